Background: an optimization exercise with open tools, aiming at small area. Do not read the settings as production practice.
Function was checked by simulation only, so behaviour that the tests miss may differ from the original.
Order is by start time. A run may have started before the one above it ended, and the first run may already hold edits.
Some runs may be left out. An edit can pass the tests and still lose a function that they never use.
No activity file was given, so power comes from the tool's default toggle rates.

==> design.v <==
module ram_1r1w_sync
  #(parameter [31:0] width_p = 8
  ,parameter [31:0] depth_p = 512
  /*verilator lint_off UNUSEDPARAM*/
  ,parameter filename_p = "memory_init_file.bin")
  /*verilator lint_on UNUSEDPARAM*/
  (input [0:0] clk_i
  ,input [0:0] reset_i
  ,input [0:0] wr_valid_i
  ,input [width_p-1:0] wr_data_i
  ,input [$clog2(depth_p) - 1 : 0] wr_addr_i
  ,input [0:0] rd_valid_i
  ,input [$clog2(depth_p) - 1 : 0] rd_addr_i
  ,output [width_p-1:0] rd_data_o);
  logic [width_p-1:0] ram [depth_p-1:0];
  logic [width_p-1:0] rd_data_l;
  always_ff @(posedge clk_i) begin
    if (~reset_i && rd_valid_i)
      rd_data_l <= ram[rd_addr_i];
    if (~reset_i && wr_valid_i) 
      ram[wr_addr_i] <= wr_data_i;
  end
  assign rd_data_o = rd_data_l;
endmodule
module fifo_1r1w
  #(parameter [31:0] width_p = 32
   ,parameter [31:0] depth_log2_p = 4
   )
  (input [0:0] clk_i
  ,input [0:0] reset_i
  ,input [width_p-1:0] data_i
  ,input [0:0] ready_i
  ,input [0:0] valid_i
  ,output [0:0] ready_o 
  ,output [0:0] valid_o 
  ,output [width_p-1:0] data_o 
  );
  logic [depth_log2_p:0] wr_ptr, rd_ptr;
  logic wr_en;
  assign wr_en = valid_i & ready_o;
  logic rd_en;
  assign rd_en = valid_o & ready_i;
  logic [0:0] full;
  assign full = (wr_ptr[depth_log2_p] ^ rd_ptr[depth_log2_p]) 
                && (wr_ptr[depth_log2_p-1:0] == rd_ptr[depth_log2_p-1:0]);
  logic [0:0] empty;
  assign empty = ~(wr_ptr[depth_log2_p] ^ rd_ptr[depth_log2_p]) 
                 && (wr_ptr[depth_log2_p-1:0] == rd_ptr[depth_log2_p-1:0]);
  assign ready_o = ~full;
  assign valid_o = ~empty;
  logic [width_p-1:0] rd_data_l;
  logic [depth_log2_p:0] mux;
  assign mux = (rd_en) ? (rd_ptr + 1) : rd_ptr;
  ram_1r1w_sync #(
    .width_p(width_p),
    .depth_p(1<<depth_log2_p),
    .filename_p("")
  ) ram_inst (
    .clk_i(clk_i),
    .reset_i(reset_i),
    .wr_valid_i(wr_en),
    .wr_data_i(data_i),
    .wr_addr_i(wr_ptr[depth_log2_p-1:0]),
    .rd_valid_i(1'b1),
    .rd_addr_i(mux[depth_log2_p-1:0]),
    .rd_data_o(rd_data_l)
  );
  logic [0:0] trail;
  logic [width_p-1:0] data_l;
  logic [0:0] firstwrite;
  always_ff @(posedge clk_i) begin
    if (reset_i) begin
      wr_ptr <= '0;
      rd_ptr <= '0;
      data_l <= '0;
      trail <= '0;
      firstwrite <= '0;
    end
    else begin
      if (wr_en) begin
        wr_ptr <= wr_ptr + 1;
        data_l <= data_i;
      end
      if (rd_en) begin
        rd_ptr <= rd_ptr + 1;
      end
    firstwrite <= (wr_en & empty) | (firstwrite & rd_en);
    trail <= (mux == wr_ptr) & rd_en;
    end
  end
  assign data_o = (firstwrite | trail) ? data_l : rd_data_l;
endmodule
==> run.sh <==
#!/bin/bash
# synth_recipe.tcl (not shown) runs the flow's synth.tcl, then flattens the netlist and writes it again
# the make line also repeats each setting of config.mk as NAME=value (left out here)
make -C /OpenROAD-flow-scripts/flow DESIGN_CONFIG=/design/flow/config.mk WORK_HOME=/design/flow/orfs CLKGATE_MAP_FILE= SYNTH_SCRIPT=/design/flow/synth_recipe.tcl finish
==> config.mk <==
export PLATFORM = sky130hd
export DESIGN_NAME = fifo_1r1w
export DESIGN_NICKNAME = fifo_1r1w
export VERILOG_FILES = /design/flow/design.v
export SDC_FILE = /design/flow/constraint.sdc
export NUM_CORES = 4
export LEC_CHECK = 0
export CAP_MARGIN = 20
export CORE_MARGIN = 2
export CORE_UTILIZATION = 40
export SLEW_MARGIN = 20
==> constraint.sdc <==
create_clock -name core_clock -period 5.0 [get_ports {clk_i}]
set_input_delay 1.0000 -clock core_clock [delete_from_list [all_inputs] [get_ports {clk_i}]]
set_output_delay 1.0000 -clock core_clock [all_outputs]
set_load 0.01 [all_outputs]
==> out/results.txt, run 1 <==
outcome - finished clean
DP Worst Slack - 0.862 ns
IO buf count - 69
residual DRC count - 0
Clk pwr share - 0.335
worst skew pair latency - 0.63 ns
number of flops mapped to enable cells by yosys - 544
Via-to-Cell Ratio - 6.14
CTS tree - done
Overflow after GRT - 0
Placed Instances - 2,590
Clk pin slew, worst setup/hold paths - 0.06 ns
FMAX - 236 MHz
Slew HR - 0.371
Net Sw Frac - 0.277
clock sink count - 588
Mapped Nets - 1,759
Crit. End Element - output port
Avg Inst Size Synth - 16.1 µm²
Main synth FF type - edfxtp_1
Worst setup SP type - flop
largest net degree at the start of global routing - 125
post-synth cell types - 45
Final Non-Filler Cells - 2,704
period utilisation layout - 0.849
final period demand of the worst path - 4.24 ns
Req. time, crit path - 4.00 ns
async set-reset flop share out of synthesis - 0
Syn Std Cell Area - 27,600 µm²
Data arrival, critical path - 3.24 ns
peak supply drop - 0.277 mV
routed vias - 16.6k
Max-Cap Viols - 0
Final Hold Viols - 0
Setup violations, final - 0
die area - 71,100 µm²
die span in x - 267 µm
Synth Instances - 1,718
placed wire-length estimate - 43,600 µm
Power Total - 13.2 mW
hold path depth - 2
cts bufs inserted - 60
all-layer global routing usage - 0.215
initial drt markers - 1,664
row count - 96
Leakage Power - 10.1 nW
Sw Pwr - 3.65 mW
P_int - 9.54 mW
post-CTS resize count - 0
Logic pwr share - 0.239
register area share after synthesis - 0.624
Starting Density - 0.403
final setup margin - 0.757 ns
initial antenna violation count - 1
worst slew pin tran - 0.941 ns
GPL Wtd Cong - 0.828
number of nets in the layout - 1,811
chip height - 267 µm
RSZ-0062 raised after global routing - no
CP Max Fanout - 17
io pins - 70
router iterations before antenna repair - 6
final WL - 76,100 µm
Detail Route Antenna Nets - 0
Ys Warns - 2
Layout Skew - 0.0174 ns
#FFs+latches synth - 588
wire per inst - 28.1 µm
clock root cell - clkbuf_16
Slew Limit Fails - 0
placeable core area - 68,500 µm²
layout cells sized above 1 - 0.263
setup bufs post-CTS - 0
Worst Hold Class - flop to flop
PwrDens - 419 nW/µm²
Area growth syn-to-layout - 14.1%
kind of critical path - flop to output port
vias in the first global route - 17.2k
H-tree depth - 2
cts hold-fix bufs - 0
global-route wire length before repair - 113,000 µm
Setup Total Neg Slack - 0 ns
Worst Reg-to-Reg Cells - 7
Seq pwr share - 0.425
Max Buffers Root-to-Sink - 3
[worst paths after layout]
path	endpoint	start	slack (ns)
worst min-delay path	data_l[25]$_SDFFE_PP0N_	data_l[25]$_SDFFE_PP0N_	0.45
worst min register to register	data_l[25]$_SDFFE_PP0N_	data_l[25]$_SDFFE_PP0N_	0.45
worst max register to register	ram_inst.rd_data_l[13]$_DFFE_PN_	rd_ptr[3]$_SDFFE_PP0N_	1.13
worst max-delay path	ready_o[0]	rd_ptr[3]$_SDFFE_PP0N_	0.76
[state kept, by name, indices dropped and copies added, names as in the netlist]
| name | count |
|---|---|
| data_l | 32 |
| firstwrite | 1 |
| ram_inst.ram | 512 |
| ram_inst.rd_data_l | 32 |
| rd_ptr | 5 |
| trail | 1 |
| wr_ptr | 5 |
[kinds of logic after synthesis]
kind of cell | synth area share
compound gates | 0.0541
mux | 0.234
buf+inv | 0.0236
xor+xnor | 0.00508
fa+ha+maj | 0.00227
simple gates | 0.0575
flops | 0.624
[layer usage]
metal,share of wire,GRT usage
met1,0.41,0.290
met5,0,0
met4,0.037,0.0809
met2,0.49,0.353
met3,0.062,0.0351
[power by group through the flow]
stage               Sequential (mW)  Combinational, mW  Clock, mW
finish                         5.61               3.16       4.42
CTS                            5.61               3.18       4.50
global route                   5.62               3.39       4.69
global placement               5.72               3.14          0
floorplan                      5.65               2.30          0
detailed placement             5.72               3.17          0
[area by class of cell]
| cell class | instances | area (µm²) |
|---|---|---|
| tap | 882 | 1100 |
| clock inverter | 34 | 253 |
| inverter | 6 | 22.5 |
| multi-input combinational | 989 | 9940 |
| sequential | 588 | 17200 |
| antenna | 1 | 2.50 |
| fill | 5874 | 37000 |
| clock buffer | 79 | 1680 |
| timing repair buffer | 125 | 1270 |
[cells in the final DEF, fill, tap and decap left out, types with 7 or more instances in the layout]
master,synthesis,layout
clkdlybuf4s50_1,0,68
clkbuf_8,0,9
mux2_2,56,56
nor3_1,13,13
mux4_2,232,232
clkinv_2,0,19
buf_4,10,43
nor2_1,96,78
a21oi_1,110,109
dfxtp_1,44,42
a211o_1,22,22
xnor2_1,9,8
mux2i_1,60,60
nor2_4,0,17
o21ai_0,51,51
buf_12,0,13
a22oi_1,21,21
xor2_1,7,7
nand2_1,200,199
o221ai_1,22,22
clkinv_1,0,7
or4_1,11,11
nand3_1,35,35
clkbuf_1,57,9
edfxtp_1,544,544
clkbuf_16,0,61
[stage by stage]
| stage | utilization | instance area [µm²] | hold WS (ns) |
|---|---|---|---|
| after global routing | 0.460 | 31500 | 0.470 |
| after CTS | 0.460 | 31500 | 0.454 |
| after floorplan | - | 27600 | 0.434 |
| after detailed placement | 0.432 | 29600 | 0.446 |
| after global placement | 0.432 | 29500 | 0.439 |
| final | 0.460 | 31500 | 0.452 |
[synthesized netlist by cell type, types with 3 or more instances]
master | n | share of area
or4_1 | 11 | 0.0030
nand3_1 | 35 | 0.0063
xnor2_1 | 9 | 0.0029
clkbuf_1 | 57 | 0.0078
dfxtp_1 | 44 | 0.032
a21oi_1 | 110 | 0.020
ha_1 | 5 | 0.0023
nand2b_1 | 5 | 0.0011
edfxtp_1 | 544 | 0.59
a22oi_1 | 21 | 0.0057
o221ai_1 | 22 | 0.0070
mux2_2 | 56 | 0.023
mux4_2 | 232 | 0.19
nor2_1 | 96 | 0.013
o21ai_0 | 51 | 0.0092
nand4_1 | 3 | 0.00068
nor3_1 | 13 | 0.0024
nand2_1 | 200 | 0.027
a2bb2oi_1 | 3 | 0.00095
mux2i_1 | 60 | 0.022
a211o_1 | 22 | 0.0070
inv_1 | 6 | 0.00082
or2_2 | 5 | 0.0011
buf_4 | 10 | 0.0027
buf_1 | 11 | 0.0015
xor2_1 | 7 | 0.0022
buf_2 | 55 | 0.010
[worst max-delay path: stages (launching register included)]
cell	delay (ns)
dfxtp_1	0.63
xnor2_1	0.26
and4_1	0.80
nand2_1	0.35
clkdlybuf4s50_1	0.56
==> run 2: changes to the inputs <==
==> design.v (replaced) <==
module ram_1r1w_sync
  #(parameter [31:0] width_p = 8
   ,parameter [31:0] depth_p = 16
   )
  (input [0:0] clk_i
  ,input [0:0] shift_i
  ,input [width_p-1:0] data_i
  ,input [$clog2(depth_p)-1:0] rd_addr_i
  ,output [width_p-1:0] rd_data_o
  );
  logic [width_p-1:0] mem [depth_p-1:0];
  always_ff @(posedge clk_i) begin
    if (shift_i) begin
      mem[0] <= data_i;
      for (int i = 1; i < depth_p; i++)
        mem[i] <= mem[i-1];
    end
  end
  assign rd_data_o = mem[rd_addr_i];
endmodule
module fifo_1r1w
  #(parameter [31:0] width_p = 32
   ,parameter [31:0] depth_log2_p = 4
   )
  (input [0:0] clk_i
  ,input [0:0] reset_i
  ,input [width_p-1:0] data_i
  ,input [0:0] ready_i
  ,input [0:0] valid_i
  ,output [0:0] ready_o
  ,output [0:0] valid_o
  ,output [width_p-1:0] data_o
  );
  localparam int depth_lp = 1 << depth_log2_p;
  logic [depth_log2_p-1:0] ptr;
  logic v, f;
  assign valid_o = v;
  assign ready_o = ~f;
  wire wr_en = valid_i & ~f;
  wire rd_en = v & ready_i;
  always_ff @(posedge clk_i) begin
    if (reset_i) begin
      ptr <= '1;
      v <= 1'b0;
      f <= 1'b0;
    end else if (wr_en & ~rd_en) begin
      ptr <= ptr + 1'b1;
      v <= 1'b1;
      f <= (ptr == depth_log2_p'(depth_lp - 2));
    end else if (rd_en & ~wr_en) begin
      ptr <= ptr - 1'b1;
      v <= (ptr != '0);
      f <= 1'b0;
    end
  end
  ram_1r1w_sync #(.width_p(width_p), .depth_p(depth_lp)) mem
    (.clk_i(clk_i)
    ,.shift_i(wr_en)
    ,.data_i(data_i)
    ,.rd_addr_i(ptr)
    ,.rd_data_o(data_o)
    );
endmodule
==> run 2 against run 1 <==
Still clean. Final area shrank 28%. Via count shrank 34%. Worst hold slack lost 0.0059 ns. Fmax shrank 12%. Non-clock buffer count shrank 19. Critical path depth grew 4. Die area shrank 29%.
==> out/results.txt, run 2 <==
async set-reset flop share out of synthesis - 0 (unchanged)
RSZ-0062 raised after global routing - no (unchanged)
largest family of logic cells by synthesized area - compound AO/OA/AOI/OAI gates (was multiplexers)
cts bufs inserted - 52 (was 60)
Starting Density - 0.407 (was 0.403)
Final Cell Area - 22,600 µm² (was 31,500 µm²)
global-route wire length before repair - 67,300 µm (was 113,000 µm)
peak supply drop - 0.215 mV (was 0.277 mV)
cts hold-fix bufs - 0 (unchanged)
Final Non-Filler Cells - 1,849 (was 2,704)
mux share of post-synthesis cell area - 0.0118 (was 0.234)
H-tree depth - 2 (unchanged)
Area growth syn-to-layout - 15.7% (was 14.1%)
Biggest register - mem.mem (was ram_inst.ram)
Max-Cap Viols - 0 (unchanged)
final WL - 44,700 µm (was 76,100 µm)
Placed Instance Area - 21,000 µm² (was 29,600 µm²)
max incr delay on CP - 0.67 ns (was 0.80 ns)
most common cell after layout, fill and taps aside - edfxtp_1 (unchanged)
Leakage Power - 7.51 nW (was 10.1 nW)
chip height - 225 µm (was 267 µm)
Worst Hold Class - flop to flop (unchanged)
post-synth cell types - 46 (was 45)
Clk pin slew, worst setup/hold paths - 0.06 ns (about the same)
period utilisation layout - 0.970 (was 0.849)
die span in x - 225 µm (was 267 µm)
initial drt markers - 1,248 (was 1,664)
Clk pwr share - 0.335 (about the same)
simple-gate share of the synthesized area - 0.0308 (was 0.0575)
Commonest cells post-synth - edfxtp_1 (512), a22oi_1 (91), nor2_1 (55), clkbuf_1 (54), a221oi_1 (46) (was edfxtp_1 (544), mux4_2 (232), nand2_1 (200), a21oi_1 (110), nor2_1 (96))
routed vias - 10.9k (was 16.6k)
Seq pwr share - 0.494 (was 0.425)
residual DRC count - 0 (unchanged)
Max Buffers Root-to-Sink - 3 (unchanged)
kind of critical path - flop to output port (unchanged)
Via-to-Cell Ratio - 5.90 (was 6.14)
P_int - 7.95 mW (was 9.54 mW)
FMAX - 206 MHz (was 236 MHz)
row count - 80 (was 96)
Overflow after GRT - 0 (unchanged)
Synth Instances - 1,119 (was 1,718)
xor/xnor cell area share of the yosys netlist - 0.00135 (was 0.00508)
Data arrival, critical path - 3.85 ns (was 3.24 ns)
largest net degree at the start of global routing - 189 (was 125)
CP Max Fanout - 24 (was 17)
Regs by FF count - mem.mem (512), ptr (4) (was ram_inst.ram (512), data_l (32), ram_inst.rd_data_l (32))
Detail Route Antenna Nets - 0 (unchanged)
Crit. End Element - output port (unchanged)
Req. time, crit path - 4.00 ns (about the same)
Logic pwr share - 0.171 (was 0.239)
#FFs+latches synth - 518 (was 588)
setup bufs post-CTS - 0 (unchanged)
final period demand of the worst path - 4.85 ns (was 4.24 ns)
GPL Wtd Cong - 0.778 (was 0.828)
adder-cell share of the synthesized area - 0.00385 (was 0.00227)
placeable core area - 47,900 µm² (was 68,500 µm²)
Syn Std Cell Area - 19,500 µm² (was 27,600 µm²)
Net Sw Frac - 0.267 (was 0.277)
Slowest cell on crit path - ha_2 (was and4_1)
Slew HR - 0.246 (was 0.371)
CP cell instances - inv_1 > ha_2 > nor2b_2 > buf_4 > a22oi_1 > a211o_1 > a31oi_1 > clkdlybuf4s50_1 (was xnor2_1 > and4_1 > nand2_1 > clkdlybuf4s50_1)
wire per inst - 24.2 µm (was 28.1 µm)
most frequent cells in the layout - edfxtp_1 (512), a22oi_1 (91), clkdlybuf4s50_1 (69) (was edfxtp_1 (544), mux4_2 (232), nand2_1 (199))
vias in the first global route - 10.9k (was 17.2k)
clock root cell - clkbuf_16 (unchanged)
Slew Limit Fails - 0 (unchanged)
post-CTS resize count - 0 (unchanged)
final setup margin - 0.152 ns (was 0.757 ns)
io pins - 70 (unchanged)
Sw Pwr - 2.89 mW (was 3.65 mW)
all-layer global routing usage - 0.175 (was 0.215)
post-synthesis compound-gate area fraction - 0.138 (was 0.0541)
Placed Instances - 1,756 (was 2,590)
Setup violations, final - 0 (unchanged)
count leader, synth - edfxtp_1 (unchanged)
outcome - finished clean (unchanged)
PwrDens - 481 nW/µm² (was 419 nW/µm²)
DP Worst Slack - 0.799 ns (was 0.862 ns)
Inserted Diodes - 0 (was 1)
die area - 50,600 µm² (was 71,100 µm²)
Avg Inst Size Synth - 17.4 µm² (was 16.1 µm²)
worst slew pin tran - 1.13 ns (was 0.941 ns)
Main synth FF type - edfxtp_1 (unchanged)
Worst setup SP type - flop (unchanged)
Ys Warns - 3 (was 2)
worst skew pair latency - 0.59 ns (was 0.63 ns)
CTS tree - done (unchanged)
post-synth top area cell - edfxtp_1 (unchanged)
layout cells sized above 1 - 0.0956 (was 0.263)
Yosys top cell area share - 0.788 (was 0.592)
Mapped Nets - 1,161 (was 1,759)
Layout Skew - 0.0218 ns (was 0.0174 ns)
initial antenna violation count - 0 (was 1)
number of flops mapped to enable cells by yosys - 512 (was 544)
clock sink count - 518 (was 588)
number of nets in the layout - 1,237 (was 1,811)
worst hold slack - 0.446 ns (was 0.452 ns)
IO buf count - 69 (unchanged)
number of flip-flops in the largest register - 512 (unchanged)
Final Hold Viols - 0 (unchanged)
router iterations before antenna repair - 5 (was 6)
register area share after synthesis - 0.794 (was 0.624)
placed wire-length estimate - 24,200 µm (was 43,600 µm)
top cells by area, synth - edfxtp_1 (79%), a22oi_1 (3.5%), a221oi_1 (2.1%) (was edfxtp_1 (59%), mux4_2 (19%), dfxtp_1 (3.2%))
[run 2: cell types whose count changed after synthesis, moves of 37 or more]
cell,previous run,this run
dfxtp_1,44,6
mux2i_1,60,23
mux2_2,56,0
a221oi_1,0,46
nand2_1,200,22
a21oi_1,110,42
nor2_1,96,55
mux4_2,232,0
buf_2,55,15
o21ai_0,51,3
a22oi_1,21,91
[run 2: path summary, 6_finish.rpt]
path                            startpoint                        to  slack (ns)  cells past startpoint
setup / recovery       ptr[0]$_SDFFE_PP1P_                data_o[31]        0.15                      8
hold / removal    mem.mem[7][23]$_DFFE_PP_  mem.mem[8][23]$_DFFE_PP_        0.45                      0
setup reg to reg       ptr[3]$_SDFFE_PP1P_            f$_SDFFE_PP0P_        2.55                      7
hold reg to reg   mem.mem[7][23]$_DFFE_PP_  mem.mem[8][23]$_DFFE_PP_        0.45                      0
[run 2: layout make-up]
class,instances,area (µm²)
fillers,3975,25400
clock inverters,32,195
inverters,3,11.3
well taps,615,769
clock buffers,61,1360
multi-input cells,514,3690
repair buffers,106,1040
flip-flops and latches,518,15500
[run 2: kinds of logic (layout without fill, tap and decap cells)]
| kind of cell | count (synthesis) | in the layout |
|---|---|---|
| multiplexers | 23 | 23 |
| adder cells (fa/ha/maj) | 6 | 6 |
| AO/OA/AOI/OAI | 356 | 356 |
| AND/OR/NAND/NOR | 126 | 126 |
| XOR/XNOR | 3 | 3 |
| buffers and inverters | 87 | 202 |
| flip-flops | 518 | 518 |
[run 2: routing by layer]
metal  global-route usage  share of wire  wire length (µm)
met2                0.269           0.46             20800
met1                0.252           0.44             19600
met5                    0              0                 0
met3               0.0358          0.070              3150
met4               0.0549          0.026              1150
[run 2: power groups by stage]
stage / clock (mW) / combinational, mW / sequential [mW]
finish: 3.63 / 1.85 / 5.36
global route: 3.89 / 1.97 / 5.40
CTS: 3.72 / 1.86 / 5.36
detailed placement: 0 / 1.85 / 5.44
global placement: 0 / 1.84 / 5.44
floorplan: 0 / 1.03 / 5.42
[run 2: through the flow]
| stage | util | power [mW] | setup TNS, ns |
|---|---|---|---|
| finish | 0.471 | 10.8 | 0 |
| global route | 0.471 | 11.3 | 0 |
| CTS | 0.471 | 10.9 | 0 |
| detailed placement | 0.438 | 7.30 | 0 |
| global placement | 0.438 | 7.28 | 0 |
| floorplan | - | 6.44 | -2125.05 |
[run 2: worst max-delay path: cells and delay by family (launching register included)]
family	cells	cell delay [ns]
adders and majority gates	1	0.67
DFF	1	0.41
and+or+nand+nor	1	0.32
AOI/OAI and AO/OA	3	0.76
buffers and inverters	3	1.09
==> run 3: changes to the inputs <==
--- a/design.v
+++ b/design.v
@@ -1,22 +1,10 @@
 module ram_1r1w_sync
-  #(parameter [31:0] width_p = 8
-   ,parameter [31:0] depth_p = 16
-   )
-  (input [0:0] clk_i
-  ,input [0:0] shift_i
-  ,input [width_p-1:0] data_i
-  ,input [$clog2(depth_p)-1:0] rd_addr_i
-  ,output [width_p-1:0] rd_data_o
+  #(parameter [31:0] depth_p = 16)
+  (input [depth_p-1:0] d_i
+  ,input [depth_p-1:0] sel_n_i
+  ,output d_o
   );
-  logic [width_p-1:0] mem [depth_p-1:0];
-  always_ff @(posedge clk_i) begin
-    if (shift_i) begin
-      mem[0] <= data_i;
-      for (int i = 1; i < depth_p; i++)
-        mem[i] <= mem[i-1];
-    end
-  end
-  assign rd_data_o = mem[rd_addr_i];
+  assign d_o = &(d_i | sel_n_i);
 endmodule
 module fifo_1r1w
   #(parameter [31:0] width_p = 32
@@ -53,11 +41,24 @@
       f <= 1'b0;
     end
   end
-  ram_1r1w_sync #(.width_p(width_p), .depth_p(depth_lp)) mem
-    (.clk_i(clk_i)
-    ,.shift_i(wr_en)
-    ,.data_i(data_i)
-    ,.rd_addr_i(ptr)
-    ,.rd_data_o(data_o)
-    );
+  logic [width_p-1:0] mem [depth_lp-1:0];
+  always_ff @(posedge clk_i) begin
+    if (wr_en) begin
+      mem[0] <= data_i;
+      for (int i = 1; i < depth_lp; i++)
+        mem[i] <= mem[i-1];
+    end
+  end
+  logic [depth_lp-1:0] sel_n;
+  always_comb
+    for (int i = 0; i < depth_lp; i++)
+      sel_n[i] = (ptr != depth_log2_p'(i));
+  for (genvar b = 0; b < width_p; b++) begin : rd
+    logic [depth_lp-1:0] col;
+    for (genvar i = 0; i < depth_lp; i++) begin : c
+      assign col[i] = mem[i][b];
+    end
+    ram_1r1w_sync #(.depth_p(depth_lp)) mux
+      (.d_i(col), .sel_n_i(sel_n), .d_o(data_o[b]));
+  end
 endmodule
--- a/config.mk
+++ b/config.mk
@@ -9,3 +9,4 @@
 export CORE_MARGIN = 2
 export CORE_UTILIZATION = 40
 export SLEW_MARGIN = 20
+export SYNTH_HIERARCHICAL = 1
==> run 3 against run 2 <==
Still clean. First-iteration DRC count up 6.3%. Register-to-register slack gained 0.39 ns. Non-clock buffer count is 7 lower. Clock-buffer cell count grew 11. Sequential cell count stayed put. Clock power about the same. Sequential power hardly changed. Global-route usage hardly changed. Final area fell by 4.6%. Synthesized cell count is 12% lower. Setup slack improved by 0.58 ns. Critical endpoint is now data_o[7].
==> out/results.txt, run 3 <==
clock root cell - clkbuf_16 (unchanged)
kind of critical path - flop to output port (unchanged)
Syn Std Cell Area - 18,200 µm² (was 19,500 µm²)
layout cells sized above 1 - 0.0840 (was 0.0956)
most common cell after layout, fill and taps aside - edfxtp_1 (unchanged)
Sw Pwr - 2.37 mW (was 2.89 mW)
outcome - finished clean (unchanged)
worst slew pin tran - 1.04 ns (was 1.13 ns)
#FFs+latches synth - 518 (unchanged)
H-tree depth - 2 (unchanged)
Worst Hold Class - flop to flop (unchanged)
FMAX - 234 MHz (was 206 MHz)
peak supply drop - 0.231 mV (was 0.215 mV)
routed vias - 10.2k (was 10.9k)
Buf/Inv on CP - 3 (unchanged)
GR Util met2 - 0.254 (was 0.269)
PwrDens - 467 nW/µm² (was 481 nW/µm²)
row count - 78 (was 80)
GRT met3 Usage - 0.0331 (was 0.0358)
most frequent cells in the layout - edfxtp_1 (512), o22ai_1 (256), nor2_1 (131) (was edfxtp_1 (512), a22oi_1 (91), clkdlybuf4s50_1 (69))
Slowest cell on crit path - clkdlybuf4s50_1 (was ha_2)
clock sink count - 518 (unchanged)
Final Hold Viols - 0 (unchanged)
io pins - 70 (unchanged)
Slew Limit Fails - 0 (unchanged)
number of flip-flops in the largest register - 512 (unchanged)
die area - 47,200 µm² (was 50,600 µm²)
vias in the first global route - 10.2k (was 10.9k)
worst hold slack - 0.439 ns (was 0.446 ns)
number of flops mapped to enable cells by yosys - 512 (unchanged)
IO buf count - 69 (unchanged)
Slew HR - 0.306 (was 0.246)
async set-reset flop share out of synthesis - 0 (unchanged)
register area share after synthesis - 0.852 (was 0.794)
count leader, synth - edfxtp_1 (unchanged)
router iterations before antenna repair - 5 (unchanged)
initial antenna violation count - 0 (unchanged)
Final Non-Filler Cells - 1,778 (was 1,849)
Regs by FF count - mem (512), ptr (4) (was mem.mem (512), ptr (4))
Leakage Power - 7.03 nW (was 7.51 nW)
die span in x - 217 µm (was 225 µm)
post-synth cell types - 23 (was 46)
Commonest cells post-synth - edfxtp_1 (512), o22ai_1 (256), nor2_1 (131), and4_1 (32), nand2_1 (16) (was edfxtp_1 (512), a22oi_1 (91), nor2_1 (55), clkbuf_1 (54), a221oi_1 (46))
CP cell instances - inv_1 > ha_1 > nand2_1 > buf_4 > o22ai_1 > nor2_1 > and4_1 > clkdlybuf4s50_1 (was inv_1 > ha_2 > nor2b_2 > buf_4 > a22oi_1 > a211o_1 > a31oi_1 > clkdlybuf4s50_1)
Area growth syn-to-layout - 18.4% (was 15.7%)
top cells by area, synth - edfxtp_1 (85%), o22ai_1 (8.8%), nor2_1 (2.7%) (was edfxtp_1 (79%), a22oi_1 (3.5%), a221oi_1 (2.1%))
final WL - 41,500 µm (was 44,700 µm)
placeable core area - 45,100 µm² (was 47,900 µm²)
Worst setup SP type - flop (unchanged)
Net Sw Frac - 0.235 (was 0.267)
post-CTS resize count - 0 (unchanged)
Max Buffers Root-to-Sink - 3 (unchanged)
initial drt markers - 1,327 (was 1,248)
max incr delay on CP - 0.57 ns (was 0.67 ns)
Seq pwr share - 0.532 (was 0.494)
global-route wire length before repair - 62,200 µm (was 67,300 µm)
Main synth FF type - edfxtp_1 (unchanged)
all-layer global routing usage - 0.175 (about the same)
grt met1 use - 0.266 (was 0.252)
Clk pwr share - 0.360 (was 0.335)
Detail Route Antenna Nets - 0 (unchanged)
cts bufs inserted - 52 (unchanged)
Clk pin slew, worst setup/hold paths - 0.06 ns (about the same)
chip height - 217 µm (was 225 µm)
largest net degree at the start of global routing - 170 (was 189)
CP delay by family, top - buffers and inverters (unchanged)
residual DRC count - 0 (unchanged)
Layout Skew - 0.0139 ns (was 0.0218 ns)
Req. time, crit path - 4.00 ns (about the same)
Starting Density - 0.403 (was 0.407)
placed wire-length estimate - 22,800 µm (was 24,200 µm)
worst skew pair latency - 0.58 ns (was 0.59 ns)
Setup violations, final - 0 (unchanged)
Power Total - 10.1 mW (was 10.8 mW)
cts hold-fix bufs - 0 (unchanged)
post-synth top area cell - edfxtp_1 (unchanged)
Inserted Diodes - 0 (unchanged)
Max-Cap Viols - 0 (unchanged)
Biggest register - mem (was mem.mem)
Via-to-Cell Ratio - 5.72 (was 5.90)
Synth Instances - 989 (was 1,119)
CP Max Fanout - 16 (was 24)
wire per inst - 23.3 µm (was 24.2 µm)
Logic pwr share - 0.108 (was 0.171)
period utilisation layout - 0.853 (was 0.970)
GPL Wtd Cong - 0.773 (was 0.778)
final period demand of the worst path - 4.27 ns (was 4.85 ns)
Avg Inst Size Synth - 18.4 µm² (was 17.4 µm²)
Fill cells - 3,774 (was 3,975)
Crit. End Element - output port (unchanged)
Ys Warns - 8 (was 3)
Data arrival, critical path - 3.27 ns (was 3.85 ns)
busiest grt layer - met1 (was met2)
P_int - 7.70 mW (was 7.95 mW)
Yosys top cell area share - 0.845 (was 0.788)
Mapped Nets - 1,031 (was 1,161)
CTS tree - done (unchanged)
setup bufs post-CTS - 0 (unchanged)
RSZ-0062 raised after global routing - no (unchanged)
Placed Instances - 1,685 (was 1,756)
Overflow after GRT - 0 (unchanged)
number of nets in the layout - 1,181 (was 1,237)
[run 3: changes by cell type after synthesis, moves of 29 or more]
| cell | previous run | this run |
|---|---|---|
| a211oi_1 | 29 | 0 |
| a21oi_1 | 42 | 0 |
| a221oi_1 | 46 | 0 |
| a22oi_1 | 91 | 0 |
| a31oi_1 | 32 | 0 |
| and4_1 | 0 | 32 |
| clkbuf_1 | 54 | 2 |
| nor2_1 | 55 | 131 |
| o22ai_1 | 23 | 256 |
[run 3: cell families after synthesis]
logic type,after synthesis,share of synthesized area
multiplexers,2,0.00110
AO/OA/AOI/OAI,261,0.0903
buffers and inverters,8,0.00172
AND/OR/NAND/NOR,192,0.0499
adder cells (fa/ha/maj),6,0.00413
flip-flops,518,0.852
XOR/XNOR,2,0.000963
[run 3: worst paths after layout]
check / startpoint / to / slack (ns) / cells after the start
hold / removal: mem[1][11]$_DFFE_PP_ / mem[2][11]$_DFFE_PP_ / 0.44 / 0
hold reg to reg: mem[1][11]$_DFFE_PP_ / mem[2][11]$_DFFE_PP_ / 0.44 / 0
setup reg to reg: f$_SDFFE_PP0P_ / mem[15][9]$_DFFE_PP_ / 2.94 / 3
setup / recovery: ptr[0]$_SDFFE_PP1P_ / data_o[7] / 0.73 / 8
[run 3: per-stage QoR]
step                 util  worst slack (ns)  TNS [ns]  area, µm²
finish              0.478             0.735         0      21500
global route        0.478             0.589         0      21500
CTS                 0.478             0.715         0      21500
detailed placement  0.443              1.35         0      20000
global placement    0.443              1.41         0      20000
floorplan               -             -5.12  -2124.36      18200
[run 3: routing by layer]
layer  share of wire  wire (µm)  vias to the layer above
met5               0          0                        -
met4           0.027       1110                        0
met3           0.074       3090                       93
met2            0.44      18300                      416
met1            0.46      19000                     5211
li1                -          -                     4456
[run 3: power groups by stage]
stage                     clock, mW  sequential, mW  combinational [mW]
after floorplan                   0            5.42               0.536
after global placement            0            5.42                1.09
after detailed placement          0            5.43                1.09
after CTS                      3.72            5.35                1.09
after global routing           3.87            5.39                1.16
final                          3.63            5.35                1.09
[run 3: final cells by class]
| type | instances | area, µm² | area share |
|---|---|---|---|
| multi-input cells | 463 | 2680 | 0.124 |
| inverters | 5 | 18.8 | 0.000872 |
| flip-flops and latches | 518 | 15500 | 0.720 |
| well taps | 600 | 751 | 0.0349 |
| clock buffers | 72 | 1400 | 0.0649 |
| repair buffers | 99 | 1040 | 0.0483 |
| clock inverters | 21 | 150 | 0.00697 |
[run 3: worst register-to-register path, delay by kind of cell (launching register included)]
family | cells | cell delay (ns)
buffers and inverters | 2 | 0.85
DFF | 1 | 0.34
and+or+nand+nor | 1 | 0.17
==> run 4: changes to the inputs <==
==> design.v (replaced) <==
module ram_1r1w_sync
  #(parameter [31:0] depth_p = 16)
  (input [depth_p-1:0] d_i
  ,input [depth_p-1:0] sel_n_i
  ,input odd_i
  ,output d_o
  );
  localparam int pairs_lp = depth_p / 2;
  logic [pairs_lp-1:0] y;
  for (genvar p = 0; p < pairs_lp; p++) begin : pr
    localparam int k = 4 * (p / 2) + (p % 2);
    rd_pair u (.a_i(d_i[k]), .sa_n_i(sel_n_i[k]), .b_i(d_i[k+2]), .sb_n_i(sel_n_i[k+2]), .y_o(y[p]));
  end
  logic [pairs_lp/2-1:0] ye, yo;
  for (genvar p = 0; p < pairs_lp / 2; p++) begin : sp
    assign ye[p] = y[2*p];
    assign yo[p] = y[2*p+1];
  end
  rd_fin uf (.ye_i(ye), .yo_i(yo), .odd_i(odd_i), .d_o(d_o));
endmodule
module ring_bit
  (input din_i
  ,input we_i
  ,input we_n_i
  ,input prev_i
  ,output d_o
  );
  assign d_o = ~((din_i | we_n_i) & (prev_i | we_i));
endmodule
module rd_pair
  (input a_i
  ,input sa_n_i
  ,input b_i
  ,input sb_n_i
  ,output y_o
  );
  assign y_o = ~((a_i | sa_n_i) & (b_i | sb_n_i));
endmodule
module rd_fin
  (input [3:0] ye_i
  ,input [3:0] yo_i
  ,input odd_i
  ,output d_o
  );
  assign d_o = ~|ye_i & ~(~|yo_i & odd_i);
endmodule
module fifo_1r1w
  #(parameter [31:0] width_p = 32
   ,parameter [31:0] depth_log2_p = 4
   )
  (input [0:0] clk_i
  ,input [0:0] reset_i
  ,input [width_p-1:0] data_i
  ,input [0:0] ready_i
  ,input [0:0] valid_i
  ,output [0:0] ready_o
  ,output [0:0] valid_o
  ,output [width_p-1:0] data_o
  );
  localparam int depth_lp = 1 << depth_log2_p;
  logic [depth_log2_p-1:0] wp, rp;
  logic v, f;
  assign valid_o = v;
  assign ready_o = ~f;
  wire wr_en = valid_i & ~f;
  wire rd_en = v & ready_i;
  always_ff @(posedge clk_i) begin
    if (reset_i) begin
      wp <= depth_log2_p'(1);
      rp <= '0;
      v <= 1'b0;
      f <= 1'b0;
    end else begin
      wp <= wp + {{(depth_log2_p-1){1'b0}}, 1'b1} + {{(depth_log2_p-1){1'b0}}, wr_en};
      rp <= rp + {{(depth_log2_p-1){1'b0}}, 1'b1} + {{(depth_log2_p-1){1'b0}}, rd_en};
      if (wr_en & ~rd_en) begin
        v <= 1'b1;
        f <= (wp == rp);
      end else if (rd_en & ~wr_en) begin
        v <= (wp != rp + depth_log2_p'(2));
        f <= 1'b0;
      end
    end
  end
  logic [depth_lp-1:0] we, we_n;
  always_comb
    for (int j = 0; j < depth_lp; j++) begin
      we[j] = wr_en & (wp == depth_log2_p'(j));
      we_n[j] = ~we[j];
    end
  logic [depth_lp-1:0] rs_n;
  always_comb
    for (int j = 0; j < depth_lp; j++)
      rs_n[j] = (rp != depth_log2_p'(j));
  wire [width_p-1:0] data_n = ~data_i;
  logic [width_p-1:0] mem [depth_lp-1:0];
  logic [width_p-1:0] mem_d [depth_lp-1:0];
  for (genvar j = 0; j < depth_lp; j++) begin : slot
    wire [width_p-1:0] din = (j % 2 == 0) ? data_n : data_i;
    for (genvar b = 0; b < width_p; b++) begin : b_
      ring_bit rb
        (.din_i(din[b]), .we_i(we[j]), .we_n_i(we_n[j])
        ,.prev_i(mem[(j + depth_lp - 1) % depth_lp][b])
        ,.d_o(mem_d[j][b]));
    end
  end
  always_ff @(posedge clk_i)
    for (int j = 0; j < depth_lp; j++)
      mem[j] <= mem_d[j];
  for (genvar b = 0; b < width_p; b++) begin : rd
    logic [depth_lp-1:0] col;
    for (genvar j = 0; j < depth_lp; j++) begin : c
      assign col[j] = mem[j][b];
    end
    ram_1r1w_sync #(.depth_p(depth_lp)) mux
      (.d_i(col), .sel_n_i(rs_n), .odd_i(rp[0]), .d_o(data_o[b]));
  end
endmodule
==> run 4 against run 3 <==
Setup slack got worse by 0.57 ns. Sequential cell count rose by 4. Global-route usage increased by 14 points. Sequential share of layout area is 21 points lower. Combinational power rose to 2.6 times the previous value. Cell count grew 28%. Core utilization is 2.2 points higher. Critical endpoint is now data_o[8]. Largest power group unchanged.
==> out/results.txt, run 4 <==
setup bufs post-CTS - 0 (unchanged)
Worst setup SP type - flop (unchanged)
Area growth syn-to-layout - 23.0% (was 18.4%)
Slew Limit Fails - 0 (unchanged)
Yosys top cell area share - 0.627 (was 0.845)
outcome - finished clean (unchanged)
Crit. End Element - output port (unchanged)
peak supply drop - 0.306 mV (was 0.231 mV)
layout cells sized above 1 - 0.111 (was 0.0840)
Buf/Inv on CP - 3 (unchanged)
Slowest cell on crit path - nand2_2 (was clkdlybuf4s50_1)
Req. time, crit path - 4.00 ns (about the same)
row count - 74 (was 78)
post-synth cell types - 31 (was 23)
Inserted Diodes - 0 (unchanged)
Overflow after GRT - 0 (unchanged)
Fill cells - 3,715 (was 3,774)
flop-to-flop setup slack - 2.17 ns (was 2.94 ns)
Max-Cap Viols - 0 (unchanged)
FF-to-FF End - mem[4][24]$_DFF_P_ (was mem[15][9]$_DFFE_PP_)
Avg Inst Size Synth - 10.8 µm² (was 18.4 µm²)
residual DRC count - 0 (unchanged)
end of the critical path - data_o[8] (was data_o[7])
cts bufs inserted - 52 (unchanged)
clock root cell - clkbuf_16 (unchanged)
most common cell after layout, fill and taps aside - o22ai_1 (was edfxtp_1)
count leader, synth - o22ai_1 (was edfxtp_1)
number of nets in the layout - 1,750 (was 1,181)
largest net degree at the start of global routing - 33 (was 170)
initial antenna violation count - 1 (was 0)
Crit path depth - 8 (unchanged)
clock sink count - 522 (was 518)
Mapped Nets - 1,580 (was 1,031)
RSZ-0062 raised after global routing - no (unchanged)
CTS tree - done (unchanged)
final period demand of the worst path - 4.83 ns (was 4.27 ns)
crit path from - rp[0]$_SDFF_PP0_ (was ptr[0]$_SDFFE_PP1P_)
worst skew pair latency - 0.61 ns (was 0.58 ns)
H-tree depth - 2 (unchanged)
die span in x - 208 µm (was 217 µm)
chip height - 208 µm (was 217 µm)
Starting Density - 0.407 (was 0.403)
Ys Warns - 10 (was 8)
Biggest register - mem (unchanged)
top cells by area, synth - dfxtp_1 (63%), o22ai_1 (29%), or4_1 (1.4%) (was edfxtp_1 (85%), o22ai_1 (8.8%), nor2_1 (2.7%))
global-route wire length before repair - 103,000 µm (was 62,200 µm)
GPL Wtd Cong - 0.880 (was 0.773)
Commonest cells post-synth - o22ai_1 (768), dfxtp_1 (522), inv_1 (38) (was edfxtp_1 (512), o22ai_1 (256), nor2_1 (131), and4_1 (32), nand2_1 (16))
area taken by multi-input logic gates - 6260 µm² (was 2680 µm²)
IO buf count - 69 (unchanged)
Layout Skew - 0.0214 ns (was 0.0139 ns)
Regs by FF count - mem (512), rp (4), wp (4) (was mem (512), ptr (4))
Synth Instances - 1,538 (was 989)
most frequent cells in the layout - o22ai_1 (768), dfxtp_1 (521), clkdlybuf4s50_1 (69) (was edfxtp_1 (512), o22ai_1 (256), nor2_1 (131))
router iterations before antenna repair - 6 (was 5)
final WL - 71,500 µm (was 41,500 µm)
CP delay by family, top - buffers and inverters (unchanged)
worst hold slack - 0.424 ns (was 0.439 ns)
vias in the first global route - 16.3k (was 10.2k)
Max Buffers Root-to-Sink - 3 (unchanged)
register area share after synthesis - 0.627 (was 0.852)
kind of critical path - flop to output port (unchanged)
Via-to-Cell Ratio - 7.18 (was 5.72)
initial drt markers - 2,196 (was 1,327)
number of flip-flops in the largest register - 512 (unchanged)
die area - 43,300 µm² (was 47,200 µm²)
PwrDens - 716 nW/µm² (was 467 nW/µm²)
#FFs+latches synth - 522 (was 518)
number of flops mapped to enable cells by yosys - 0 (was 512)
worst slew pin tran - 1.16 ns (was 1.04 ns)
Main synth FF type - dfxtp_1 (was edfxtp_1)
placed wire-length estimate - 38,700 µm (was 22,800 µm)
all-layer global routing usage - 0.317 (was 0.175)
Slew HR - 0.225 (was 0.306)
FMAX - 207 MHz (was 234 MHz)
io pins - 70 (unchanged)
wire per inst - 31.3 µm (was 23.3 µm)
Power Total - 14.7 mW (was 10.1 mW)
FF/Latch Area - 10,500 µm² (was 15,500 µm²)
Clk pin slew, worst setup/hold paths - 0.07 ns (was 0.06 ns)
CP Max Fanout - 21 (was 16)
Setup violations, final - 0 (unchanged)
placeable core area - 41,000 µm² (was 45,100 µm²)
Detail Route Antenna Nets - 0 (unchanged)
r2r startpoint - wp[2]$_SDFF_PP0_ (was f$_SDFFE_PP0P_)
Setup Total Neg Slack - 0 ns (unchanged)
Final Hold Viols - 0 (unchanged)
Worst Hold Class - flop to flop (unchanged)
async set-reset flop share out of synthesis - 0 (unchanged)
max incr delay on CP - 0.60 ns (was 0.57 ns)
period utilisation layout - 0.966 (was 0.853)
Data arrival, critical path - 3.83 ns (was 3.27 ns)
CP cell instances - inv_1 > nor2_1 > nand2_2 > buf_4 > o22ai_1 > nor4_1 > a21oi_1 > clkdlybuf4s50_1 (was inv_1 > ha_1 > nand2_1 > buf_4 > o22ai_1 > nor2_1 > and4_1 > clkdlybuf4s50_1)
Syn Std Cell Area - 16,700 µm² (was 18,200 µm²)
post-synth top area cell - dfxtp_1 (was edfxtp_1)
routed vias - 16.4k (was 10.2k)
Leakage Power - 7.71 nW (was 7.03 nW)
Worst Reg-to-Reg Cells - 4 (was 3)
run 4: cell type report:
| type | count | share of cell area |
|---|---|---|
| multi-input cells | 968 | 0.305 |
| well taps | 532 | 0.0325 |
| inverters | 38 | 0.00696 |
| flip-flops and latches | 522 | 0.510 |
| clock buffers | 68 | 0.0703 |
| repair buffers | 126 | 0.0564 |
| clock inverters | 27 | 0.0187 |
run 4: layer usage:
layer | share of wire | wire length [µm] | track usage | up-vias
met4 | 0.064 | 4560 | 0.196 | 0
li1 | - | - | - | 6777
met3 | 0.13 | 8950 | 0.0762 | 358
met5 | 0 | 0 | 0.00445 | -
met1 | 0.38 | 27400 | 0.408 | 7921
met2 | 0.43 | 30600 | 0.481 | 1320
run 4: per-module statistics from Yosys (local to each module, per instance), excerpt:
module     copies in the design  cell area (µm²)
rd_fin                       32             18.8
ring_bit                    512             6.26
fifo_1r1w                     1            11300
rd_pair                     256             6.26
run 4: stage by stage:
stage / setup slack [ns] / instance area [µm²] / util / std cells
2_1_floorplan: 1.40 / 16700 / - / 1538
3_3_place_gp: 0.861 / 18600 / 0.454 / 2185
3_5_place_dp: 0.839 / 18600 / 0.454 / 2185
4_1_cts: 0.119 / 20500 / 0.499 / 2280
5_1_grt: 0.0785 / 20500 / 0.500 / 2281
6_report: 0.169 / 20500 / 0.500 / 2281
run 4: repair_timing:
item,4_1_cts,5_1_grt
hold buffers,0,0
endpoints found under the setup margin,0,1
gates resized for setup,0,1
run 4: worst reg2reg max path: cells and delay by family (launching register included):
kind                   cells  cell delay, ns
AO/OA/AOI/OAI              1            0.14
flip-flops                 1            0.87
buffers and inverters      1            0.41
AND/OR/NAND/NOR            2            1.25
run 4: how the worst min path moves through the flow:
stage,cells after the start,endpoint,slack [ns],startpoint
CTS,1,mem[5][14]$_DFF_P_,0.42,mem[4][14]$_DFF_P_
global route,1,mem[9][2]$_DFF_P_,0.44,mem[8][2]$_DFF_P_
finish,1,mem[5][14]$_DFF_P_,0.42,mem[4][14]$_DFF_P_
detailed placement,1,mem[2][22]$_DFF_P_,0.42,mem[1][22]$_DFF_P_
floorplan,1,mem[10][0]$_DFF_P_,0.41,mem[9][0]$_DFF_P_
global placement,1,mem[9][2]$_DFF_P_,0.41,mem[8][2]$_DFF_P_
run 4: cells by family after synthesis:
group,share of synthesized area
AOI/OAI and AO/OA,0.299
DFF,0.627
and+or+nand+nor,0.0517
buffers and inverters,0.0120
xor gates and xnor gates,0.00638
adders and majority gates,0.00450
run 4: power by group:
part / switching (mW) / internal [mW] / leakage, nW / total [mW]
clock network: 1.69 / 2.50 / 0.902 / 4.19
logic: 1.44 / 1.38 / 2.40 / 2.82
registers: 1.28 / 6.39 / 4.41 / 7.67
total: 4.41 / 10.3 / 7.71 / 14.7
==> run 5: changes to the inputs <==
--- a/config.mk
+++ b/config.mk
@@ -8,5 +8,7 @@
 export CAP_MARGIN = 20
 export CORE_MARGIN = 2
 export CORE_UTILIZATION = 40
+export CTS_CLUSTER_DIAMETER = 100
+export CTS_CLUSTER_SIZE = 30
 export SLEW_MARGIN = 20
 export SYNTH_HIERARCHICAL = 1
==> run 5 against run 4 <==
Power fell by 15%. Critical path type unchanged. Sequential share of layout area rose by 3.4 points. Sequential cell count did not move. Clock power fell by 51%. Critical path depth did not move. Routed wire length fell by 1.7%. Largest cell class unchanged. Worst hold slack improved by 0.0074 ns. Cell count fell by 3.2%. Clock-buffer cell count fell by 47. Area after synthesis did not move.
==> out/results.txt, run 5 <==
outcome - finished clean (unchanged)
DP Worst Slack - 0.839 ns (unchanged)
async set-reset flop share out of synthesis - 0 (unchanged)
Avg Inst Size Synth - 10.8 µm² (unchanged)
Clk pwr share - 0.165 (was 0.285)
#FFs+latches synth - 522 (unchanged)
largest net degree at the start of global routing - 33 (unchanged)
final setup margin - 0.159 ns (was 0.169 ns)
cts bufs inserted - 21 (was 52)
die span in x - 208 µm (unchanged)
Starting Density - 0.407 (unchanged)
Worst Hold Class - flop to flop (unchanged)
post-synth cell types - 31 (unchanged)
CP Max Fanout - 16 (was 21)
H-tree depth - 1 (was 2)
hold path depth - 1 (unchanged)
FMAX - 207 MHz (about the same)
post-synth top area cell - dfxtp_1 (unchanged)
setup bufs post-CTS - 0 (unchanged)
final WL - 70,300 µm (was 71,500 µm)
top cells by area, synth - dfxtp_1 (63%), o22ai_1 (29%), or4_1 (1.4%) (unchanged)
number of flops mapped to enable cells by yosys - 0 (unchanged)
Placed Instances - 2,185 (unchanged)
Placed Instance Area - 18,600 µm² (unchanged)
Leakage Power - 7.08 nW (was 7.71 nW)
post-CTS resize count - 0 (unchanged)
Syn Std Cell Area - 16,700 µm² (unchanged)
row count - 74 (unchanged)
placed wire-length estimate - 38,700 µm (unchanged)
Req. time, crit path - 4.00 ns (about the same)
Mapped Nets - 1,580 (unchanged)
initial drt markers - 2,235 (was 2,196)
io pins - 70 (unchanged)
clock sink count - 522 (unchanged)
Power Total - 12.5 mW (was 14.7 mW)
Worst Reg-to-Reg Cells - 4 (unchanged)
Commonest cells post-synth - o22ai_1 (768), dfxtp_1 (522), inv_1 (38) (unchanged)
Logic pwr share - 0.225 (was 0.192)
most common cell after layout, fill and taps aside - o22ai_1 (unchanged)
all-layer global routing usage - 0.310 (was 0.317)
Sw Pwr - 4.00 mW (was 4.41 mW)
layout cells sized above 1 - 0.0776 (was 0.111)
Via-to-Cell Ratio - 7.35 (was 7.18)
Setup Total Neg Slack - 0 ns (unchanged)
Area growth syn-to-layout - 15.3% (was 23.0%)
kind of critical path - flop to output port (unchanged)
Slew HR - 0.220 (was 0.225)
Final Hold Viols - 0 (unchanged)
Overflow after GRT - 0 (unchanged)
most frequent cells in the layout - o22ai_1 (768), dfxtp_1 (521), clkdlybuf4s50_1 (69) (unchanged)
Yosys top cell area share - 0.627 (unchanged)
global-route wire length before repair - 102,000 µm (was 103,000 µm)
Regs by FF count - mem (512), rp (4), wp (4) (unchanged)
Slew Limit Fails - 0 (unchanged)
Final Non-Filler Cells - 2,209 (was 2,281)
Worst setup SP type - flop (unchanged)
final period demand of the worst path - 4.84 ns (was 4.83 ns)
Crit. End Element - output port (unchanged)
Max Buffers Root-to-Sink - 3 (unchanged)
PwrDens - 652 nW/µm² (was 716 nW/µm²)
Setup violations, final - 0 (unchanged)
number of flip-flops in the largest register - 512 (unchanged)
period utilisation layout - 0.968 (was 0.966)
Net Sw Frac - 0.320 (was 0.300)
worst hold slack - 0.432 ns (was 0.424 ns)
die area - 43,300 µm² (unchanged)
IO buf count - 69 (unchanged)
residual DRC count - 0 (unchanged)
Data arrival, critical path - 3.84 ns (was 3.83 ns)
Fill cells - 3,820 (was 3,715)
placeable core area - 41,000 µm² (unchanged)
count leader, synth - o22ai_1 (unchanged)
number of nets in the layout - 1,719 (was 1,750)
final core occ - 0.469 (was 0.500)
cts hold-fix bufs - 0 (unchanged)
clock root cell - clkbuf_16 (unchanged)
worst skew pair latency - 0.58 ns (was 0.61 ns)
Layout Skew - 0.0243 ns (was 0.0214 ns)
Seq pwr share - 0.610 (was 0.523)
Biggest register - mem (unchanged)
router iterations before antenna repair - 7 (was 6)
worst slew pin tran - 1.17 ns (was 1.16 ns)
Main synth FF type - dfxtp_1 (unchanged)
Detail Route Antenna Nets - 0 (unchanged)
GPL Wtd Cong - 0.880 (unchanged)
register area share after synthesis - 0.627 (unchanged)
Max-Cap Viols - 0 (unchanged)
Clk pin slew, worst setup/hold paths - 0.12 ns (was 0.07 ns)
P_int - 8.53 mW (was 10.3 mW)
wire per inst - 31.8 µm (was 31.3 µm)
initial antenna violation count - 1 (unchanged)
flop-to-flop setup slack - 2.17 ns (about the same)
peak supply drop - 0.346 mV (was 0.306 mV)
CTS tree - done (unchanged)
Final Cell Area - 19,200 µm² (was 20,500 µm²)
Ys Warns - 10 (unchanged)
vias in the first global route - 15.8k (was 16.3k)
routed vias - 16.2k (was 16.4k)
RSZ-0062 raised after global routing - no (unchanged)
Synth Instances - 1,538 (unchanged)
chip height - 208 µm (unchanged)
==> run 5: cell types whose count changed in the layout (fill, tap and decap cells not counted), sizes merged <==
cell,before,now
clkinv,15,0
bufinv,9,0
clkinvlp,2,0
diode,0,1
clkbuf,68,21
==> run 5: final cells by class <==
type / count / area (µm²) / share of cell area
diodes: 1 / 2.50 / 0.000130
clock buffers: 21 / 526 / 0.0273
clock inverters: 1 / 20.0 / 0.00104
inverters: 38 / 143 / 0.00742
multi-input cells: 968 / 6260 / 0.326
flip-flops and latches: 522 / 10500 / 0.544
well taps: 532 / 666 / 0.0346
repair buffers: 126 / 1160 / 0.0601
==> run 5: logic make-up (layout without fill, tap and decap cells) <==
family | after synthesis | in the layout | synth area share
other | 0 | 1 | 0
AO/OA/AOI/OAI | 802 | 802 | 0.299
XOR/XNOR | 10 | 10 | 0.00638
flip-flops | 522 | 522 | 0.627
buffers and inverters | 48 | 186 | 0.0120
AND/OR/NAND/NOR | 150 | 150 | 0.0517
adder cells (fa/ha/maj) | 6 | 6 | 0.00450
==> run 5: Yosys stat by module, one instance, submodules excluded, excerpt <==
module / cell area [µm²] / flip-flops and latches / cells
fifo_1r1w: 11300 / 522 / 674
rd_fin: 18.8 / 0 / 3
rd_pair: 6.26 / 0 / 1
ring_bit: 6.26 / 0 / 1
==> run 5: per-layer routing <==
metal / vias to the layer above / GRT usage / share of wire
li1: 6679 / - / -
met1: 7894 / 0.405 / 0.38
met2: 1344 / 0.481 / 0.44
met3: 323 / 0.0670 / 0.12
met4: 2 / 0.168 / 0.059
met5: - / 0 / 0.00014
==> run 5: power groups by stage <==
stage	logic, mW	clock network [mW]	registers, mW
3_3_place_gp	2.65	0	7.67
6_report	2.82	2.07	7.65
3_5_place_dp	2.74	0	7.67
2_1_floorplan	1.75	0	7.29
4_1_cts	2.75	2.08	7.60
5_1_grt	3.03	2.22	7.86
==> run 5: critical path, stage by stage, from the launching register on <==
cell             delay [ns]
dfxtp_2                0.60
inv_1                  0.13
nor2_1                 0.44
nand2_2                0.51
buf_4                  0.37
o22ai_1                0.20
nor4_1                 0.08
a21oi_1                0.32
clkdlybuf4s50_1        0.61
==> run 5: path summary, 6_finish.rpt <==
kind	startpoint	to
worst min register to register	mem[9][23]$_DFF_P_	mem[10][23]$_DFF_P_
worst max-delay path	rp[0]$_SDFF_PP0_	data_o[14]
worst min-delay path	mem[9][23]$_DFF_P_	mem[10][23]$_DFF_P_
worst max register to register	wp[2]$_SDFF_PP0_	mem[5][31]$_DFF_P_
==> run 6: changes to the inputs <==
--- a/design.v
+++ b/design.v
@@ -85,7 +85,7 @@
   logic [depth_lp-1:0] we, we_n;
   always_comb
     for (int j = 0; j < depth_lp; j++) begin
-      we[j] = wr_en & (wp == depth_log2_p'(j));
+      we[j] = ~f & (wp == depth_log2_p'(j));
       we_n[j] = ~we[j];
     end
   logic [depth_lp-1:0] rs_n;
--- a/config.mk
+++ b/config.mk
@@ -7,8 +7,9 @@
 export LEC_CHECK = 0
 export CAP_MARGIN = 20
 export CORE_MARGIN = 2
-export CORE_UTILIZATION = 40
+export CORE_UTILIZATION = 70
 export CTS_CLUSTER_DIAMETER = 100
 export CTS_CLUSTER_SIZE = 30
+export PLACE_DENSITY = 0.8
 export SLEW_MARGIN = 20
 export SYNTH_HIERARCHICAL = 1
==> run 6 against run 5 <==
Register-to-register slack got worse by 0.44 ns. Critical path depth unchanged. Core utilization increased by 34 points. Area after synthesis decreased by 0.31%. Critical endpoint is now data_o[6]. Largest cell class unchanged.
==> out/results.txt, run 6 <==
PwrDens - 673 nW/µm² (was 652 nW/µm²)
most frequent cells in the layout - o22ai_1 (768), dfxtp_1 (521), clkdlybuf4s50_1 (69) (unchanged)
initial drt markers - 3,096 (was 2,235)
Final Hold Viols - 0 (unchanged)
io pins - 70 (unchanged)
setup bufs post-CTS - 0 (unchanged)
post-synth cell types - 27 (was 31)
RSZ-0062 raised after global routing - no (unchanged)
chip height - 158 µm (was 208 µm)
Ys Warns - 10 (unchanged)
Worst Hold Class - flop to flop (unchanged)
Slew Limit Fails - 0 (unchanged)
Avg Inst Size Synth - 10.8 µm² (about the same)
Yosys top cell area share - 0.629 (was 0.627)
Detail Route Antenna Nets - 0 (unchanged)
CTS tree - done (unchanged)
Setup violations, final - 0 (unchanged)
Data arrival, critical path - 3.93 ns (was 3.84 ns)
Regs by FF count - mem (512), rp (4), wp (4) (unchanged)
CP Max Fanout - 23 (was 16)
Req. time, crit path - 4.00 ns (about the same)
Main synth FF type - dfxtp_1 (unchanged)
router iterations before antenna repair - 9 (was 7)
Worst setup SP type - flop (unchanged)
Max Buffers Root-to-Sink - 3 (unchanged)
Overflow after GRT - 0 (unchanged)
final WL - 65,300 µm (was 70,300 µm)
final period demand of the worst path - 4.93 ns (was 4.84 ns)
layout cells sized above 1 - 0.0662 (was 0.0776)
Synth Instances - 1,533 (was 1,538)
cts hold-fix bufs - 0 (unchanged)
FMAX - 203 MHz (was 207 MHz)
placed wire-length estimate - 34,800 µm (was 38,700 µm)
post-CTS resize count - 0 (unchanged)
period utilisation layout - 0.985 (was 0.968)
peak supply drop - 0.450 mV (was 0.346 mV)
count leader, synth - o22ai_1 (unchanged)
Leakage Power - 7.11 nW (was 7.08 nW)
Crit. End Element - output port (unchanged)
H-tree depth - 1 (unchanged)
Inserted Diodes - 0 (was 1)
residual DRC count - 0 (unchanged)
Layout Skew - 0.0217 ns (was 0.0243 ns)
kind of critical path - flop to output port (unchanged)
number of flip-flops in the largest register - 512 (unchanged)
Syn Std Cell Area - 16,600 µm² (was 16,700 µm²)
#FFs+latches synth - 522 (unchanged)
Slew HR - 0.145 (was 0.220)
die area - 25,000 µm² (was 43,300 µm²)
placeable core area - 23,400 µm² (was 41,000 µm²)
Setup Total Neg Slack - 0 ns (unchanged)
Mapped Nets - 1,575 (was 1,580)
global-route wire length before repair - 95,500 µm (was 102,000 µm)
Area growth syn-to-layout - 13.2% (was 15.3%)
Placed Instance Area - 18,300 µm² (was 18,600 µm²)
initial antenna violation count - 0 (was 1)
number of flops mapped to enable cells by yosys - 0 (unchanged)
routed vias - 16.8k (was 16.2k)
register area share after synthesis - 0.629 (was 0.627)
clock root cell - clkbuf_16 (unchanged)
number of nets in the layout - 1,720 (was 1,719)
GPL Wtd Cong - 0.949 (was 0.880)
final setup margin - 0.0744 ns (was 0.159 ns)
Starting Density - 0.710 (was 0.407)
Final Non-Filler Cells - 1,996 (was 2,209)
largest net degree at the start of global routing - 34 (was 33)
Clk pin slew, worst setup/hold paths - 0.11 ns (was 0.12 ns)
die span in x - 158 µm (was 208 µm)
DP Worst Slack - 0.929 ns (was 0.839 ns)
top cells by area, synth - dfxtp_1 (63%), o22ai_1 (29%), or4_1 (1.4%) (unchanged)
row count - 56 (was 74)
post-synth top area cell - dfxtp_1 (unchanged)
outcome - finished clean (unchanged)
Power Total - 12.7 mW (was 12.5 mW)
cts bufs inserted - 21 (unchanged)
async set-reset flop share out of synthesis - 0 (unchanged)
IO buf count - 69 (unchanged)
worst skew pair latency - 0.56 ns (was 0.58 ns)
wire per inst - 32.7 µm (was 31.8 µm)
Placed Instances - 1,973 (was 2,185)
Biggest register - mem (unchanged)
all-layer global routing usage - 0.513 (was 0.310)
Via-to-Cell Ratio - 8.43 (was 7.35)
Max-Cap Viols - 0 (unchanged)
vias in the first global route - 16.5k (was 15.8k)
Final Cell Area - 18,800 µm² (was 19,200 µm²)
Commonest cells post-synth - o22ai_1 (768), dfxtp_1 (522), inv_1 (52) (was o22ai_1 (768), dfxtp_1 (522), inv_1 (38))
worst slew pin tran - 1.28 ns (was 1.17 ns)
most common cell after layout, fill and taps aside - o22ai_1 (unchanged)
clock sink count - 522 (unchanged)
run 6: final cells by class:
type	count	area, µm²
fillers	1582	4580
multi-input cells	951	6040
flip-flops and latches	522	10500
well taps	319	399
repair buffers	130	1200
inverters	52	195
clock inverters	1	20.0
clock buffers	21	526
run 6: logic make-up (layout without fill, tap and decap cells):
family	count (synthesis)	after routing	share of synthesized area
simple gates	133	133	0.0473
flops	522	522	0.629
buf+inv	60	204	0.0142
fa+ha+maj	6	6	0.00452
compound gates	802	802	0.300
xor+xnor	10	10	0.00572
run 6: worst max-delay path: stages (launching register included):
cell	delay [ns]
dfxtp_2	0.40
buf_4	0.36
nor2_1	0.18
nand2_1	0.47
buf_12	0.29
o22ai_1	0.11
or4_1	0.55
a21oi_1	0.37
clkdlybuf4s50_1	0.62
run 6: final timing paths:
path	start	end	slack (ns)	depth (start not counted)
setup reg to reg	wp[3]$_SDFF_PP0_	mem[9][18]$_DFF_P_	1.73	6
setup / recovery	rp[0]$_SDFF_PP0_	data_o[6]	0.07	8
hold reg to reg	mem[11][4]$_DFF_P_	mem[12][4]$_DFF_P_	0.42	1
hold / removal	mem[11][4]$_DFF_P_	mem[12][4]$_DFF_P_	0.42	1
run 6: stage by stage:
step,util,hold WS [ns]
finish,0.804,0.423
global route,0.804,0.423
CTS,0.804,0.426
detailed placement,0.780,0.423
global placement,0.780,0.415
floorplan,-,0.412
run 6: per-module statistics from Yosys (local to each module, per instance), excerpt:
| module | flops+latches | copies in the design | area [µm²] | cells |
|---|---|---|---|---|
| fifo_1r1w | 522 | 1 | 11200 | 669 |
| rd_fin | 0 | 32 | 18.8 | 3 |
| rd_pair | 0 | 256 | 6.26 | 1 |
| ring_bit | 0 | 512 | 6.26 | 1 |
run 6: per-layer routing:
layer | vias to the layer above | global-route usage | part of all wire
met5 | - | 0 | 0
met1 | 7728 | 0.662 | 0.33
met2 | 1865 | 0.723 | 0.40
li1 | 6649 | - | -
met4 | 0 | 0.336 | 0.087
met3 | 590 | 0.188 | 0.18
run 6: power by group:
part | switching, mW | total, mW | leakage [nW] | internal, mW
sequential | 1.29 | 7.66 | 4.40 | 6.37
combinational | 1.58 | 2.99 | 2.44 | 1.42
clock | 1.25 | 2.02 | 0.269 | 0.773
total | 4.11 | 12.7 | 7.11 | 8.56
==> run 7: changes to the inputs <==
--- a/design.v
+++ b/design.v
@@ -20,12 +20,11 @@
 endmodule
 module ring_bit
   (input din_i
-  ,input we_i
   ,input we_n_i
   ,input prev_i
   ,output d_o
   );
-  assign d_o = ~((din_i | we_n_i) & (prev_i | we_i));
+  assign d_o = ~((din_i | we_n_i) & prev_i);
 endmodule
 module rd_pair
   (input a_i
@@ -82,24 +81,30 @@
       end
     end
   end
-  logic [depth_lp-1:0] we, we_n;
+  wire at_wp = ~f | rd_en;
+  wire at_wp1 = ~f & ((wp != rp) | rd_en);
+  logic [depth_lp-1:0] we_n;
   always_comb
-    for (int j = 0; j < depth_lp; j++) begin
-      we[j] = ~f & (wp == depth_log2_p'(j));
-      we_n[j] = ~we[j];
-    end
+    for (int j = 0; j < depth_lp; j++)
+      we_n[j] = ~((at_wp & (wp == depth_log2_p'(j)))
+                | (at_wp1 & (wp == depth_log2_p'(j + depth_lp - 1)))
+                | (reset_i & (j == 0)));
+  wire hs = wr_en & ~reset_i;
+  wire hs_e = hs & ~wp[0];
+  wire hs_o = hs & wp[0];
+  wire [width_p-1:0] din_e = ~data_i & {width_p{hs_e}};
+  wire [width_p-1:0] din_o = data_i & {width_p{hs_o}};
   logic [depth_lp-1:0] rs_n;
   always_comb
     for (int j = 0; j < depth_lp; j++)
       rs_n[j] = (rp != depth_log2_p'(j));
-  wire [width_p-1:0] data_n = ~data_i;
   logic [width_p-1:0] mem [depth_lp-1:0];
   logic [width_p-1:0] mem_d [depth_lp-1:0];
   for (genvar j = 0; j < depth_lp; j++) begin : slot
-    wire [width_p-1:0] din = (j % 2 == 0) ? data_n : data_i;
+    wire [width_p-1:0] din = (j % 2 == 0) ? din_e : din_o;
     for (genvar b = 0; b < width_p; b++) begin : b_
       ring_bit rb
-        (.din_i(din[b]), .we_i(we[j]), .we_n_i(we_n[j])
+        (.din_i(din[b]), .we_n_i(we_n[j])
         ,.prev_i(mem[(j + depth_lp - 1) % depth_lp][b])
         ,.d_o(mem_d[j][b]));
     end
==> run 7 against run 6 <==
Still clean. Cell count down 0.20%. Fmax up 0.73%. Setup slack better by 0.036 ns. Highest routed layer unchanged.
==> out/results.txt, run 7 <==
outcome - finished clean (unchanged)
Worst setup SP type - flop (unchanged)
final WL - 54,100 µm (was 65,300 µm)
Leakage Power - 6.99 nW (was 7.11 nW)
register area share after synthesis - 0.641 (was 0.629)
worst skew pair latency - 0.55 ns (was 0.56 ns)
H-tree depth - 1 (unchanged)
Worst Hold Class - flop to flop (unchanged)
Commonest cells post-synth - dfxtp_1 (522), o21ai_1 (512), o22ai_1 (256), nor2_1 (42), a21oi_1 (34) (was o22ai_1 (768), dfxtp_1 (522), inv_1 (52))
top cells by area, synth - dfxtp_1 (64%), o21ai_1 (16%), o22ai_1 (9.8%) (was dfxtp_1 (63%), o22ai_1 (29%), or4_1 (1.4%))
RSZ-0062 raised after global routing - no (unchanged)
r2r startpoint - wp[1]$_SDFF_PP0_ (was wp[3]$_SDFF_PP0_)
hold path depth - 1 (unchanged)
placed wire-length estimate - 30,400 µm (was 34,800 µm)
post-synth top area cell - dfxtp_1 (unchanged)
Main synth FF type - dfxtp_1 (unchanged)
placeable core area - 22,800 µm² (was 23,400 µm²)
router iterations before antenna repair - 10 (was 9)
final core occ - 0.803 (was 0.804)
CP cell instances - nor2_1 > nand2_2 > buf_4 > o22ai_1 > or4_1 > a21oi_1 > clkdlybuf4s50_1 (was buf_4 > nor2_1 > nand2_1 > buf_12 > o22ai_1 > or4_1 > a21oi_1 > clkdlybuf4s50_1)
Avg Inst Size Synth - 10.4 µm² (was 10.8 µm²)
Buf/Inv on CP - 2 (was 3)
all-layer global routing usage - 0.435 (was 0.513)
routed vias - 14.6k (was 16.8k)
FF/Latch Area - 10,500 µm² (unchanged)
cts hold-fix bufs - 0 (unchanged)
CP delay by family, top - simple AND/OR/NAND/NOR gates (was buffers and inverters)
async set-reset flop share out of synthesis - 0 (unchanged)
setup bufs post-CTS - 0 (unchanged)
worst hold slack - 0.404 ns (was 0.423 ns)
chip height - 157 µm (was 158 µm)
CP Max Fanout - 17 (was 23)
layout cells sized above 1 - 0.0619 (was 0.0662)
Inserted Diodes - 0 (unchanged)
Detail Route Antenna Nets - 0 (unchanged)
max incr delay on CP - 0.61 ns (was 0.62 ns)
Yosys top cell area share - 0.641 (was 0.629)
CTS tree - done (unchanged)
cts bufs inserted - 21 (unchanged)
FF-to-FF End - mem[1][17]$_DFF_P_ (was mem[9][18]$_DFF_P_)
Syn Std Cell Area - 16,300 µm² (was 16,600 µm²)
residual DRC count - 0 (unchanged)
worst slew pin tran - 1.23 ns (was 1.28 ns)
die area - 24,500 µm² (was 25,000 µm²)
count leader, synth - dfxtp_1 (was o22ai_1)
clock root cell - clkbuf_16 (unchanged)
largest net degree at the start of global routing - 33 (was 34)
Layout Skew - 0.0199 ns (was 0.0217 ns)
Max Buffers Root-to-Sink - 3 (unchanged)
most common cell after layout, fill and taps aside - dfxtp_1 (was o22ai_1)
post-CTS resize count - 0 (unchanged)
Final Hold Viols - 0 (unchanged)
most frequent cells in the layout - dfxtp_1 (521), o21ai_1 (512), o22ai_1 (256) (was o22ai_1 (768), dfxtp_1 (521), clkdlybuf4s50_1 (69))
Ys Warns - 10 (unchanged)
Fill cells - 1,524 (was 1,582)
Slew HR - 0.175 (was 0.145)
Slowest cell on crit path - dfxtp_1 (was clkdlybuf4s50_1)
Overflow after GRT - 0 (unchanged)
Synth Instances - 1,562 (was 1,533)
number of nets in the layout - 1,722 (was 1,720)
adder-cell share of the synthesized area - 0.00460 (was 0.00452)
Data arrival, critical path - 3.89 ns (was 3.93 ns)
Regs by FF count - mem (512), rp (4), wp (4) (unchanged)
row count - 55 (was 56)
die span in x - 157 µm (was 158 µm)
Crit. End Element - output port (unchanged)
initial drt markers - 2,082 (was 3,096)
final setup margin - 0.110 ns (was 0.0744 ns)
Biggest register - mem (unchanged)
vias in the first global route - 14.3k (was 16.5k)
Setup violations, final - 0 (unchanged)
post-synth cell types - 42 (was 27)
io pins - 70 (unchanged)
clock sink count - 522 (unchanged)
PwrDens - 664 nW/µm² (was 673 nW/µm²)
Starting Density - 0.716 (was 0.710)
Slew Limit Fails - 0 (unchanged)
hold_sp - mem[10][4]$_DFF_P_ (was mem[11][4]$_DFF_P_)
global-route wire length before repair - 80,700 µm (was 95,500 µm)
area taken by multi-input logic gates - 5890 µm² (was 6040 µm²)
peak supply drop - 0.455 mV (was 0.450 mV)
post-synthesis compound-gate area fraction - 0.273 (was 0.300)
number of flops mapped to enable cells by yosys - 0 (unchanged)
Clk pin slew, worst setup/hold paths - 0.11 ns (about the same)
Mapped Nets - 1,604 (was 1,575)
mux share of post-synthesis cell area - 0 (unchanged)
Req. time, crit path - 4.00 ns (about the same)
GPL Wtd Cong - 0.886 (was 0.949)
Max-Cap Viols - 0 (unchanged)
period utilisation layout - 0.978 (was 0.985)
Endpoint, Worst Hold - mem[11][4]$_DFF_P_ (was mem[12][4]$_DFF_P_)
largest family of logic cells by synthesized area - compound AO/OA/AOI/OAI gates (unchanged)
wire per inst - 27.2 µm (was 32.7 µm)
number of flip-flops in the largest register - 512 (unchanged)
Area growth syn-to-layout - 12.2% (was 13.2%)
Setup Total Neg Slack - 0 ns (unchanged)
simple-gate share of the synthesized area - 0.0663 (was 0.0473)
flop-to-flop setup slack - 1.79 ns (was 1.73 ns)
initial antenna violation count - 0 (unchanged)
#FFs+latches synth - 522 (unchanged)
Via-to-Cell Ratio - 7.33 (was 8.43)
IO buf count - 69 (unchanged)
final period demand of the worst path - 4.89 ns (was 4.93 ns)
Worst Reg-to-Reg Cells - 5 (was 6)
DP Worst Slack - 0.886 ns (was 0.929 ns)
FMAX - 205 MHz (was 203 MHz)
xor/xnor cell area share of the yosys netlist - 0.00675 (was 0.00572)
kind of critical path - flop to output port (unchanged)
==> run 7: Yosys stat by module (local to each module, per instance), excerpt <==
module / copies in the design / cells
fifo_1r1w: 1 / 698
rd_fin: 32 / 3
rd_pair: 256 / 1
ring_bit: 512 / 1
==> run 7: per-layer routing <==
metal,track usage,wire [µm]
met2,0.669,23600
met5,0,0
met4,0.221,3380
met1,0.584,19300
met3,0.0900,7860
==> run 7: power breakdown <==
part	total [mW]	internal (mW)	switching [mW]
registers	7.49	6.31	1.17
clock network	2.00	0.774	1.23
logic	2.66	1.21	1.45
total	12.2	8.29	3.86
==> run 7: worst max path at each step <==
stage / start / endpoint / slack, ns / cells past startpoint
after global routing: rp[1]$_SDFF_PP0_ / data_o[20] / 0.18 / 7
after global placement: rp[1]$_SDFF_PP0_ / data_o[7] / 0.96 / 7
final: rp[1]$_SDFF_PP0_ / data_o[20] / 0.11 / 7
after CTS: rp[1]$_SDFF_PP0_ / data_o[20] / 0.28 / 7
after floorplan: rp[0]$_SDFF_PP0_ / mem[10][0]$_DFF_P_ / 1.24 / 6
after detailed placement: rp[1]$_SDFF_PP0_ / data_o[20] / 0.89 / 7
==> run 7: kinds of logic (layout without fill, tap and decap cells) <==
| family | after synthesis | after routing |
|---|---|---|
| xor+xnor | 10 | 10 |
| fa+ha+maj | 6 | 6 |
| compound gates | 815 | 815 |
| simple gates | 188 | 188 |
| buf+inv | 21 | 138 |
| flops | 522 | 522 |
==> run 7: cell type report <==
type	count	area share
clock buffers	21	0.0287
clock inverters	1	0.00109
inverters	7	0.00144
multi-input cells	1019	0.322
flip-flops and latches	522	0.571
well taps	313	0.0214
repair buffers	109	0.0542
==> run 7: stage by stage <==
stage / instances / total power [mW] / area [µm²]
finish: 1992 / 12.2 / 18300
global route: 1992 / 12.7 / 18300
CTS: 1992 / 12.0 / 18300
detailed placement: 1970 / 10.1 / 17800
global placement: 1970 / 9.89 / 17800
floorplan: 1562 / 8.79 / 16300
